Background: an optimization exercise with open tools, aiming at small area, a short achievable clock period and few clock cycles per item. Do not read the settings as production practice.
Only simulation tests tie the RTL to the original design; equivalence was not proved.
Runs are listed by start time; runs that overlapped did not see each other's results, and the first one shown may already differ from the original design.
The series may have gaps, and a smaller design here may also do less where the tests do not look.

## flow/constraint.sdc

```tcl
create_clock -name core_clock -period 12.5 [get_ports {clk}]
set_input_delay 2.5000 -clock core_clock [delete_from_list [all_inputs] [get_ports {clk}]]
set_output_delay 2.5000 -clock core_clock [all_outputs]
set_load 0.01 [all_outputs]
```

## flow/config.mk

```make
export PLATFORM = sky130hd
export DESIGN_NAME = quantsilicon_top
export DESIGN_NICKNAME = quantsilicon_top
export VERILOG_FILES = /design/flow/design.v
export SDC_FILE = /design/flow/constraint.sdc
export NUM_CORES = 4
export LEC_CHECK = 0
export CAP_MARGIN = 20
export CORE_MARGIN = 2
export CORE_UTILIZATION = 40
export SLEW_MARGIN = 20
```

## flow/run.sh

```bash
#!/bin/bash
# synth_recipe.tcl (not shown) runs the flow's synth.tcl, then flattens the netlist and writes it again
# the make line also repeats each setting of config.mk as NAME=value (left out here)
make -C /OpenROAD-flow-scripts/flow DESIGN_CONFIG=/design/flow/config.mk WORK_HOME=/design/flow/orfs CLKGATE_MAP_FILE= SYNTH_SCRIPT=/design/flow/synth_recipe.tcl finish
```

## flow/design.v

```verilog
package fxp_pkg;
  localparam int FXP_FRAC = 16;
  localparam int ALPHA_SHIFT = 5;   
  localparam logic signed [31:0] W1 = 32'sd49152;    
  localparam logic signed [31:0] W2 = 32'sd16384;    
  localparam logic signed [31:0] LIMIT = 32'sd131072;  
  function automatic logic signed [31:0] fxp_abs(
      input logic signed [31:0] x
  );
    fxp_abs = (x < 0) ? -x : x;
  endfunction
  function automatic logic signed [31:0] fxp_mul_q16(
      input logic signed [31:0] a,
      input logic signed [31:0] b
  );
    logic signed [63:0] product;
    begin
      product = $signed(a) * $signed(b);
      fxp_mul_q16 = product >>> FXP_FRAC;
    end
  endfunction
endpackage
import fxp_pkg::*;
module feature_engine (
    input  logic                clk,
    input  logic                rst_n,
    input  logic                in_valid,
    output logic                in_ready,
    input  logic signed [31:0]  price_in,     
    output logic                out_valid,
    input  logic                out_ready,
    output logic signed [31:0]  ret_out,      
    output logic signed [31:0]  ema_out       
);
    logic signed [31:0] prev_price;
    logic signed [31:0] ema;
    logic signed [31:0] ret_reg;
    logic signed [31:0] ema_reg;
    logic signed [31:0] ret_next;
    logic signed [31:0] ema_delta;
    logic signed [31:0] ema_next;
    logic accept_input;
    logic consume_output;
    assign consume_output = out_valid && out_ready;
    assign accept_input = in_valid && in_ready;
    assign in_ready = ~out_valid || consume_output;
    assign ret_next = price_in - prev_price;
    assign ema_delta = ret_next - ema;
    assign ema_next = ema + (ema_delta >>> ALPHA_SHIFT);
    assign ret_out = ret_reg;
    assign ema_out = ema_reg;
    always_ff @(posedge clk or negedge rst_n) begin
        if (!rst_n) begin
            prev_price  <= 32'sd0;
            ema         <= 32'sd0;
            ret_reg     <= 32'sd0;
            ema_reg     <= 32'sd0;
            out_valid   <= 1'b0;
        end else begin
            if (consume_output && !accept_input) begin
                out_valid <= 1'b0;
            end else if (accept_input) begin
                out_valid <= 1'b1;
            end
            if (accept_input) begin
                prev_price <= price_in;
                ema <= ema_next;
                ret_reg <= ret_next;
                ema_reg <= ema_next;
            end
        end
    end
endmodule
import fxp_pkg::*;
module signal_engine (
    input  logic                clk,
    input  logic                rst_n,
    input  logic                in_valid,
    output logic                in_ready,
    input  logic signed [31:0]  ret_in,       
    input  logic signed [31:0]  ema_in,       
    output logic                out_valid,
    input  logic                out_ready,
    output logic signed [31:0]  signal_out    
);
    logic signed [31:0] signal_reg;
    logic signed [31:0] signal_next;
    logic signed [31:0] term1;
    logic signed [31:0] term2;
    logic accept_input;
    logic consume_output;
    assign consume_output = out_valid && out_ready;
    assign accept_input = in_valid && in_ready;
    assign in_ready = ~out_valid || consume_output;
    assign term1 = fxp_pkg::fxp_mul_q16(ret_in, W1);
    assign term2 = fxp_pkg::fxp_mul_q16(ema_in, W2);
    assign signal_next = term1 + term2;
    assign signal_out = signal_reg;
    always_ff @(posedge clk or negedge rst_n) begin
        if (!rst_n) begin
            signal_reg  <= 32'sd0;
            out_valid   <= 1'b0;
        end else begin
            if (consume_output && !accept_input) begin
                out_valid <= 1'b0;
            end else if (accept_input) begin
                out_valid <= 1'b1;
            end
            if (accept_input) begin
                signal_reg <= signal_next;
            end
        end
    end
endmodule
import fxp_pkg::*;
module risk_engine (
    input  logic                clk,
    input  logic                rst_n,
    input  logic                in_valid,
    output logic                in_ready,
    input  logic signed [31:0]  position_in,  
    input  logic signed [31:0]  beta_in,      
    output logic                out_valid,
    input  logic                out_ready,
    output logic                allow_trade,
    output logic                kill_switch
);
    logic allow_trade_reg;
    logic kill_switch_reg;
    logic signed [31:0] abs_pos;
    logic signed [31:0] expo;
    logic allow_trade_next;
    logic kill_switch_next;
    logic accept_input;
    logic consume_output;
    assign consume_output = out_valid && out_ready;
    assign accept_input = in_valid && in_ready;
    assign in_ready = ~out_valid || consume_output;
    assign abs_pos = fxp_pkg::fxp_abs(position_in);
    assign expo = fxp_pkg::fxp_mul_q16(abs_pos, beta_in);
    assign kill_switch_next = (expo > LIMIT) ? 1'b1 : 1'b0;
    assign allow_trade_next = (expo > LIMIT) ? 1'b0 : 1'b1;
    assign allow_trade = allow_trade_reg;
    assign kill_switch = kill_switch_reg;
    always_ff @(posedge clk or negedge rst_n) begin
        if (!rst_n) begin
            allow_trade_reg <= 1'b0;
            kill_switch_reg <= 1'b0;
            out_valid       <= 1'b0;
        end else begin
            if (consume_output && !accept_input) begin
                out_valid <= 1'b0;
            end else if (accept_input) begin
                out_valid <= 1'b1;
            end
            if (accept_input) begin
                allow_trade_reg <= allow_trade_next;
                kill_switch_reg <= kill_switch_next;
            end
        end
    end
endmodule
import fxp_pkg::*;
module quantsilicon_top (
    input  logic                clk,
    input  logic                rst_n,
    input  logic                in_valid,
    output logic                in_ready,
    input  logic signed [31:0]  price,        
    input  logic signed [31:0]  position,     
    input  logic signed [31:0]  beta,         
    output logic                out_valid,
    input  logic                out_ready,
    output logic signed [31:0]  signal_out,   
    output logic                allow_trade,
    output logic                kill_switch
);
    logic                feat_in_valid;
    logic                feat_in_ready;
    logic signed [31:0]  feat_price_in;
    logic                feat_out_valid;
    logic                feat_out_ready;
    logic signed [31:0]  feat_ret_out;
    logic signed [31:0]  feat_ema_out;
    logic                sig_in_valid;
    logic                sig_in_ready;
    logic signed [31:0]  sig_ret_in;
    logic signed [31:0]  sig_ema_in;
    logic                sig_out_valid;
    logic                sig_out_ready;
    logic signed [31:0]  sig_signal_out;
    logic                risk_in_valid;
    logic                risk_in_ready;
    logic signed [31:0]  risk_position_in;
    logic signed [31:0]  risk_beta_in;
    logic                risk_out_valid;
    logic                risk_out_ready;
    logic                risk_allow_trade;
    logic                risk_kill_switch;
    logic                signal_buf_valid;
    logic signed [31:0]  signal_buf_data;
    logic                risk_buf_valid;
    logic                risk_buf_allow;
    logic                risk_buf_kill;
    assign in_ready = feat_in_ready && risk_in_ready;
    assign feat_in_valid = in_valid && risk_in_ready;   
    assign feat_price_in = price;
    assign risk_in_valid = in_valid && feat_in_ready;   
    assign risk_position_in = position;
    assign risk_beta_in = beta;
    assign sig_in_valid = feat_out_valid;
    assign sig_ret_in = feat_ret_out;
    assign sig_ema_in = feat_ema_out;
    assign feat_out_ready = sig_in_ready;
wire pop = out_valid && out_ready;
assign sig_out_ready  = !signal_buf_valid || pop;
assign risk_out_ready = !risk_buf_valid   || pop;
always_ff @(posedge clk or negedge rst_n) begin
  if (!rst_n) begin
    signal_buf_valid <= 1'b0;
    signal_buf_data  <= '0;
  end else begin
    if (sig_out_valid && sig_out_ready) begin
      signal_buf_valid <= 1'b1;
      signal_buf_data  <= sig_signal_out;
    end else if (pop) begin
      signal_buf_valid <= 1'b0;
    end
  end
end
always_ff @(posedge clk or negedge rst_n) begin
  if (!rst_n) begin
    risk_buf_valid <= 1'b0;
    risk_buf_allow <= 1'b0;
    risk_buf_kill  <= 1'b0;
  end else begin
    if (risk_out_valid && risk_out_ready) begin
      risk_buf_valid <= 1'b1;
      risk_buf_allow <= risk_allow_trade;
      risk_buf_kill  <= risk_kill_switch;
    end else if (pop) begin
      risk_buf_valid <= 1'b0;
    end
  end
end
assign out_valid    = signal_buf_valid && risk_buf_valid;
assign signal_out   = signal_buf_data;
assign allow_trade  = risk_buf_allow;
assign kill_switch  = risk_buf_kill;
    feature_engine u_feature_engine (
        .clk        (clk),
        .rst_n      (rst_n),
        .in_valid   (feat_in_valid),
        .in_ready   (feat_in_ready),
        .price_in   (feat_price_in),
        .out_valid  (feat_out_valid),
        .out_ready  (feat_out_ready),
        .ret_out    (feat_ret_out),
        .ema_out    (feat_ema_out)
    );
    signal_engine u_signal_engine (
        .clk        (clk),
        .rst_n      (rst_n),
        .in_valid   (sig_in_valid),
        .in_ready   (sig_in_ready),
        .ret_in     (sig_ret_in),
        .ema_in     (sig_ema_in),
        .out_valid  (sig_out_valid),
        .out_ready  (sig_out_ready),
        .signal_out (sig_signal_out)
    );
    risk_engine u_risk_engine (
        .clk         (clk),
        .rst_n       (rst_n),
        .in_valid    (risk_in_valid),
        .in_ready    (risk_in_ready),
        .position_in (risk_position_in),
        .beta_in     (risk_beta_in),
        .out_valid   (risk_out_valid),
        .out_ready   (risk_out_ready),
        .allow_trade (risk_allow_trade),
        .kill_switch (risk_kill_switch)
    );
endmodule
```

==> qor.yml, run 1 <==
outcome: "complete, no violations"
synth_edf_count: 0
dieArea_um2: 110700
slowest_stage: "or4_1"
critPathLaunchType: "input port"
antenna_found_initial: 1
nets: 6198
gp_congestion: 0.9046
seqCellArea_um2: 4229
drtIter0Drc: 1520
crit_required_ps: 12820
clock-skew-final_ps: 9.216
max-cap-violations: 0
rsz0062_at_grt: "false"
synthToLayoutAreaGrowth_pct: 11.31
path_class: "in -> reg"
clkTransAtPathRegs_ps: 70
syn_avg_cell_area_um2: 9.094
cts_root_buf: "clkbuf_16"
rows: 120
gr-usage-all-layers_pct: 20.74
vias_per_cell: 5.003
cts_buffers: 17
port_buffers: 135
slew_headroom_pct: 28.96
dp_slack_ps: -302.1
num_io_pins: 136
cts_hold_buf: 0
setup_violations: 0
dieWidth_um: 332.7
worstPathMaxFanout: 9
netlist_area_um2: 43220
ys_ff_latch: 169
clk_path_buf_depth: 2
synthCells: 4752
layout_common_cells: "inv_1, fa_1, and2_1, nand2_1, ha_1"
period_needed_ps: 12050
dieHeight_um: 332.7
yosysWarningCount: 4
synth_cell_types: 76
firstDrtPassIters: 7
r2r_slack_ps: 4690
multi_input_comb_area_um2: 35070
nFillCells: 10420
mostFrequentLayoutCell: "inv_1"
routed_wirelength_um: 108900
async_flop_share_pct: 100.0
grt_first_pass_wirelength_um: 185100
ys_seq_area_share_pct: 9.786
synth-main-ff-cell: "dfrtp_1"
clock.fmax_ghz: 0.08298
drv_slew: 0
grt_overflow: 0
cp-end-kind: "register"
clkLatencyLatePin_ps: 450
dp_hpwl_um: 95320
postLayoutSetupSlackWorst_ps: 449.5
start_util_pct: 40.37
ant_nets: 0
hold_viol: 0
min_path_type: "reg -> reg"
cp_common_cell: "fa_1"
vias: 31650
cts_sinks: 169
htree_levels: 4
grt_pass1_vias: 34580
post-route-period-util_pct: 96.40
drc: 0
arrival_ps: 12370
grt_max_degree: 97
cpPeakStageDelay_ps: 610
wl_per_cell_um: 17.21
core_um2: 107100
cts_tree: "yes"
worst_pin_slew_ps: 1062
drive_above_1_share_pct: 7.659
[per-layer routing]
metal	wire, um	vias to the layer above	share of wire (%)	track usage (%)
li1	-	14930	-	-
met1	51670	16080	47	29.24
met2	51610	566	47	34.83
met3	4477	74	4.1	2.402
met4	1133	0	1.0	3.395
met5	0	-	0	0
[cells by family (layout without fill, tap and decap cells)]
kind of cell | after synthesis | count (layout) | share of synthesized area, %
other | 0 | 1 | 0
DFF | 169 | 169 | 9.786
and+or+nand+nor | 1418 | 1418 | 16.86
adders and majority gates | 1189 | 1189 | 49.05
AOI/OAI and AO/OA | 578 | 578 | 8.532
buffers and inverters | 1120 | 1290 | 9.734
xor gates and xnor gates | 219 | 219 | 4.505
muxes | 59 | 59 | 1.534
[synthesized netlist by cell type (all sizes together), types with 14 or more instances]
cell type	count	area [um2]
a211oi	15	112.6
a21o	78	585.6
a21oi	142	710.7
a31oi	22	137.6
and2	570	3566
and3	23	143.9
clkbuf	197	739.5
dfrtp	169	4229
fa	842	16860
ha	347	4342
inv	913	3427
mux2	58	653.1
nand2	529	1988
nand2b	30	187.7
nand3	25	125.1
nand4	18	112.6
nor2	113	424.2
nor2b	16	100.1
nor3	18	90.09
o211ai	15	112.6
o21a	30	225.2
o21ai	160	800.8
o21bai	18	135.1
o31ai	22	165.2
or2	18	112.6
or3	14	87.58
or4	15	116.4
xnor2	154	1356
xor2	64	568.1
[path summary, 6_finish.rpt]
check | cells past startpoint | start | to
setup / recovery | 35 | position[8] | u_risk_engine.kill_switch_reg$_DFFE_PN0P_
hold / removal | 2 | u_signal_engine.signal_reg[22]$_DFFE_PN0P_ | u_signal_engine.signal_reg[22]$_DFFE_PN0P_
setup reg to reg | 32 | u_feature_engine.prev_price[8]$_DFFE_PN0P_ | u_feature_engine.ema_reg[31]$_DFFE_PN0P_
hold reg to reg | 2 | u_signal_engine.signal_reg[22]$_DFFE_PN0P_ | u_signal_engine.signal_reg[22]$_DFFE_PN0P_
max in group asynchronous | 2 | rst_n | u_feature_engine.ret_reg[20]$_DFFE_PN0P_
min in group asynchronous | 1 | rst_n | u_feature_engine.prev_price[29]$_DFFE_PN0P_
[worst max-delay path: cells and delay by family]
| family | cells | cell delay [ps] |
|---|---|---|
| buffers and inverters | 12 | 1610 |
| adders and majority gates | 9 | 4410 |
| AOI/OAI and AO/OA | 6 | 1310 |
| and+or+nand+nor | 7 | 2300 |
| xor gates and xnor gates | 1 | 200 |
[area by class of cell]
| type | count | share of cell area (%) |
|---|---|---|
| diodes | 1 | 0.005202 |
| flip-flops and latches | 169 | 8.791 |
| clock buffers | 22 | 1.007 |
| repair buffers | 345 | 6.297 |
| clock inverters | 10 | 0.2263 |
| multi-input cells | 3463 | 72.90 |
| well taps | 1403 | 3.649 |
| inverters | 913 | 7.124 |
[metrics by stage]
stage	cells	hold slack, ps	cell area, um2	util [%]	TNS (ps)
after global placement	6291	465.2	47400	44.28	-440.0
after floorplan	4752	439.3	43220	-	0
after CTS	6323	486.7	48000	44.84	0
after global routing	6326	508.7	48110	44.94	0
after detailed placement	6291	469.3	47400	44.28	-597.8
final	6326	477.3	48110	44.94	0
[what timing repair did]
action / CTS / global route
resized for setup: 0 / 21
endpoints found under the setup margin: 0 / 2
buffers inserted: 0 / 1
Testbench counts, summed over its fixed seeds: cycles 36,016, items 24,000.
Power of run 1 is not shown: default switching activity piles up to over one toggle a cycle in this logic, so the estimate is an artifact.
--- run 2: outline of the changes from run 1 ---
flow/design.v: 284 -> 2830 lines; modules unchanged: 0
  feature_engine: edited, 50 -> 13 lines
  signal_engine: edited, 40 -> 14 lines
  risk_mul_tree: new, 2683 lines, shown in part
  quantsilicon_top: edited, 121 -> 115 lines
  removed: risk_engine
  code outside the modules changed too, not shown
==> module feature_engine as of run 2 <==
module feature_engine (
    input  logic signed [31:0] ret,
    input  logic signed [31:0] ema,
    output logic signed [31:0] ema_next,
    output logic signed [31:0] t
);
    logic signed [31:0] d;
    logic        [33:0] ret3;
    assign d        = ret - ema;
    assign ema_next = ema + (d >>> fxp_pkg::ALPHA_SHIFT);
    assign ret3     = {{2{ret[31]}}, ret} + {ret[31], ret, 1'b0};
    assign t        = ret3[33:2];
endmodule
==> module signal_engine as of run 2 <==
module signal_engine (
    input  logic signed [31:0] t,
    input  logic signed [31:0] ema,
    input  logic        [31:0] px,
    input  logic        [31:0] py,
    input  logic               pc,
    output logic signed [31:0] signal_out,
    output logic               kill
);
    logic signed [31:0] expo;
    assign signal_out = t + (ema >>> 2);
    assign expo       = px + py + {31'd0, pc};
    assign kill       = expo > fxp_pkg::LIMIT;
endmodule
==> module risk_mul_tree as of run 2, first 98 of 2683 lines <==
module risk_mul_tree (
    input  logic [31:0] a,
    input  logic [31:0] b,
    input  logic        flip,
    output logic [47:0] x,
    output logic [47:0] y
);
    logic [15:0] one, two, neg;
    logic pp0_0;
    logic pp0_1;
    logic pp0_2;
    logic pp0_3;
    logic pp0_4;
    logic pp0_5;
    logic pp0_6;
    logic pp0_7;
    logic pp0_8;
    logic pp0_9;
    logic pp0_10;
    logic pp0_11;
    logic pp0_12;
    logic pp0_13;
    logic pp0_14;
    logic pp0_15;
    logic pp0_16;
    logic pp0_17;
    logic pp0_18;
    logic pp0_19;
    logic pp0_20;
    logic pp0_21;
    logic pp0_22;
    logic pp0_23;
    logic pp0_24;
    logic pp0_25;
    logic pp0_26;
    logic pp0_27;
    logic pp0_28;
    logic pp0_29;
    logic pp0_30;
    logic pp0_31;
    logic pp0_32;
    logic pp1_0;
    logic pp1_1;
    logic pp1_2;
    logic pp1_3;
    logic pp1_4;
    logic pp1_5;
    logic pp1_6;
    logic pp1_7;
    logic pp1_8;
    logic pp1_9;
    logic pp1_10;
    logic pp1_11;
    logic pp1_12;
    logic pp1_13;
    logic pp1_14;
    logic pp1_15;
    logic pp1_16;
    logic pp1_17;
    logic pp1_18;
    logic pp1_19;
    logic pp1_20;
    logic pp1_21;
    logic pp1_22;
    logic pp1_23;
    logic pp1_24;
    logic pp1_25;
    logic pp1_26;
    logic pp1_27;
    logic pp1_28;
    logic pp1_29;
    logic pp1_30;
    logic pp1_31;
    logic pp1_32;
    logic pp2_0;
    logic pp2_1;
    logic pp2_2;
    logic pp2_3;
    logic pp2_4;
    logic pp2_5;
    logic pp2_6;
    logic pp2_7;
    logic pp2_8;
    logic pp2_9;
    logic pp2_10;
    logic pp2_11;
    logic pp2_12;
    logic pp2_13;
    logic pp2_14;
    logic pp2_15;
    logic pp2_16;
    logic pp2_17;
    logic pp2_18;
    logic pp2_19;
    logic pp2_20;
    logic pp2_21;
    logic pp2_22;
    logic pp2_23;
==> module quantsilicon_top as of run 2 <==
module quantsilicon_top (
    input  logic                clk,
    input  logic                rst_n,
    input  logic                in_valid,
    output logic                in_ready,
    input  logic signed [31:0]  price,        
    input  logic signed [31:0]  position,     
    input  logic signed [31:0]  beta,         
    output logic                out_valid,
    input  logic                out_ready,
    output logic signed [31:0]  signal_out,   
    output logic                allow_trade,
    output logic                kill_switch
);
    logic v0, v1;           
    logic mv, sv;           
    logic adv;
    assign adv       = ~sv;
    assign in_ready  = adv;
    assign out_valid = mv;
    logic signed [31:0] prev, ema;
    logic signed [31:0] ret_r;
    logic        [31:0] pos_r, beta_r;
    always_ff @(posedge clk or negedge rst_n) begin
        if (!rst_n) begin
            prev <= 32'sd0;
            v0   <= 1'b0;
        end else if (adv) begin
            v0 <= in_valid;
            if (in_valid) prev <= price;
        end
    end
    always_ff @(posedge clk) begin
        if (adv) begin
            ret_r  <= price - prev;
            pos_r  <= position;
            beta_r <= beta;
        end
    end
    logic signed [31:0] ema_next, t_next, t_r;
    logic        [47:0] mx, my;
    logic        [16:0] lo;
    logic        [31:0] px_r, py_r;
    logic               pc_r;
    logic               flip;
    feature_engine u_feature (
        .ret      (ret_r),
        .ema      (ema),
        .ema_next (ema_next),
        .t        (t_next)
    );
    assign flip = pos_r[31] & (|pos_r[30:0]);
    risk_mul_tree u_mul (
        .a    (pos_r),
        .b    (beta_r),
        .flip (flip),
        .x    (mx),
        .y    (my)
    );
    assign lo = {1'b0, mx[15:0]} + {1'b0, my[15:0]};
    always_ff @(posedge clk or negedge rst_n) begin
        if (!rst_n) begin
            ema <= 32'sd0;
            v1  <= 1'b0;
        end else if (adv) begin
            v1 <= v0;
            if (v0) ema <= ema_next;
        end
    end
    always_ff @(posedge clk) begin
        if (adv) begin
            t_r  <= t_next;
            px_r <= mx[47:16];
            py_r <= my[47:16];
            pc_r <= lo[16];
        end
    end
    logic signed [31:0] sig_in, sig_h, sig_s;
    logic               kill_in, kill_h, kill_s;
    logic               pop, inc;
    signal_engine u_signal (
        .t          (t_r),
        .ema        (ema),
        .px         (px_r),
        .py         (py_r),
        .pc         (pc_r),
        .signal_out (sig_in),
        .kill       (kill_in)
    );
    assign pop = mv & out_ready;
    assign inc = v1 & adv;
    always_ff @(posedge clk or negedge rst_n) begin
        if (!rst_n) begin
            mv <= 1'b0;
            sv <= 1'b0;
        end else begin
            if (~mv | pop) mv <= sv | inc;
            if (sv) sv <= ~pop;
            else    sv <= inc & mv & ~pop;
        end
    end
    always_ff @(posedge clk) begin
        if (adv) begin
            sig_s  <= sig_in;
            kill_s <= kill_in;
        end
        if (~mv | out_ready) begin
            sig_h  <= sv ? sig_s  : sig_in;
            kill_h <= sv ? kill_s : kill_in;
        end
    end
    assign signal_out  = sig_h;
    assign kill_switch = kill_h;
    assign allow_trade = ~kill_h;
endmodule
==> qor.yml, run 2 <==
path_buf_inv: 5
clk_path_buf_depth: 3
mostFrequentLayoutCell: "a21oi_1"
crit_chain: "nor4_1, nand4_1, o21ai_4, buf_12, buf_4, xor2_1, fa_1, fa_1, inv_1, fa_1, inv_1, fa_1, inv_1, ha_1, nor2b_1, o21ai_0, nand2b_1, a221o_1, a2111oi_0, nor3_1"
post_cts_buffers: 0
yosysWarningCount: 1
layout_common_cells: "a21oi_1, nand2_1, inv_1, xor2_1, fa_1"
clock.fmax_ghz: 0.1254
final_util_pct: 43.44
drtIter0Drc: 4622
critPathLaunchType: "register"
synthToLayoutAreaGrowth_pct: 7.839
cts_sinks: 327
drc: 0
syn_avg_cell_area_um2: 8.655
dieArea_um2: 119800
ys_seq_area_share_pct: 19.54
min_path_type: "reg -> reg"
grt_max_degree: 142
clkTransAtPathRegs_ps: 60
cts_root_buf: "clkbuf_16"
cpPeakStageDelay_ps: 920
gp_congestion: 0.9458
cts_buffers: 43
cp_common_cell: "fa_1"
vias_per_cell: 6.056
dieHeight_um: 346.1
synth_edf_count: 226
cp_top_family: "adder cells"
drv_slew: 0
grt_pass1_vias: 38870
rows: 125
synth_top_area_cell: "fa_1"
cts_tree: "yes"
yosysTopAreaCellShare_pct: 15.65
async_flop_share_pct: 20.80
dieWidth_um: 346.1
clock-skew-final_ps: 19.99
htree_levels: 2
firstDrtPassIters: 7
nets: 5869
antenna_found_initial: 6
worst_pin_slew_ps: 1233
worstPathMaxFanout: 141
dp_hpwl_um: 111100
yosysMostFrequentCell: "a21oi_1"
ys_ff_latch: 327
hold_viol: 0
rsz0062_at_grt: "false"
hold-worst-slack_ps: 459.4
synth-main-ff-cell: "edfxtp_1"
cts_hold_buf: 0
grt_first_pass_wirelength_um: 238000
post-route-period-util_pct: 63.77
crit_required_ps: 12840
ant_nets: 0
routed_wirelength_um: 155600
cp-end-kind: "register"
core_um2: 116200
port_buffers: 135
slowest_stage: "buf_4"
gr-usage-all-layers_pct: 25.36
setup_violations: 0
synth.area.top_cells: "fa_1, edfxtp_1, xor2_1, a21oi_1, ha_1"
synth_cell_types: 81
ctsResizeCount: 0
path_class: "reg -> reg"
netlist_area_um2: 46810
synthCells: 5409
wl_per_cell_um: 23.15
num_io_pins: 136
vias: 40710
start_util_pct: 40.29
grt_overflow: 0
arrival_ps: 8320
max-cap-violations: 0
slew_headroom_pct: 17.78
clkLatencyLatePin_ps: 620
synthTopCellsByCount: "a21oi_1, clkbuf_1, nand2_1, inv_1, xor2_1"
period_needed_ps: 7972
setup_tns_ps: 0
outcome: "complete, no violations"
drive_above_1_share_pct: 9.257
## run 2: cell count changes after synthesis, sizes merged, moves of 169 or more
cell,before,now
a21oi,142,616
clkbuf,197,435
and2,570,28
o21ai,160,364
xor2,64,367
mux2,58,227
a221oi,5,330
inv,913,386
fa,842,366
edfxtp,0,226
## run 2: stage by stage
step                setup WS [ps]  instance area (um2)  cells
global placement             4706                49020   6640
global route                 4148                50480   6723
detailed placement           4660                49020   6640
floorplan                    5701                46810   5409
CTS                          4606                50470   6720
finish                       4528                50480   6723
## run 2: final timing paths
| kind | from | endpoint | slack, ps | cells past startpoint |
|---|---|---|---|---|
| worst max-delay path | pos_r[5]$_DFFE_PN_ | pc_r$_DFFE_PN_ | 4530 | 20 |
| worst min-delay path | sig_s[26]$_DFF_P_ | sig_s[26]$_DFF_P_ | 460 | 2 |
| worst max register to register | pos_r[5]$_DFFE_PN_ | pc_r$_DFFE_PN_ | 4530 | 20 |
| worst min register to register | sig_s[26]$_DFF_P_ | sig_s[26]$_DFF_P_ | 460 | 2 |
| max in group asynchronous | rst_n | sv$_DFF_PN0_ | 9720 | 2 |
| min in group asynchronous | rst_n | prev[1]$_DFFE_PN0P_ | 1840 | 1 |
## run 2: area by class of cell
type                       count  area, um2
antenna                        3      7.507
clock buffer                  56       1176
clock inverter                24      275.3
fill                       11330      65720
inverter                     388       1464
multi-input combinational   4140      34190
sequential                   327       9150
tap                         1524       1907
timing repair buffer         261       2320
## run 2: cell families after synthesis
logic type,share of synthesized area [%]
muxes,5.589
AOI/OAI and AO/OA,23.45
and+or+nand+nor,8.414
adders and majority gates,23.06
buffers and inverters,7.569
DFF,19.54
xor gates and xnor gates,12.38
## run 2: metal layers
layer	global-route usage, %	wire length (um)
met5	0	13
met4	10.61	7213
met3	5.635	14810
met2	39.69	68640
met1	33.74	64950
## run 2: worst reg2reg max path, stage by stage, from the launching register on
cell	delay (ps)
edfxtp_1	680
nor4_1	700
nand4_1	280
o21ai_4	250
buf_12	730
buf_4	1020
xor2_1	230
fa_1	550
fa_1	550
inv_1	60
fa_1	490
inv_1	60
fa_1	500
inv_1	40
ha_1	290
nor2b_1	130
o21ai_0	150
nand2b_1	80
a221o_1	330
a2111oi_0	450
nor3_1	130
Testbench counts for the RTL of run 2, summed over its fixed seeds: cycles 24,024, items 24,000.
Power of run 2 is left out for the same reason.
## Run 3: large edit since run 2, in outline
flow/design.v: 2830 -> 2425 lines; modules unchanged: 2
  risk_mul_tree: edited, 2683 -> 2232 lines, shown in part
  booth_enc: new, 17 lines
  booth_sel: new, 3 lines
  booth_sel_n: new, 3 lines
  full_add: new, 4 lines
  half_add: new, 4 lines
  quantsilicon_top: edited, 115 -> 130 lines
==> module risk_mul_tree as of run 3, first 98 of 2232 lines <==
module risk_mul_tree (
    input  logic [31:0] a,
    input  logic [15:0] one,
    input  logic [15:0] two,
    input  logic [15:0] neg,
    output logic [47:0] x,
    output logic [47:0] y
);
    logic pp0_0;
    logic pp0_1;
    logic pp0_2;
    logic pp0_3;
    logic pp0_4;
    logic pp0_5;
    logic pp0_6;
    logic pp0_7;
    logic pp0_8;
    logic pp0_9;
    logic pp0_10;
    logic pp0_11;
    logic pp0_12;
    logic pp0_13;
    logic pp0_14;
    logic pp0_15;
    logic pp0_16;
    logic pp0_17;
    logic pp0_18;
    logic pp0_19;
    logic pp0_20;
    logic pp0_21;
    logic pp0_22;
    logic pp0_23;
    logic pp0_24;
    logic pp0_25;
    logic pp0_26;
    logic pp0_27;
    logic pp0_28;
    logic pp0_29;
    logic pp0_30;
    logic pp0_31;
    logic pp0_32;
    logic pp1_0;
    logic pp1_1;
    logic pp1_2;
    logic pp1_3;
    logic pp1_4;
    logic pp1_5;
    logic pp1_6;
    logic pp1_7;
    logic pp1_8;
    logic pp1_9;
    logic pp1_10;
    logic pp1_11;
    logic pp1_12;
    logic pp1_13;
    logic pp1_14;
    logic pp1_15;
    logic pp1_16;
    logic pp1_17;
    logic pp1_18;
    logic pp1_19;
    logic pp1_20;
    logic pp1_21;
    logic pp1_22;
    logic pp1_23;
    logic pp1_24;
    logic pp1_25;
    logic pp1_26;
    logic pp1_27;
    logic pp1_28;
    logic pp1_29;
    logic pp1_30;
    logic pp1_31;
    logic pp1_32;
    logic pp2_0;
    logic pp2_1;
    logic pp2_2;
    logic pp2_3;
    logic pp2_4;
    logic pp2_5;
    logic pp2_6;
    logic pp2_7;
    logic pp2_8;
    logic pp2_9;
    logic pp2_10;
    logic pp2_11;
    logic pp2_12;
    logic pp2_13;
    logic pp2_14;
    logic pp2_15;
    logic pp2_16;
    logic pp2_17;
    logic pp2_18;
    logic pp2_19;
    logic pp2_20;
    logic pp2_21;
    logic pp2_22;
    logic pp2_23;
==> module booth_enc as of run 3 <==
module booth_enc (
    input  logic [31:0] b,
    input  logic        flip,
    output logic [15:0] one,
    output logic [15:0] two,
    output logic [15:0] neg
);
    logic [32:0] bx;
    assign bx = {b, 1'b0};
    always_comb begin
        for (int k = 0; k < 16; k++) begin
            one[k] = bx[2*k+1] ^ bx[2*k];
            two[k] = (bx[2*k+2] & ~bx[2*k+1] & ~bx[2*k]) | (~bx[2*k+2] & bx[2*k+1] & bx[2*k]);
            neg[k] = bx[2*k+2] ^ flip;
        end
    end
endmodule
==> module booth_sel as of run 3 <==
module booth_sel (input logic one, two, neg, a0, a1, output logic p);
    assign p = ((one & a0) | (two & a1)) ^ neg;
endmodule
==> module booth_sel_n as of run 3 <==
module booth_sel_n (input logic one, two, neg, a0, a1, output logic p);
    assign p = ~(((one & a0) | (two & a1)) ^ neg);
endmodule
==> module full_add as of run 3 <==
module full_add (input logic a, b, c, output logic s, co);
    assign s  = a ^ b ^ c;
    assign co = (a & b) | (a & c) | (b & c);
endmodule
==> module half_add as of run 3 <==
module half_add (input logic a, b, output logic s, co);
    assign s  = a ^ b;
    assign co = a & b;
endmodule
==> module quantsilicon_top, changes in run 3 <==
@@ -14,13 +14,24 @@
 );
     logic v0, v1;           
     logic mv, sv;           
+    logic rdy;              
     logic adv;
     assign adv       = ~sv;
-    assign in_ready  = adv;
+    assign in_ready  = rdy;
     assign out_valid = mv;
     logic signed [31:0] prev, ema;
     logic signed [31:0] ret_r;
-    logic        [31:0] pos_r, beta_r;
+    logic        [31:0] pos_r;
+    logic        [15:0] one_d, two_d, neg_d, one_r, two_r, neg_r;
+    logic               flip;
+    assign flip = position[31] & (|position[30:0]);
+    booth_enc u_enc (
+        .b    (beta),
+        .flip (flip),
+        .one  (one_d),
+        .two  (two_d),
+        .neg  (neg_d)
+    );
     always_ff @(posedge clk or negedge rst_n) begin
         if (!rst_n) begin
             prev <= 32'sd0;
@@ -34,7 +45,9 @@
         if (adv) begin
             ret_r  <= price - prev;
             pos_r  <= position;
-            beta_r <= beta;
+            one_r  <= one_d;
+            two_r  <= two_d;
+            neg_r  <= neg_d;
         end
     end
     logic signed [31:0] ema_next, t_next, t_r;
@@ -42,18 +55,17 @@
     logic        [16:0] lo;
     logic        [31:0] px_r, py_r;
     logic               pc_r;
-    logic               flip;
     feature_engine u_feature (
         .ret      (ret_r),
         .ema      (ema),
         .ema_next (ema_next),
         .t        (t_next)
     );
-    assign flip = pos_r[31] & (|pos_r[30:0]);
     risk_mul_tree u_mul (
         .a    (pos_r),
-        .b    (beta_r),
-        .flip (flip),
+        .one  (one_r),
+        .two  (two_r),
+        .neg  (neg_r),
         .x    (mx),
         .y    (my)
     );
@@ -89,14 +101,17 @@
     );
     assign pop = mv & out_ready;
     assign inc = v1 & adv;
+    logic sv_next;
+    assign sv_next = sv ? ~pop : (inc & mv & ~pop);
     always_ff @(posedge clk or negedge rst_n) begin
         if (!rst_n) begin
-            mv <= 1'b0;
-            sv <= 1'b0;
+            mv  <= 1'b0;
+            sv  <= 1'b0;
+            rdy <= 1'b1;
         end else begin
             if (~mv | pop) mv <= sv | inc;
-            if (sv) sv <= ~pop;
-            else    sv <= inc & mv & ~pop;
+            sv  <= sv_next;
+            rdy <= ~sv_next;
         end
     end
     always_ff @(posedge clk) begin
--- a/flow/config.mk
+++ b/flow/config.mk
@@ -9,3 +9,5 @@
 export CORE_MARGIN = 2
 export CORE_UTILIZATION = 40
 export SLEW_MARGIN = 20
+export SYNTH_HIERARCHICAL = 1
+export SYNTH_MINIMUM_KEEP_SIZE = 0
==> qor.yml, run 3 <==
cts_root_buf: "clkbuf_16"
start_util_pct: 40.32
rows: 116
syn_avg_cell_area_um2: 11.65
nFillCells: 9319
core_um2: 100000
port_buffers: 135
setup_violations: 0
cts_hold_buf: 0
outcome: "complete, no violations"
grt_pass1_vias: 30000
cts_sinks: 344
synth.area.top_cells: "fa_1, edfxtp_1, a22oi_2, xnor2_1, ha_1"
cts_buffers: 43
ys_ff_latch: 344
htree_levels: 2
yosysMostFrequentCell: "xnor2_1"
clk_path_buf_depth: 3
ctsResizeCount: 0
clock.fmax_ghz: 0.1966
drv_slew: 0
path_buf_inv: 1
nets: 4347
synthToLayoutAreaGrowth_pct: 10.40
path_class: "reg -> reg"
grt_max_degree: 131
holdCritStartpoint: "sig_s[13]$_DFF_P_"
r2r_slack_ps: 7410
worstPathMaxFanout: 6
wl_met2_um: 53770
dieWidth_um: 321.5
netlist_area_um2: 40320
grt_first_pass_wirelength_um: 173500
slowest_stage: "dfrtp_1"
ant_nets: 0
hold_viol: 0
vias: 28460
cp_top_family: "compound AO/OA/AOI/OAI gates"
worst_pin_slew_ps: 1096
firstDrtPassIters: 5
yosysWarningCount: 8
layout_common_cells: "xnor2_1, a22oi_2, fa_1, ha_1, edfxtp_1"
fin_area_um2: 44520
min_path_type: "reg -> reg"
met3_wirelength_um: 7261
highest_layer: "met4"
post-route-period-util_pct: 40.69
gr-usage-all-layers_pct: 21.65
clkLatencyLatePin_ps: 630
routed_wirelength_um: 111500
critPathLaunchType: "register"
post_cts_buffers: 0
slew_headroom_pct: 26.93
gp_congestion: 0.8455
r2r_cells: 22
synth_cell_types: 96
drc: 0
dpl_cell_area_um2: 43110
synth_edf_count: 242
cp-end-kind: "register"
synthCells: 3460
cp_num_cells: 22
clock-skew-final_ps: 25.99
crit_required_ps: 13000
cts_tree: "yes"
wl_met1_um: 47520
clkTransAtPathRegs_ps: 60
max-cap-violations: 0
rsz0062_at_grt: "false"
synth-main-ff-cell: "edfxtp_1"
dp_slack_ps: 7020
dieHeight_um: 321.5
mostFrequentLayoutCell: "xnor2_1"
arrival_ps: 5590
wl_per_cell_um: 22.57
r2r-start: "ema[4]$_DFFE_PN0P_"
synthTopCellsByCount: "xnor2_1, a22oi_2, fa_1, ha_1, edfxtp_1"
cpPeakStageDelay_ps: 410
num_io_pins: 136
reg2reg_to: "ema[30]$_DFFE_PN0P_"
vias_per_cell: 5.759
yosysTopAreaCellShare_pct: 19.41
hold_path_end: "sig_s[13]$_DFF_P_"
dieArea_um2: 103400
holdPathStages: 1
drive_above_1_share_pct: 20.04
ys_seq_area_share_pct: 23.95
cp_common_cell: "o21ai_1"
crit_chain: "inv_1, ha_1, a21oi_1, o21ai_1, a21oi_1, o21ai_1, nor2_1, nor2b_1, o21ai_1, nand2b_1, xor2_1, ha_1, a2111oi_0, o21ai_1, o21a_1, o2111ai_1, a21oi_1, a31oi_1, o21bai_1, a311oi_1, xnor2_1, mux2_2"
async_flop_share_pct: 20.06
drtIter0Drc: 2028
period_needed_ps: 5087
synth_top_area_cell: "fa_1"
dp_hpwl_um: 76350
setup_tns_ps: 0
grt_overflow: 0
postLayoutSetupSlackWorst_ps: 7413
antenna_found_initial: 1
## run 3: changes by cell type after synthesis, sizes merged, moves of 215 or more
| cell | delta |
|---|---|
| a21oi | -451 |
| a221oi | -321 |
| a22oi | +426 |
| clkbuf | -412 |
| inv | -251 |
| nand2 | -269 |
| o21ai | -215 |
| xnor2 | +253 |
| xor2 | -276 |
## run 3: worst max path at each step
stage	start	endpoint	slack, ps
final	ema[4]$_DFFE_PN0P_	ema[30]$_DFFE_PN0P_	7410
after global routing	ret_r[2]$_DFFE_PN_	ema[30]$_DFFE_PN0P_	6880
after CTS	ema[4]$_DFFE_PN0P_	ema[30]$_DFFE_PN0P_	7440
after detailed placement	price[0]	ret_r[30]$_DFFE_PN_	7020
after global placement	price[0]	ret_r[30]$_DFFE_PN_	7040
after floorplan	sv$_DFF_PN0_	neg_r[0]$_DFFE_PN_	7040
## run 3: metal layers
layer	up-vias	track usage, %
met4	0	6.428
met1	14280	27.59
met2	982	37.52
met3	198	3.653
li1	12990	-
met5	-	0
## run 3: cell families (layout without fill, tap and decap cells)
family | after synthesis | after routing | share of synthesized area, %
adders and majority gates | 638 | 638 | 27.08
buffers and inverters | 267 | 433 | 3.519
muxes | 73 | 73 | 2.020
xor gates and xnor gates | 636 | 636 | 13.81
AOI/OAI and AO/OA | 1043 | 1043 | 23.76
DFF | 344 | 344 | 23.95
and+or+nand+nor | 458 | 458 | 5.858
other | 1 | 18 | 0.009300
## run 3: worst reg2reg max path, stage by stage, from the launching register on
cell,delay [ps]
dfrtp_1,410
inv_1,70
ha_1,320
a21oi_1,190
o21ai_1,90
a21oi_1,320
o21ai_1,160
nor2_1,220
nor2b_1,100
o21ai_1,130
nand2b_1,100
xor2_1,150
ha_1,360
a2111oi_0,390
o21ai_1,110
o21a_1,150
o2111ai_1,330
a21oi_1,220
a31oi_1,250
o21bai_1,150
a311oi_1,380
xnor2_1,100
mux2_2,260
## run 3: layout make-up
type,instances,area [um2],share of cell area (%)
tap,1298,1624,3.648
inverter,135,514.2,1.155
clock inverter,27,269.0,0.6043
timing repair buffer,220,1987,4.463
sequential,344,9657,21.69
clock buffer,51,1137,2.555
multi-input combinational,2865,29330,65.88
antenna,1,2.502,0.005621
## run 3: stage by stage
stage / hold WS, ps / std cells / utilization (%)
after detailed placement: 455.2 / 4862 / 43.11
final: 467.1 / 4941 / 44.52
after global routing: 480.5 / 4940 / 44.51
after floorplan: 446.0 / 3476 / -
after CTS: 472.0 / 4940 / 44.51
after global placement: 454.0 / 4862 / 43.11
## run 3: per-module statistics from Yosys (local to each module, per instance)
| module | copies in the design | cell area (um2) |
|---|---|---|
| signal_engine | 1 | 3442 |
| full_add | 385 | 20.02 |
| risk_mul_tree | 1 | 754.5 |
| feature_engine | 1 | 4288 |
| booth_sel | 456 | 21.27 |
| booth_sel_n | 8 | 21.27 |
| half_add | 46 | 12.51 |
| booth_enc | 1 | 595.6 |
| quantsilicon_top | 1 | 13090 |
Testbench counts for the RTL of run 3, summed over its fixed seeds: cycles 24,024, items 24,000.
Power of run 3 is left out for the same reason.
==> inputs of run 4 (changes only) <==
==> flow/flow/run.sh (new file) <==
#!/bin/bash
# Layout flow: the standard synthesis, then every cell set to its smallest
# drive strength, then the standard ORFS layout with timing repair aiming
# SETUP_SLACK_MARGIN ns below the clock period (cells on critical paths get
# upsized again). Each tool's output goes to a log file of its own here.
set -euo pipefail
MARGIN=${MARGIN:-8}
bash standard.sh synth > synth.log 2>&1
R=$PWD/orfs/results/$FLOW_PLATFORM/quantsilicon_top/base
DS_IN=$R/1_synth.odb DS_OUT=$R/1_synth.odb \
  openroad -no_init -exit flow/downsize.tcl > downsize.log 2>&1
bash standard.sh SETUP_SLACK_MARGIN=$MARGIN finish > layout.log 2>&1
==> flow/flow/downsize.tcl (new file) <==
# Set every cell of the synthesized netlist to the smallest drive strength of
# its type (same function and pins); the timing repair that follows upsizes
# the cells on critical paths again.
set db [ord::get_db]

read_db $::env(DS_IN)
set block [ord::get_db_block]

set n 0
foreach inst [$block getInsts] {
  set m [$inst getMaster]
  set name [$m getName]
  if {![regexp {^(sky130_fd_sc_hd__[a-z0-9]+)_([0-9]+)$} $name -> base drv]} { continue }
  if {[string match "*lpflow*" $name] || [string match "*probe*" $name]} { continue }
  set best $m
  set best_area [expr {[$m getWidth] * [$m getHeight]}]
  foreach d {0 1 2} {
    set cand ${base}_$d
    if {$cand eq $name} { continue }
    set cm [$db findMaster $cand]
    if {$cm eq "NULL"} { continue }
    set a [expr {[$cm getWidth] * [$cm getHeight]}]
    if {$a < $best_area} { set best $cm; set best_area $a }
  }
  if {$best ne $m} { $inst swapMaster $best; incr n }
}
puts "downsize: swapped $n instances"
write_db $::env(DS_OUT)
==> flow/standard.sh (new file) <==
#!/bin/bash
# synth_recipe.tcl (not shown) runs the flow's synth.tcl, then flattens the netlist and writes it again
# the make line also repeats each setting of config.mk as NAME=value (left out here)
make -C /OpenROAD-flow-scripts/flow DESIGN_CONFIG=/design/flow/config.mk WORK_HOME=/design/flow/orfs CLKGATE_MAP_FILE= SYNTH_SCRIPT=/design/flow/synth_recipe.tcl "${@:-finish}"
--- a/flow/config.mk
+++ b/flow/config.mk
@@ -9,5 +9,3 @@
 export CORE_MARGIN = 2
 export CORE_UTILIZATION = 40
 export SLEW_MARGIN = 20
-export SYNTH_HIERARCHICAL = 1
-export SYNTH_MINIMUM_KEEP_SIZE = 0
removed: flow/run.sh
==> qor.yml, run 4 <==
outcome: "complete, no violations"
drive_above_1_share_pct: 12.80
cts_sinks: 344
yosysWarningCount: 2
synthToLayoutAreaGrowth_pct: 17.50
grt_first_pass_wirelength_um: 168000
wl_per_cell_um: 20.86
start_util_pct: 40.24
clock.fmax_ghz: 0.2110
cpPeakStageDelay_ps: 430
post-route-period-util_pct: 37.92
vias: 29310
min_path_type: "reg -> reg"
netlist_area_um2: 38070
dp_hpwl_um: 71830
setup_tns_ps: 0
hold_viol: 0
worst_pin_slew_ps: 1028
cp-end-kind: "register"
mostFrequentLayoutCell: "a22oi_1"
slowest_stage: "clkdlybuf4s50_1"
cts_root_buf: "clkbuf_16"
rsz0062_at_grt: "true"
arrival_ps: 5110
routed_wirelength_um: 109300
num_io_pins: 136
multi_input_comb_area_um2: 26980
syn_avg_cell_area_um2: 9.970
synth_top_area_cell: "fa_1"
path_class: "in -> reg"
cp_common_cell: "a211o_1"
synth-main-ff-cell: "edfxtp_1"
rows: 113
synth_cell_types: 78
layout_common_cells: "a22oi_1, inv_1, xor2_1, fa_1, xnor2_1"
dieWidth_um: 312.5
worstPathMaxFanout: 5
grt_overflow: 0
ys_seq_area_share_pct: 25.35
clkLatencyLatePin_ps: 620
port_buffers: 135
ant_nets: 0
place_inst: 5029
r2r_slack_ps: 7880
crit_required_ps: 12870
grt_max_degree: 146
clock-skew-final_ps: 22.59
core_um2: 94590
seqCellArea_um2: 9662
cts_tree: "yes"
synth_edf_count: 242
yosysTopAreaCellShare_pct: 19.65
gr-usage-all-layers_pct: 21.82
drc: 0
synthTopCellsByCount: "a22oi_1, inv_1, fa_1, xor2_1, xnor2_1"
nets: 4662
firstDrtPassIters: 6
synthCells: 3818
final_cells: 5242
htree_levels: 2
gp_congestion: 0.8634
crit_chain: "clkdlybuf4s50_1, ha_1, a21o_1, a32o_2, a31o_4, a211o_1, a211o_1, o311a_1, xor2_1"
clk_path_buf_depth: 3
critPathLaunchType: "input port"
drtIter0Drc: 2322
nFillCells: 8719
vias_per_cell: 5.591
synth.area.top_cells: "fa_1, edfxtp_1, a22oi_1, xor2_1, ha_1"
setup_violations: 0
dieArea_um2: 97650
antenna_found_initial: 4
max-cap-violations: 0
drv_slew: 0
yosysMostFrequentCell: "a22oi_1"
grt_pass1_vias: 29840
slew_headroom_pct: 30.56
dieHeight_um: 312.5
async_flop_share_pct: 20.06
ys_ff_latch: 344
period_needed_ps: 4740
cts_buffers: 42
final_util_pct: 47.29
clkTransAtPathRegs_ps: 60
-- run 4: final cells by class --
type | count | area share (%)
Timing Repair Buffer | 349 | 8.040
Antenna cell | 1 | 0.005595
Tap cell | 1265 | 3.539
Clock inverter | 27 | 0.5875
Clock buffer | 50 | 2.532
Multi-Input combinational cell | 2809 | 60.32
Sequential cell | 344 | 21.60
Inverter | 397 | 3.377
-- run 4: repair_timing --
item	in CTS	in global routing
hold buffers	0	0
gates cloned	0	9
resized for setup	131	226
endpoints found under the setup margin	79	50
buffers inserted	65	61
pin swaps	48	137
-- run 4: layer usage --
metal / wire (um) / part of all wire [%] / up-vias / global-route usage (%)
met4: 4996 / 4.6 / 0 / 8.927
met5: 0 / 0 / - / 0
met1: 45180 / 41 / 14180 / 28.07
met3: 9389 / 8.6 / 344 / 4.930
li1: - / - / 13500 / -
met2: 49790 / 46 / 1288 / 35.51
-- run 4: path summary, 6_finish.rpt --
check,startpoint,end,depth (start not counted)
setup / recovery,price[13],ret_r[30]$_DFFE_PN_,9
max in group asynchronous,rst_n,sv$_DFF_PN0_,2
min in group asynchronous,rst_n,prev[4]$_DFFE_PN0P_,1
setup reg to reg,ret_r[4]$_DFFE_PN_,ema[30]$_DFFE_PN0P_,23
hold / removal,sig_s[3]$_DFF_P_,sig_s[3]$_DFF_P_,2
hold reg to reg,sig_s[3]$_DFF_P_,sig_s[3]$_DFF_P_,2
-- run 4: logic make-up after synthesis --
family / count (synthesis) / share of synthesized area, %
AND/OR/NAND/NOR: 490 / 6.211
multiplexers: 20 / 0.5649
AO/OA/AOI/OAI: 1025 / 18.53
buffers and inverters: 665 / 6.552
adder cells (fa/ha/maj): 619 / 27.70
flip-flops: 344 / 25.35
XOR/XNOR: 655 / 15.10
-- run 4: worst max-delay path, delay by kind of cell --
kind            cells  cell delay, ps
compound gates      6            1660
buf+inv             1             430
fa+ha+maj           1             370
xor+xnor            1             150
-- run 4: through the flow --
stage	setup WS [ps]	cell area (um2)	hold WS [ps]
global route	7699	44730	491.2
detailed placement	6460	40750	445.8
global placement	6462	40750	444.2
floorplan	7378	38200	422.5
finish	7760	44730	456.4
CTS	7704	43220	460.4
Power of run 4 is left out for the same reason.
==> inputs of run 5 (changes only) <==
--- a/flow/design.v
+++ b/flow/design.v
@@ -9,12 +9,49 @@
     output logic signed [31:0] ema_next,
     output logic signed [31:0] t
 );
-    logic signed [31:0] d;
-    logic        [33:0] ret3;
-    assign d        = ret - ema;
-    assign ema_next = ema + (d >>> fxp_pkg::ALPHA_SHIFT);
-    assign ret3     = {{2{ret[31]}}, ret} + {ret[31], ret, 1'b0};
-    assign t        = ret3[33:2];
+    logic [37:0] a, b, c, s, k;
+    logic [32:0] lo, d;
+    logic [4:0]  h0;
+    logic        wp, wn;
+    logic [33:0] ret3;
+    assign a = {ema[31], ema, 5'b0};           
+    assign b = ~{{6{ema[31]}}, ema};           
+    assign c = {{6{ret[31]}}, ret};            
+    for (genvar i = 0; i < 5; i++) begin : g_ha
+        half_add u_ha (.a(b[i]), .b(c[i]), .s(s[i]), .co(k[i]));
+    end
+    for (genvar i = 5; i < 38; i++) begin : g_fa
+        full_add u_fa (.a(a[i]), .b(b[i]), .c(c[i]), .s(s[i]), .co(k[i]));
+    end
+    assign lo = {1'b0, s[31:0]} + {1'b0, k[30:0], 1'b1};
+    assign h0 = s[36:32] + k[35:31];
+    assign d  = {ret[31], ret} - {ema[31], ema};
+    assign wp = ~d[32] &  d[31];
+    assign wn =  d[32] & ~d[31];
+    ema_hi_sel u_hi (
+        .h0  (h0),
+        .cin (lo[32]),
+        .wp  (wp),
+        .wn  (wn),
+        .hi  (ema_next[31:27])
+    );
+    assign ema_next[26:0] = lo[31:5];
+    assign ret3 = {{2{ret[31]}}, ret} + {ret[31], ret, 1'b0};
+    assign t    = ret3[33:2];
+endmodule
+module ema_hi_sel (
+    input  logic [4:0] h0,
+    input  logic       cin,
+    input  logic       wp,
+    input  logic       wn,
+    output logic [4:0] hi
+);
+    logic [4:0] hm1, hp1, hp2;
+    assign hm1 = h0 - 5'd1;
+    assign hp1 = h0 + 5'd1;
+    assign hp2 = h0 + 5'd2;
+    assign hi = cin ? (wp ? h0  : (wn ? hp2 : hp1))
+                    : (wp ? hm1 : (wn ? hp1 : h0));
 endmodule
 module signal_engine (
     input  logic signed [31:0] t,
--- a/flow/config.mk
+++ b/flow/config.mk
@@ -9,3 +9,5 @@
 export CORE_MARGIN = 2
 export CORE_UTILIZATION = 40
 export SLEW_MARGIN = 20
+export SYNTH_HIERARCHICAL = 1
+export SYNTH_MINIMUM_KEEP_SIZE = 0
==> qor.yml, run 5 <==
drc: 0
cts_root_buf: "clkbuf_16"
wl_per_cell_um: 22.61
cts_buffers: 41
clk_path_buf_depth: 3
drv_slew: 0
slowest_stage: "clkdlybuf4s50_1"
nets: 4416
core_um2: 94730
firstDrtPassIters: 6
arrival_ps: 4780
num_io_pins: 136
rsz0062_at_grt: "false"
antenna_found_initial: 2
synthCells: 3481
cp_common_cell: "o31ai_1"
grt_max_degree: 70
rows: 113
nFillCells: 8835
gr-usage-all-layers_pct: 22.62
slew_headroom_pct: 25.93
final_cells: 4929
yosysWarningCount: 8
min_path_type: "reg -> reg"
hold-worst-slack_ps: 470.5
path_class: "in -> reg"
mostFrequentLayoutCell: "xnor2_1"
seqCellArea_um2: 9666
critPathLaunch: "price[12]"
multi_input_comb_area_um2: 28040
cp_top_family: "simple AND/OR/NAND/NOR gates"
cts_sinks: 344
clkLatencyLatePin_ps: 600
r2r-start: "pos_r[13]$_DFFE_PN_"
syn_avg_cell_area_um2: 10.95
drive_above_1_share_pct: 10.81
cp-end-kind: "register"
dieHeight_um: 312.7
ant_nets: 0
drtIter0Drc: 2566
routed_wirelength_um: 111400
port_buffers: 135
clock.fmax_ghz: 0.2248
start_util_pct: 40.24
fin_area_um2: 43820
post-route-period-util_pct: 35.58
cts_tree: "yes"
htree_levels: 2
crit_required_ps: 12840
dieWidth_um: 312.7
synthToLayoutAreaGrowth_pct: 14.96
holdCritStartpoint: "sig_s[21]$_DFF_P_"
dpl_cell_area_um2: 41280
worstPathMaxFanout: 6
clkTransAtPathRegs_ps: 60
critPathLaunchType: "input port"
path_buf_inv: 1
clock-skew-final_ps: 15.82
layout_common_cells: "xnor2_1, a22oi_1, fa_1, edfxtp_1, ha_1"
grt_first_pass_wirelength_um: 173800
netlist_area_um2: 38120
period_needed_ps: 4448
setup_violations: 0
dp_hpwl_um: 77340
grt_overflow: 0
vias: 29000
max-cap-violations: 0
cpPeakStageDelay_ps: 490
setup_tns_ps: 0
worst_pin_slew_ps: 1111
hold_viol: 0
crit_chain: "clkdlybuf4s50_1, ha_4, nand4_1, or4_4, a211oi_4, o31ai_1, o31ai_1, xor2_1"
diodes: 0
dieArea_um2: 97770
place_inst: 4804
grt_pass1_vias: 29710
vias_per_cell: 5.884
outcome: "complete, no violations"
gp_congestion: 0.9084
## run 5: what timing repair did
action,4_1_cts,5_1_grt
setup endpoints to repair,46,34
gates resized for setup,53,131
hold buffers,0,0
gates cloned,0,2
setup buffers,26,23
pin swaps,8,22
## run 5: final timing paths
check | to | slack, ps | cells past startpoint
worst max-delay path | ret_r[30]$_DFFE_PN_ | 8050 | 8
worst min-delay path | sig_s[21]$_DFF_P_ | 470 | 1
worst max register to register | pc_r$_DFFE_PN_ | 8070 | 12
worst min register to register | sig_s[21]$_DFF_P_ | 470 | 1
max in group asynchronous | rdy$_DFF_PN1_ | 9980 | 2
min in group asynchronous | ema[1]$_DFFE_PN0P_ | 1850 | 1
## run 5: per-layer routing
metal  routed length, um  vias to the layer above  GRT usage, %
met3                7738                      208         3.718
met2               53790                     1121         37.84
li1                    -                    13030             -
met5                   0                        -             0
met1               46940                    14640         30.16
met4                2986                        0         6.742
## run 5: worst register-to-register path: cells and delay by family (launching register included)
family	cells	cell delay, ps
XOR/XNOR	1	110
buffers and inverters	1	190
AND/OR/NAND/NOR	2	540
flip-flops	1	420
adder cells (fa/ha/maj)	5	2380
AO/OA/AOI/OAI	3	530
## run 5: cell type report
| class | count | share of cell area, % |
|---|---|---|
| clock buffer | 52 | 2.533 |
| clock inverter | 21 | 0.3626 |
| inverter | 134 | 1.156 |
| multi-input combinational | 2850 | 64.00 |
| sequential | 344 | 22.06 |
| tap | 1265 | 3.612 |
| timing repair buffer | 263 | 6.279 |
## run 5: stage by stage
step           utilization [%]  worst slack (ps)
2_1_floorplan                -              7630
3_3_place_gp             43.58              7099
3_5_place_dp             43.58              7078
4_1_cts                  45.44              7998
5_1_grt                  46.26              8000
6_report                 46.26              8052
Testbench counts for the RTL of run 5, summed over its fixed seeds: cycles 24,024, items 24,000.
Power of run 5 is left out for the same reason.
==> inputs of run 6 (changes only) <==
==> flow/flow/run.sh (replaced) <==
#!/bin/bash
# Layout flow: the standard synthesis, then every cell set to its smallest
# drive strength, then the standard ORFS layout with timing repair aiming
# SETUP_SLACK_MARGIN ns below the clock period (cells on critical paths get
# upsized again) and buf_2 port buffers. Each tool's output goes to a log file
# of its own here.
set -euo pipefail
MARGIN=${MARGIN:-8}
bash standard.sh synth > synth.log 2>&1
R=$PWD/orfs/results/$FLOW_PLATFORM/quantsilicon_top/base
DS_IN=$R/1_synth.odb DS_OUT=$R/1_synth.odb \
  openroad -no_init -exit flow/downsize.tcl > downsize.log 2>&1
bash standard.sh SETUP_SLACK_MARGIN=$MARGIN \
  "BUFFER_PORTS_ARGS=-buffer_cell sky130_fd_sc_hd__buf_2" finish > layout.log 2>&1
--- a/flow/config.mk
+++ b/flow/config.mk
@@ -7,7 +7,10 @@
 export LEC_CHECK = 0
 export CAP_MARGIN = 20
 export CORE_MARGIN = 2
-export CORE_UTILIZATION = 40
+export CORE_UTILIZATION = 55
+export CTS_BUF_LIST = sky130_fd_sc_hd__clkbuf_8
+export CTS_CLUSTER_DIAMETER = 80
+export CTS_CLUSTER_SIZE = 20
 export SLEW_MARGIN = 20
 export SYNTH_HIERARCHICAL = 1
 export SYNTH_MINIMUM_KEEP_SIZE = 0
==> qor.yml, run 6 <==
min_path_type: "reg -> reg"
dieArea_um2: 71420
clkLatencyLatePin_ps: 730
core_um2: 68590
vias: 30220
port_buffers: 135
drc: 0
antenna_found_initial: 2
holdPathStages: 1
worstPathMaxFanout: 17
cp-end-kind: "register"
setup_tns_ps: 0
cts_buffers: 28
worst_pin_slew_ps: 1156
routed_wirelength_um: 121000
path_class: "reg -> reg"
final_util_pct: 61.84
hold-worst-slack_ps: 483.0
slew_headroom_pct: 22.96
syn_avg_cell_area_um2: 10.95
drtIter0Drc: 3092
clock.fmax_ghz: 0.2177
cts_root_buf: "clkbuf_8"
vias_per_cell: 6.579
cts_tree: "yes"
mostFrequentLayoutCell: "xnor2_1"
start_util_pct: 55.57
drive_above_1_share_pct: 14.29
hold_viol: 0
crit_chain: "buf_12, a22oi_2, xnor2_2, fa_2, fa_1, fa_1, fa_2, ha_4, and3_4, nand3_1, a21oi_1, or4b_4"
period_needed_ps: 4595
rsz0062_at_grt: "true"
num_io_pins: 136
gr-usage-all-layers_pct: 32.84
clk_path_buf_depth: 3
clock-skew-final_ps: 23.06
clkTransAtPathRegs_ps: 120
r2r_cells: 12
synthToLayoutAreaGrowth_pct: 11.28
grt_first_pass_wirelength_um: 180500
setup_violations: 0
wl_per_cell_um: 26.34
gp_congestion: 0.9616
max-cap-violations: 0
layout_common_cells: "xnor2_1, a22oi_1, fa_1, ha_1, edfxtp_1"
multi_input_comb_area_um2: 27860
cpPeakStageDelay_ps: 590
cts_sinks: 344
postLayoutSetupSlackWorst_ps: 7905
yosysWarningCount: 8
arrival_ps: 5040
dieHeight_um: 267.3
grt_overflow: 0
firstDrtPassIters: 7
critPathLaunchType: "register"
nets: 4423
seqCellArea_um2: 9663
synthCells: 3481
drv_slew: 0
cts_hold_buf: 0
post-route-period-util_pct: 36.76
grt_max_degree: 82
htree_levels: 1
slowest_stage: "fa_1"
crit_required_ps: 12950
dp_slack_ps: 7402
rows: 96
outcome: "complete, no violations"
nFillCells: 5514
ant_nets: 0
dp_hpwl_um: 80590
grt_pass1_vias: 31620
dieWidth_um: 267.3
netlist_area_um2: 38120
-- run 6: path summary, 6_finish.rpt --
kind                                       end  slack (ps)          startpoint
setup / recovery                pc_r$_DFFE_PN_        7910  one_r[0]$_DFFE_PN_
hold / removal               sig_s[21]$_DFF_P_         480   sig_s[21]$_DFF_P_
setup reg to reg                pc_r$_DFFE_PN_        7910  one_r[0]$_DFFE_PN_
hold reg to reg              sig_s[21]$_DFF_P_         480   sig_s[21]$_DFF_P_
max in group asynchronous         sv$_DFF_PN0_        9770               rst_n
min in group asynchronous  prev[0]$_DFFE_PN0P_        1720               rst_n
-- run 6: metrics by stage --
stage | instances | area [um2]
after global routing | 4593 | 42410
final | 4594 | 42420
after global placement | 4467 | 40170
after floorplan | 3497 | 38400
after CTS | 4539 | 41230
after detailed placement | 4469 | 40200
-- run 6: area by class of cell --
cell class / count / share of cell area (%)
Multi-Input combinational cell: 2850 / 65.68
Inverter: 134 / 1.195
Clock inverter: 20 / 0.5192
Clock buffer: 30 / 0.9735
Antenna cell: 2 / 0.01180
Timing Repair Buffer: 283 / 6.097
Tap cell: 931 / 2.746
Sequential cell: 344 / 22.78
-- run 6: critical path: cells and delay by family (launching register included) --
family	cells	cell delay, ps
adder cells (fa/ha/maj)	5	2350
buffers and inverters	1	190
XOR/XNOR	1	160
AND/OR/NAND/NOR	3	850
AO/OA/AOI/OAI	2	310
flip-flops	1	450
-- run 6: metal layers --
metal / share of wire [%] / up-vias / global-route usage, %
li1: - / 13020 / -
met1: 38 / 15060 / 40.20
met2: 48 / 1712 / 57.01
met3: 8.2 / 426 / 5.480
met4: 5.3 / 2 / 14.52
met5: 0.011 / - / 0
-- run 6: what timing repair did --
action | 4_1_cts | 5_1_grt
setup endpoints to repair | 42 | 19
setup buffers | 19 | 40
pin swaps | 3 | 46
cloned | 1 | 13
gates resized for setup | 48 | 118
Power of run 6 is left out for the same reason.
==> inputs of run 7 (changes only) <==
--- a/flow/design.v
+++ b/flow/design.v
@@ -54,18 +54,14 @@
                     : (wp ? hm1 : (wn ? hp1 : h0));
 endmodule
 module signal_engine (
-    input  logic signed [31:0] t,
-    input  logic signed [31:0] ema,
-    input  logic        [31:0] px,
-    input  logic        [31:0] py,
-    input  logic               pc,
-    output logic signed [31:0] signal_out,
-    output logic               kill
+    input  logic [31:0] px,
+    input  logic [31:0] py,
+    input  logic        pc,
+    output logic        kill
 );
     logic signed [31:0] expo;
-    assign signal_out = t + (ema >>> 2);
-    assign expo       = px + py + {31'd0, pc};
-    assign kill       = expo > fxp_pkg::LIMIT;
+    assign expo = px + py + {31'd0, pc};
+    assign kill = expo > fxp_pkg::LIMIT;
 endmodule
 module risk_mul_tree (
     input  logic [31:0] a,
@@ -2345,25 +2341,17 @@
     output logic                kill_switch
 );
     logic v0, v1;           
+    logic rv0, rv1;         
     logic mv, sv;           
     logic rdy;              
-    logic adv;
+    logic adv, acc, pop;
     assign adv       = ~sv;
+    assign acc       = in_valid & adv;
+    assign pop       = mv & out_ready;
     assign in_ready  = rdy;
     assign out_valid = mv;
     logic signed [31:0] prev, ema;
     logic signed [31:0] ret_r;
-    logic        [31:0] pos_r;
-    logic        [15:0] one_d, two_d, neg_d, one_r, two_r, neg_r;
-    logic               flip;
-    assign flip = position[31] & (|position[30:0]);
-    booth_enc u_enc (
-        .b    (beta),
-        .flip (flip),
-        .one  (one_d),
-        .two  (two_d),
-        .neg  (neg_d)
-    );
     always_ff @(posedge clk or negedge rst_n) begin
         if (!rst_n) begin
             prev <= 32'sd0;
@@ -2374,34 +2362,15 @@
         end
     end
     always_ff @(posedge clk) begin
-        if (adv) begin
-            ret_r  <= price - prev;
-            pos_r  <= position;
-            one_r  <= one_d;
-            two_r  <= two_d;
-            neg_r  <= neg_d;
-        end
+        if (adv) ret_r <= price - prev;
     end
     logic signed [31:0] ema_next, t_next, t_r;
-    logic        [47:0] mx, my;
-    logic        [16:0] lo;
-    logic        [31:0] px_r, py_r;
-    logic               pc_r;
     feature_engine u_feature (
         .ret      (ret_r),
         .ema      (ema),
         .ema_next (ema_next),
         .t        (t_next)
     );
-    risk_mul_tree u_mul (
-        .a    (pos_r),
-        .one  (one_r),
-        .two  (two_r),
-        .neg  (neg_r),
-        .x    (mx),
-        .y    (my)
-    );
-    assign lo = {1'b0, mx[15:0]} + {1'b0, my[15:0]};
     always_ff @(posedge clk or negedge rst_n) begin
         if (!rst_n) begin
             ema <= 32'sd0;
@@ -2412,28 +2381,12 @@
         end
     end
     always_ff @(posedge clk) begin
-        if (adv) begin
-            t_r  <= t_next;
-            px_r <= mx[47:16];
-            py_r <= my[47:16];
-            pc_r <= lo[16];
-        end
+        if (adv) t_r <= t_next;
     end
     logic signed [31:0] sig_in, sig_h, sig_s;
-    logic               kill_in, kill_h, kill_s;
-    logic               pop, inc;
-    signal_engine u_signal (
-        .t          (t_r),
-        .ema        (ema),
-        .px         (px_r),
-        .py         (py_r),
-        .pc         (pc_r),
-        .signal_out (sig_in),
-        .kill       (kill_in)
-    );
-    assign pop = mv & out_ready;
-    assign inc = v1 & adv;
-    logic sv_next;
+    logic               inc, sv_next;
+    assign sig_in  = t_r + (ema >>> 2);        
+    assign inc     = v1 & adv;
     assign sv_next = sv ? ~pop : (inc & mv & ~pop);
     always_ff @(posedge clk or negedge rst_n) begin
         if (!rst_n) begin
@@ -2447,16 +2400,79 @@
         end
     end
     always_ff @(posedge clk) begin
-        if (adv) begin
-            sig_s  <= sig_in;
-            kill_s <= kill_in;
+        if (adv) sig_s <= sig_in;
+        if (~mv | out_ready) sig_h <= sv ? sig_s : sig_in;
+    end
+    assign signal_out = sig_h;
+    logic        [31:0] pos_r;
+    logic        [15:0] one_d, two_d, neg_d, one_r, two_r, neg_r;
+    logic               flip;
+    assign flip = position[31] & (|position[30:0]);
+    booth_enc u_enc (
+        .b    (beta),
+        .flip (flip),
+        .one  (one_d),
+        .two  (two_d),
+        .neg  (neg_d)
+    );
+    always_ff @(posedge clk) begin
+        pos_r <= position;
+        one_r <= one_d;
+        two_r <= two_d;
+        neg_r <= neg_d;
+    end
+    logic        [47:0] mx, my;
+    logic        [16:0] lo;
+    logic        [31:0] px_r, py_r;
+    logic               pc_r;
+    risk_mul_tree u_mul (
+        .a    (pos_r),
+        .one  (one_r),
+        .two  (two_r),
+        .neg  (neg_r),
+        .x    (mx),
+        .y    (my)
+    );
+    assign lo = {1'b0, mx[15:0]} + {1'b0, my[15:0]};
+    always_ff @(posedge clk) begin
+        px_r <= mx[47:16];
+        py_r <= my[47:16];
+        pc_r <= lo[16];
+    end
+    logic kill_in;
+    signal_engine u_risk_cmp (
+        .px   (px_r),
+        .py   (py_r),
+        .pc   (pc_r),
+        .kill (kill_in)
+    );
+    always_ff @(posedge clk or negedge rst_n) begin
+        if (!rst_n) begin
+            rv0 <= 1'b0;
+            rv1 <= 1'b0;
+        end else begin
+            rv0 <= acc;
+            rv1 <= rv0;
         end
-        if (~mv | out_ready) begin
-            sig_h  <= sv ? sig_s  : sig_in;
-            kill_h <= sv ? kill_s : kill_in;
+    end
+    logic [3:0] kf;
+    logic [2:0] kn;         
+    logic       wr;
+    assign wr = rv1;
+    always_ff @(posedge clk or negedge rst_n) begin
+        if (!rst_n) kn <= 3'd0;
+        else        kn <= kn + {2'b0, wr} - {2'b0, pop};
+    end
+    always_ff @(posedge clk) begin
+        for (int i = 0; i < 4; i++) begin
+            if (pop) begin
+                if (wr && kn == 3'(i + 1)) kf[i] <= kill_in;
+                else if (i < 3)            kf[i] <= kf[i + 1];
+            end else if (wr && kn == 3'(i)) begin
+                kf[i] <= kill_in;
+            end
         end
     end
-    assign signal_out  = sig_h;
-    assign kill_switch = kill_h;
-    assign allow_trade = ~kill_h;
+    assign kill_switch = kf[0];
+    assign allow_trade = ~kf[0];
 endmodule
--- a/flow/config.mk
+++ b/flow/config.mk
@@ -8,9 +8,6 @@
 export CAP_MARGIN = 20
 export CORE_MARGIN = 2
 export CORE_UTILIZATION = 55
-export CTS_BUF_LIST = sky130_fd_sc_hd__clkbuf_8
-export CTS_CLUSTER_DIAMETER = 80
-export CTS_CLUSTER_SIZE = 20
 export SLEW_MARGIN = 20
 export SYNTH_HIERARCHICAL = 1
 export SYNTH_MINIMUM_KEEP_SIZE = 0
==> qor.yml, run 7 <==
use_met3_pct: 6.512
critPathLaunchType: "register"
met1_usage_pct: 37.65
dp_hpwl_um: 74040
clkTransAtPathRegs_ps: 60
r2r_slack_ps: 8060
place_inst: 4450
critPathLaunch: "one_r[6]$_DFF_P_"
synthToLayoutAreaGrowth_pct: 10.13
antenna_found_initial: 4
period_needed_ps: 4441
holdCritStartpoint: "rv0$_DFF_PN0_"
grt_max_degree: 69
nets: 4435
vias_per_cell: 6.478
layout_common_cells: "xnor2_1, a22oi_1, fa_1, ha_1, a21oi_1"
setup_violations: 0
hold_viol: 0
drc: 0
firstDrtPassIters: 6
use_met2_pct: 55.42
ant_nets: 0
routed_wirelength_um: 111300
grt_first_pass_wirelength_um: 173100
path_buf_inv: 1
cts_sinks: 351
cts_root_buf: "clkbuf_16"
cp-end-kind: "register"
syn_avg_cell_area_um2: 10.41
path_class: "reg -> reg"
slowest_stage: "fa_1"
drv_slew: 0
final_cells: 4549
slew_headroom_pct: 16.80
port_buffers: 135
cp_common_cell: "fa_1"
worstPathMaxFanout: 33
max-cap-violations: 0
wl_per_cell_um: 24.47
synthCells: 3536
outcome: "complete, no violations"
grt_pass1_vias: 31360
netlist_area_um2: 36820
clkLatencyLatePin_ps: 580
worst_pin_slew_ps: 1246
core_um2: 65980
dieHeight_um: 262.8
rows: 94
num_io_pins: 136
drive_above_1_share_pct: 11.43
cts_buffers: 41
setup_tns_ps: 0
cpPeakStageDelay_ps: 610
cp_top_family: "adder cells"
gp_congestion: 0.9558
dieWidth_um: 262.8
crit_required_ps: 12960
r2r-start: "one_r[6]$_DFF_P_"
cts_tree: "yes"
gr-max-usage-layer: "met2"
yosysWarningCount: 8
post-route-period-util_pct: 35.53
clk_path_buf_depth: 3
hold-worst-slack_ps: 352.5
arrival_ps: 4900
clock-skew-final_ps: 15.90
grt_overflow: 0
rsz0062_at_grt: "true"
min_path_type: "reg -> reg"
start_util_pct: 55.81
clock.fmax_ghz: 0.2252
crit_chain: "buf_4, a22oi_1, xnor2_1, fa_1, fa_1, fa_1, fa_1, fa_1, fa_1"
mostFrequentLayoutCell: "xnor2_1"
final_util_pct: 61.46
drtIter0Drc: 2897
nFillCells: 5414
vias: 29470
cts_hold_buf: 0
dieArea_um2: 69040
gr-usage-all-layers_pct: 31.78
htree_levels: 2
-- run 7: metal layers --
| metal | up-vias | wire (um) |
|---|---|---|
| li1 | 12940 | - |
| met1 | 14580 | 42000 |
| met2 | 1516 | 54350 |
| met3 | 433 | 9336 |
| met4 | 4 | 5584 |
| met5 | - | 25 |
-- run 7: per-stage QoR --
step	worst slack [ps]	area [um2]
global route	7947	40550
floorplan	7827	36970
CTS	7979	40220
finish	8059	40550
detailed placement	7030	38640
global placement	7073	38640
-- run 7: repair_timing --
item	CTS	global route
gates resized for setup	27	48
buffers inserted	7	14
pin swaps	7	16
endpoints found under the setup margin	38	34
-- run 7: layout make-up --
cell class,instances,area [um2],share of cell area (%)
inverters,132,508.0,1.253
multi-input cells,2897,27600,68.06
well taps,864,1081,2.666
repair buffers,227,1505,3.712
clock buffers,57,1189,2.931
flip-flops and latches,351,8443,20.82
diodes,3,7.507,0.01851
clock inverters,18,220.2,0.5430
-- run 7: path summary, 6_finish.rpt --
| path | end | cells after the start |
|---|---|---|
| worst max-delay path | px_r[14]$_DFF_P_ | 9 |
| worst min-delay path | rv1$_DFF_PN0_ | 0 |
| worst max register to register | px_r[14]$_DFF_P_ | 9 |
| worst min register to register | rv1$_DFF_PN0_ | 0 |
| max in group asynchronous | sv$_DFF_PN0_ | 2 |
| min in group asynchronous | prev[0]$_DFFE_PN0P_ | 1 |
Testbench counts for the RTL of run 7, summed over its fixed seeds: cycles 24,024, items 24,000.
Power of run 7 is left out for the same reason.
==> inputs of run 8 (changes only) <==
--- a/flow/config.mk
+++ b/flow/config.mk
@@ -8,6 +8,8 @@
 export CAP_MARGIN = 20
 export CORE_MARGIN = 2
 export CORE_UTILIZATION = 55
+export CTS_CLUSTER_DIAMETER = 100
+export CTS_CLUSTER_SIZE = 30
 export SLEW_MARGIN = 20
 export SYNTH_HIERARCHICAL = 1
 export SYNTH_MINIMUM_KEEP_SIZE = 0
==> qor.yml, run 8 <==
outcome: "complete, no violations"
path_class: "in -> reg"
met3_wirelength_um: 9238
post-route-period-util_pct: 35.39
wl_met2_um: 54430
final_cells: 4509
grt_overflow: 0
clkTransAtPathRegs_ps: 120
setup_tns_ps: 0
max-cap-violations: 0
dieHeight_um: 262.8
seqCellArea_um2: 8443
slew_headroom_pct: 14.73
slowest_stage: "o31ai_2"
netlist_area_um2: 36820
drc: 0
arrival_ps: 4770
nFillCells: 5480
num_io_pins: 136
critPathLaunchType: "input port"
drv_slew: 0
worst_pin_slew_ps: 1277
routed_wirelength_um: 110500
gp_congestion: 0.9558
port_buffers: 135
wl_per_cell_um: 24.50
cts_buffers: 20
gr-usage-all-layers_pct: 31.44
drive_above_1_share_pct: 10.68
grt_first_pass_wirelength_um: 171800
period_needed_ps: 4423
ant_nets: 0
setup_violations: 0
multi_input_comb_area_um2: 27590
cts_hold_buf: 0
cts_sinks: 351
nets: 4414
yosysWarningCount: 8
crit_chain: "buf_2, ha_1, nor2b_1, o21ai_1, a21oi_1, o21a_1, o31ai_2, a21oi_1, a31oi_1, o21ai_1, xnor2_1"
rows: 94
clock-skew-final_ps: 44.90
rsz0062_at_grt: "true"
mostFrequentLayoutCell: "xnor2_1"
cpPeakStageDelay_ps: 350
crit_required_ps: 12840
cts_root_buf: "clkbuf_16"
core_um2: 65980
wl_met1_um: 41800
start_util_pct: 55.81
grt_max_degree: 69
layout_common_cells: "xnor2_1, a22oi_1, fa_1, ha_1, a21oi_1"
cp-end-kind: "register"
grt_pass1_vias: 31030
highest_layer: "met5"
min_path_type: "reg -> reg"
clkLatencyLatePin_ps: 600
place_inst: 4450
htree_levels: 1
dieArea_um2: 69040
hold_viol: 0
synthCells: 3536
vias_per_cell: 6.475
drtIter0Drc: 2869
cts_tree: "yes"
firstDrtPassIters: 6
dp_hpwl_um: 74040
clk_path_buf_depth: 3
clock.fmax_ghz: 0.2261
vias: 29200
synthToLayoutAreaGrowth_pct: 8.366
syn_avg_cell_area_um2: 10.41
dieWidth_um: 262.8
antenna_found_initial: 3
worstPathMaxFanout: 4
-- run 8: layout make-up --
type                    count  share of cell area [%]
repair buffers            227                   3.898
diodes                      2                 0.01254
well taps                 864                   2.709
multi-input cells        2897                   69.15
clock inverters            12                  0.4296
flip-flops and latches    351                   21.16
inverters                 132                   1.273
clock buffers              24                   1.370
-- run 8: path summary, 6_finish.rpt --
kind	endpoint	slack (ps)	startpoint	cells past startpoint
max	ret_r[31]$_DFFE_PN_	8080	price[1]	11
min	rv1$_DFF_PN0_	360	rv0$_DFF_PN0_	0
max reg2reg	px_r[14]$_DFF_P_	8090	pos_r[17]$_DFF_P_	9
max in group asynchronous	ema[7]$_DFFE_PN0P_	9620	rst_n	2
min in group asynchronous	prev[0]$_DFFE_PN0P_	1900	rst_n	1
min reg2reg	rv1$_DFF_PN0_	360	rv0$_DFF_PN0_	0
-- run 8: timing repair --
item	4_1_cts	5_1_grt
gates resized for setup	27	57
hold endpoints to repair	0	0
buffers inserted	3	18
pin swaps	3	12
endpoints found under the setup margin	38	30
-- run 8: routing by layer --
layer	global-route usage, %	vias up
met4	14.12	4
met1	37.42	14460
met2	55.22	1494
met5	0	-
met3	5.941	358
li1	-	12880
-- run 8: worst max-delay path: cells and delay by family --
family	cells	cell delay, ps
AOI/OAI and AO/OA	7	1610
buffers and inverters	1	110
xor gates and xnor gates	1	130
adders and majority gates	1	270
and+or+nand+nor	1	130
-- run 8: per-stage QoR --
step | hold slack, ps | setup WS [ps] | utilization (%) | area (um2)
2_1_floorplan | 331.2 | 7827 | - | 36970
3_3_place_gp | 335.6 | 7073 | 58.57 | 38640
3_5_place_dp | 336.2 | 7030 | 58.57 | 38640
4_1_cts | 364.0 | 8006 | 59.86 | 39500
5_1_grt | 378.6 | 7973 | 60.47 | 39900
6_report | 363.4 | 8077 | 60.48 | 39900
Power of run 8 is left out for the same reason.
==> inputs of run 9 (changes only) <==
--- a/flow/design.v
+++ b/flow/design.v
@@ -6,14 +6,12 @@
 module feature_engine (
     input  logic signed [31:0] ret,
     input  logic signed [31:0] ema,
-    output logic signed [31:0] ema_next,
-    output logic signed [31:0] t
+    output logic signed [31:0] ema_next
 );
     logic [37:0] a, b, c, s, k;
     logic [32:0] lo, d;
     logic [4:0]  h0;
     logic        wp, wn;
-    logic [33:0] ret3;
     assign a = {ema[31], ema, 5'b0};           
     assign b = ~{{6{ema[31]}}, ema};           
     assign c = {{6{ret[31]}}, ret};            
@@ -36,8 +34,24 @@
         .hi  (ema_next[31:27])
     );
     assign ema_next[26:0] = lo[31:5];
-    assign ret3 = {{2{ret[31]}}, ret} + {ret[31], ret, 1'b0};
-    assign t    = ret3[33:2];
+endmodule
+module signal_sum (
+    input  logic signed [31:0] ret,
+    input  logic signed [31:0] ema,
+    output logic signed [31:0] signal_out
+);
+    logic [33:0] a, b, c, s, k, sum;
+    assign a = {{2{ret[31]}}, ret};
+    assign b = {ret[31], ret, 1'b0};
+    assign c = {{2{ema[31]}}, ema[31:2], 2'b00};
+    assign s[0] = a[0];
+    assign k[0] = 1'b0;
+    half_add u_ha1 (.a(a[1]), .b(b[1]), .s(s[1]), .co(k[1]));
+    for (genvar i = 2; i < 34; i++) begin : g_fa
+        full_add u_fa (.a(a[i]), .b(b[i]), .c(c[i]), .s(s[i]), .co(k[i]));
+    end
+    assign sum        = s + {k[32:0], 1'b0};
+    assign signal_out = sum[33:2];
 endmodule
 module ema_hi_sel (
     input  logic [4:0] h0,
@@ -2364,12 +2378,11 @@
     always_ff @(posedge clk) begin
         if (adv) ret_r <= price - prev;
     end
-    logic signed [31:0] ema_next, t_next, t_r;
+    logic signed [31:0] ema_next, ret2_r;
     feature_engine u_feature (
         .ret      (ret_r),
         .ema      (ema),
-        .ema_next (ema_next),
-        .t        (t_next)
+        .ema_next (ema_next)
     );
     always_ff @(posedge clk or negedge rst_n) begin
         if (!rst_n) begin
@@ -2381,11 +2394,15 @@
         end
     end
     always_ff @(posedge clk) begin
-        if (adv) t_r <= t_next;
+        if (adv) ret2_r <= ret_r;
     end
     logic signed [31:0] sig_in, sig_h, sig_s;
     logic               inc, sv_next;
-    assign sig_in  = t_r + (ema >>> 2);        
+    signal_sum u_sum (
+        .ret        (ret2_r),
+        .ema        (ema),
+        .signal_out (sig_in)
+    );
     assign inc     = v1 & adv;
     assign sv_next = sv ? ~pop : (inc & mv & ~pop);
     always_ff @(posedge clk or negedge rst_n) begin
--- a/flow/config.mk
+++ b/flow/config.mk
@@ -8,8 +8,8 @@
 export CAP_MARGIN = 20
 export CORE_MARGIN = 2
 export CORE_UTILIZATION = 55
-export CTS_CLUSTER_DIAMETER = 100
-export CTS_CLUSTER_SIZE = 30
+export CTS_CLUSTER_DIAMETER = 60
+export CTS_CLUSTER_SIZE = 25
 export SLEW_MARGIN = 20
 export SYNTH_HIERARCHICAL = 1
 export SYNTH_MINIMUM_KEEP_SIZE = 0
==> qor.yml, run 9 <==
final_util_pct: 61.05
grt_pass1_vias: 30950
firstDrtPassIters: 8
num_io_pins: 136
max-cap-violations: 0
wl_per_cell_um: 25.33
cts_root_buf: "clkbuf_16"
netlist_area_um2: 36550
core_um2: 65750
drtIter0Drc: 2909
yosysWarningCount: 8
rsz0062_at_grt: "true"
synthToLayoutAreaGrowth_pct: 9.826
gr-max-usage-layer: "met2"
dieHeight_um: 261.8
worst_pin_slew_ps: 1036
clkLatencyLatePin_ps: 600
synthCells: 3430
rows: 94
grt_first_pass_wirelength_um: 171800
use_met3_pct: 8.391
drv_slew: 0
clock.fmax_ghz: 0.2190
hold-worst-slack_ps: 361.5
port_buffers: 135
hold_viol: 0
routed_wirelength_um: 111800
mostFrequentLayoutCell: "xnor2_1"
post-route-period-util_pct: 36.53
holdCritStartpoint: "rv0$_DFF_PN0_"
clkTransAtPathRegs_ps: 70
setup_violations: 0
cts_tree: "yes"
period_needed_ps: 4566
nets: 4306
arrival_ps: 4900
cts_buffers: 37
vias: 28970
outcome: "complete, no violations"
gp_congestion: 0.9123
fin_area_um2: 40140
clock-skew-final_ps: 28.51
grt_overflow: 0
gr-usage-all-layers_pct: 32.48
dieWidth_um: 261.8
met1_usage_pct: 38.17
layout_common_cells: "xnor2_1, a22oi_1, fa_1, ha_1, a21oi_1"
cp-end-kind: "register"
syn_avg_cell_area_um2: 10.65
htree_levels: 2
start_util_pct: 55.59
slew_headroom_pct: 30.91
path_class: "in -> reg"
ant_nets: 0
critPathLaunchType: "input port"
clk_path_buf_depth: 3
dieArea_um2: 68530
dp_hpwl_um: 74880
cts_sinks: 351
critPathLaunch: "price[0]"
worstPathMaxFanout: 3
drive_above_1_share_pct: 12.26
grt_max_degree: 66
r2r-start: "neg_r[4]$_DFF_P_"
antenna_found_initial: 1
min_path_type: "reg -> reg"
setup_tns_ps: 0
vias_per_cell: 6.564
crit_required_ps: 12830
cts_hold_buf: 0
dpl_cell_area_um2: 38300
use_met2_pct: 55.18
drc: 0
nFillCells: 5453
==> run 9: worst paths after layout <==
| kind | end | slack, ps | cells past startpoint |
|---|---|---|---|
| worst max-delay path | ret_r[28]$_DFFE_PN_ | 7930 | 14 |
| worst min-delay path | rv1$_DFF_PN0_ | 360 | 0 |
| worst max register to register | px_r[22]$_DFF_P_ | 8050 | 8 |
| worst min register to register | rv1$_DFF_PN0_ | 360 | 0 |
| max in group asynchronous | ema[5]$_DFFE_PN0P_ | 9600 | 2 |
| min in group asynchronous | prev[2]$_DFFE_PN0P_ | 1790 | 1 |
==> run 9: timing repair <==
action | CTS | global route
hold endpoints to repair | 0 | 0
cloned | 0 | 0
pin swaps | 7 | 13
endpoints found under the setup margin | 47 | 29
setup buffers | 5 | 10
resized for setup | 32 | 53
==> run 9: final cells by class <==
| cell class | instances | area (um2) | share of cell area (%) |
|---|---|---|---|
| Multi-Input combinational cell | 2782 | 27270 | 67.94 |
| Clock buffer | 40 | 989.7 | 2.466 |
| Clock inverter | 28 | 374.1 | 0.9321 |
| Sequential cell | 351 | 8467 | 21.09 |
| Timing Repair Buffer | 215 | 1445 | 3.601 |
| Antenna cell | 1 | 2.502 | 0.006235 |
| Inverter | 132 | 508.0 | 1.266 |
| Tap cell | 864 | 1081 | 2.693 |
==> run 9: stage by stage <==
stage | worst slack, ps | std cells
CTS | 7961 | 4402
global placement | 7107 | 4329
global route | 7882 | 4412
finish | 7934 | 4413
detailed placement | 7045 | 4329
floorplan | 7737 | 3446
==> run 9: worst max-delay path, stage by stage <==
cell and delay (ps):
buf_8 110, clkinv_8 40, ha_4 120, fa_2 200, nand2b_4 140, a21oi_4 70
o311ai_4 320, a31oi_4 150, a31oi_4 260, a21oi_4 90, buf_12 150, a221o_1 370
a221oi_2 270, xnor2_1 100
==> run 9: routing by layer <==
metal	up-vias	part of all wire (%)
li1	12510	-
met1	14310	37
met2	1656	48
met3	489	9.7
met4	2	5.3
met5	-	0.033
Testbench counts for the RTL of run 9, summed over its fixed seeds: cycles 24,024, items 24,000.
Power of run 9 is left out for the same reason.
==> inputs of run 10 (changes only) <==
--- a/flow/config.mk
+++ b/flow/config.mk
@@ -7,7 +7,7 @@
 export LEC_CHECK = 0
 export CAP_MARGIN = 20
 export CORE_MARGIN = 2
-export CORE_UTILIZATION = 55
+export CORE_UTILIZATION = 70
 export CTS_CLUSTER_DIAMETER = 60
 export CTS_CLUSTER_SIZE = 25
 export SLEW_MARGIN = 20
==> qor.yml, run 10 <==
syn_avg_cell_area_um2: 10.65
post-route-period-util_pct: 36.06
cp-end-kind: "register"
hold_viol: 0
vias: 29850
dp_hpwl_um: 71360
dieWidth_um: 232.5
vias_per_cell: 7.086
setup_tns_ps: 0
firstDrtPassIters: 10
ant_nets: 0
core_um2: 51510
cts_sinks: 351
grt_pass1_vias: 31440
clock.fmax_ghz: 0.2218
setup_violations: 0
cts_buffers: 31
grt_max_degree: 66
drc: 0
rsz0062_at_grt: "true"
arrival_ps: 4880
crit_required_ps: 12870
nets: 4295
drtIter0Drc: 3688
final_util_pct: 76.89
path_class: "in -> reg"
slowest_stage: "ha_1"
cts_root_buf: "clkbuf_16"
grt_first_pass_wirelength_um: 166800
dieHeight_um: 232.5
cts_hold_buf: 0
max-cap-violations: 0
antenna_found_initial: 0
clock-skew-final_ps: 25.02
min_path_type: "reg -> reg"
grt_overflow: 0
drive_above_1_share_pct: 11.41
outcome: "complete, no violations"
cpPeakStageDelay_ps: 350
wl_per_cell_um: 25.24
crit_chain: "buf_2, ha_1, a21oi_1, a21boi_1, a31oi_4, a31oi_2, a21oi_2, buf_6, a221o_1, a221oi_2, xnor2_1"
gp_congestion: 0.9897
synthCells: 3430
yosysWarningCount: 8
diodes: 0
mostFrequentLayoutCell: "xnor2_1"
slew_headroom_pct: 26.33
drv_slew: 0
worstPathMaxFanout: 4
layout_common_cells: "xnor2_1, a22oi_1, fa_1, ha_1"
port_buffers: 135
gr-usage-all-layers_pct: 39.36
period_needed_ps: 4508
start_util_pct: 70.95
worst_pin_slew_ps: 1104
clkTransAtPathRegs_ps: 70
routed_wirelength_um: 106400
htree_levels: 1
clk_path_buf_depth: 3
rows: 83
critPathLaunchType: "input port"
clkLatencyLatePin_ps: 630
cts_tree: "yes"
num_io_pins: 136
dieArea_um2: 54050
synthToLayoutAreaGrowth_pct: 8.378
netlist_area_um2: 36550
run 10: cell types whose count changed in the layout (fill, tap and decap cells not counted), moves of 3 or more:
| cell | delta |
|---|---|
| dfxtp_1 | +7 |
| clkbuf_1 | +3 |
| clkinv_2 | -3 |
| dfxtp_2 | -3 |
| dfxtp_4 | -4 |
| buf_8 | -3 |
| a2111oi_2 | -3 |
| clkbuf_16 | -6 |
| clkinv_8 | -4 |
run 10: worst paths after layout:
check,start,to,slack [ps],cells after the start
max,price[9],ret_r[28]$_DFFE_PN_,7990,11
min,rv0$_DFF_PN0_,rv1$_DFF_PN0_,350,0
max reg2reg,pos_r[16]$_DFF_P_,px_r[14]$_DFF_P_,8040,8
min reg2reg,rv0$_DFF_PN0_,rv1$_DFF_PN0_,350,0
max in group asynchronous,rst_n,prev[4]$_DFFE_PN0P_,9680,2
min in group asynchronous,rst_n,ema[22]$_DFFE_PN0P_,1780,1
run 10: per-layer routing:
metal	vias up	routed length (um)	track usage, %
met5	-	0	0
met4	0	7272	19.75
met1	14470	36570	46.43
met3	689	12320	10.53
met2	2199	50190	66.41
li1	12490	-	-
run 10: layout make-up:
class / instances / area, um2
clock buffer: 37 / 850.8
clock inverter: 21 / 336.6
fill: 3418 / 11900
inverter: 132 / 503.0
multi-input combinational: 2782 / 27250
sequential: 351 / 8447
tap: 680 / 850.8
timing repair buffer: 210 / 1371
run 10: repair_timing:
| item | 4_1_cts | 5_1_grt |
|---|---|---|
| gates resized for setup | 18 | 47 |
| pin swaps | 4 | 10 |
| buffers inserted | 4 | 5 |
| setup endpoints to repair | 45 | 42 |
| endpoints found under the hold margin | 0 | 0 |
run 10: worst max-delay path: cells and delay by family:
family | cells | cell delay (ps)
xor gates and xnor gates | 1 | 90
buffers and inverters | 2 | 270
AOI/OAI and AO/OA | 7 | 1670
adders and majority gates | 1 | 350
run 10: metrics by stage:
| step | instance area, um2 | hold WS (ps) | std cells | worst slack, ps |
|---|---|---|---|---|
| 5_1_grt | 39610 | 364.6 | 4213 | 7912 |
| 2_1_floorplan | 36690 | 331.2 | 3446 | 7737 |
| 3_5_place_dp | 38070 | 341.0 | 4146 | 7129 |
| 6_report | 39610 | 351.4 | 4213 | 7992 |
| 3_3_place_gp | 38050 | 333.6 | 4145 | 7173 |
| 4_1_cts | 39340 | 360.5 | 4208 | 7989 |
Power of run 10 is left out for the same reason.
==> inputs of run 11 (changes only) <==
--- a/flow/design.v
+++ b/flow/design.v
@@ -9,7 +9,7 @@
     output logic signed [31:0] ema_next
 );
     logic [37:0] a, b, c, s, k;
-    logic [32:0] lo, d;
+    logic [32:0] lo;
     logic [4:0]  h0;
     logic        wp, wn;
     assign a = {ema[31], ema, 5'b0};           
@@ -21,11 +21,14 @@
     for (genvar i = 5; i < 38; i++) begin : g_fa
         full_add u_fa (.a(a[i]), .b(b[i]), .c(c[i]), .s(s[i]), .co(k[i]));
     end
-    assign lo = {1'b0, s[31:0]} + {1'b0, k[30:0], 1'b1};
+    fast_add #(.W(32), .L(5)) u_lo (.a(s[31:0]), .b({k[30:0], 1'b0}), .cin(1'b1),
+                         .s(lo[31:0]), .co(lo[32]));
     assign h0 = s[36:32] + k[35:31];
-    assign d  = {ret[31], ret} - {ema[31], ema};
-    assign wp = ~d[32] &  d[31];
-    assign wn =  d[32] & ~d[31];
+    logic c31, d31;
+    fast_carry #(.W(31), .L(5)) u_c31 (.a(ret[30:0]), .b(~ema[30:0]), .cin(1'b1), .co(c31));
+    assign d31 = ret[31] ^ ~ema[31] ^ c31;
+    assign wp  = ~ret[31] &  ema[31] &  d31;
+    assign wn  =  ret[31] & ~ema[31] & ~d31;
     ema_hi_sel u_hi (
         .h0  (h0),
         .cin (lo[32]),
@@ -50,7 +53,7 @@
     for (genvar i = 2; i < 34; i++) begin : g_fa
         full_add u_fa (.a(a[i]), .b(b[i]), .c(c[i]), .s(s[i]), .co(k[i]));
     end
-    assign sum        = s + {k[32:0], 1'b0};
+    fast_add #(.W(34), .L(6)) u_add (.a(s), .b({k[32:0], 1'b0}), .cin(1'b0), .s(sum), .co());
     assign signal_out = sum[33:2];
 endmodule
 module ema_hi_sel (
@@ -74,9 +77,100 @@
     output logic        kill
 );
     logic signed [31:0] expo;
-    assign expo = px + py + {31'd0, pc};
+    fast_add #(.W(32), .L(5)) u_add (.a(px), .b(py), .cin(pc), .s(expo), .co());
     assign kill = expo > fxp_pkg::LIMIT;
 endmodule
+module fast_add #(
+    parameter int W = 32,
+    parameter int L = 5             
+) (
+    input  logic [W-1:0] a,
+    input  logic [W-1:0] b,
+    input  logic         cin,
+    output logic [W-1:0] s,
+    output logic         co
+);
+    logic [W-1:0] g [0:L];
+    logic [W-1:0] p [0:L];
+    logic [W-1:0] g0, p0;
+    for (genvar i = 0; i < W; i++) begin : g_pg
+        half_add u_pg (.a(a[i]), .b(b[i]), .s(p0[i]), .co(g0[i]));
+    end
+    pg_gray u_cin (.gh(g0[0]), .ph(p0[0]), .gl(cin), .g(g[0][0]));
+    assign p[0][0] = p0[0];
+    assign g[0][W-1:1] = g0[W-1:1];
+    assign p[0][W-1:1] = p0[W-1:1];
+    for (genvar l = 0; l < L; l++) begin : g_lvl
+        for (genvar i = 0; i < W; i++) begin : g_bit
+            if (((i >> l) & 1) == 1) begin : g_op
+                localparam int J = ((i >> l) << l) - 1;
+                localparam int START = (i >> (l + 1)) << (l + 1);
+                if (START == 0) begin : g_gray
+                    pg_gray u_c (.gh(g[l][i]), .ph(p[l][i]), .gl(g[l][J]), .g(g[l+1][i]));
+                    assign p[l+1][i] = p[l][i];
+                end else begin : g_black
+                    pg_black u_c (.gh(g[l][i]), .ph(p[l][i]), .gl(g[l][J]), .pl(p[l][J]),
+                                  .g(g[l+1][i]), .p(p[l+1][i]));
+                end
+            end else begin : g_pass
+                assign g[l+1][i] = g[l][i];
+                assign p[l+1][i] = p[l][i];
+            end
+        end
+    end
+    assign s  = p0 ^ {g[L][W-2:0], cin};
+    assign co = g[L][W-1];
+endmodule
+module pg_gray (input logic gh, ph, gl, output logic g);
+    assign g = gh | (ph & gl);
+endmodule
+module pg_black (input logic gh, ph, gl, pl, output logic g, p);
+    assign g = gh | (ph & gl);
+    assign p = ph & pl;
+endmodule
+module fast_carry #(
+    parameter int W = 16,
+    parameter int L = 4             
+) (
+    input  logic [W-1:0] a,
+    input  logic [W-1:0] b,
+    input  logic         cin,
+    output logic         co
+);
+    logic [W-1:0] g [0:L];
+    logic [W-1:0] p [0:L];
+    logic [W-1:0] g0, p0;
+    for (genvar i = 0; i < W; i++) begin : g_pg
+        half_add u_pg (.a(a[i]), .b(b[i]), .s(p0[i]), .co(g0[i]));
+    end
+    pg_gray u_cin (.gh(g0[0]), .ph(p0[0]), .gl(cin), .g(g[0][0]));
+    assign p[0][0] = p0[0];
+    assign g[0][W-1:1] = g0[W-1:1];
+    assign p[0][W-1:1] = p0[W-1:1];
+    for (genvar l = 0; l < L; l++) begin : g_lvl
+        localparam int N  = (W + (1 << l) - 1) >> l;        
+        for (genvar n = 0; n < (N + 1) / 2; n++) begin : g_node
+            if (2 * n + 1 < N) begin : g_op
+                if (n == 0) begin : g_gray
+                    pg_gray u_c (.gh(g[l][2*n+1]), .ph(p[l][2*n+1]), .gl(g[l][2*n]),
+                                 .g(g[l+1][n]));
+                    assign p[l+1][n] = 1'b0;
+                end else begin : g_black
+                    pg_black u_c (.gh(g[l][2*n+1]), .ph(p[l][2*n+1]), .gl(g[l][2*n]),
+                                  .pl(p[l][2*n]), .g(g[l+1][n]), .p(p[l+1][n]));
+                end
+            end else begin : g_pass
+                assign g[l+1][n] = g[l][2*n];
+                assign p[l+1][n] = p[l][2*n];
+            end
+        end
+        for (genvar n = (N + 1) / 2; n < W; n++) begin : g_zero
+            assign g[l+1][n] = 1'b0;
+            assign p[l+1][n] = 1'b0;
+        end
+    end
+    assign co = g[L][0];
+endmodule
 module risk_mul_tree (
     input  logic [31:0] a,
     input  logic [15:0] one,
@@ -2375,8 +2469,10 @@
             if (in_valid) prev <= price;
         end
     end
+    logic signed [31:0] ret_d;
+    fast_add #(.W(32), .L(5)) u_ret (.a(price), .b(~prev), .cin(1'b1), .s(ret_d), .co());
     always_ff @(posedge clk) begin
-        if (adv) ret_r <= price - prev;
+        if (adv) ret_r <= ret_d;
     end
     logic signed [31:0] ema_next, ret2_r;
     feature_engine u_feature (
@@ -2450,7 +2546,8 @@
         .x    (mx),
         .y    (my)
     );
-    assign lo = {1'b0, mx[15:0]} + {1'b0, my[15:0]};
+    fast_carry #(.W(16), .L(4)) u_lo (.a(mx[15:0]), .b(my[15:0]), .cin(1'b0), .co(lo[16]));
+    assign lo[15:0] = '0;
     always_ff @(posedge clk) begin
         px_r <= mx[47:16];
         py_r <= my[47:16];
--- a/flow/config.mk
+++ b/flow/config.mk
@@ -7,7 +7,7 @@
 export LEC_CHECK = 0
 export CAP_MARGIN = 20
 export CORE_MARGIN = 2
-export CORE_UTILIZATION = 70
+export CORE_UTILIZATION = 55
 export CTS_CLUSTER_DIAMETER = 60
 export CTS_CLUSTER_SIZE = 25
 export SLEW_MARGIN = 20
==> qor.yml, run 11 <==
slew_headroom_pct: 29.88
syn_avg_cell_area_um2: 11.31
cts_hold_buf: 0
wl_per_cell_um: 23.91
critPathLaunch: "neg_r[3]$_DFF_P_"
cp-end-kind: "register"
r2r_cells: 8
cp_num_cells: 8
cts_tree: "yes"
r2r_slack_ps: 8090
cpPeakStageDelay_ps: 630
cp_common_cell: "fa_1"
grt_pass1_vias: 28550
cp_top_family: "adder cells"
cts_sinks: 351
nets: 4136
core_um2: 65510
wl_met1_um: 40400
critPathLaunchType: "register"
synthCells: 3200
clk_path_buf_depth: 3
drc: 0
cp-endpoint: "px_r[14]$_DFF_P_"
yosysWarningCount: 28
gr-usage-all-layers_pct: 30.19
grt_overflow: 0
firstDrtPassIters: 6
grt_max_degree: 67
synthToLayoutAreaGrowth_pct: 9.190
met3_wirelength_um: 9075
dieWidth_um: 260.6
wl_met2_um: 47690
setup_tns_ps: 0
reg2reg_to: "px_r[14]$_DFF_P_"
clock-skew-final_ps: 28.60
antenna_found_initial: 0
htree_levels: 2
setup_violations: 0
cts_buffers: 35
drtIter0Drc: 2180
highest_layer: "met4"
dieHeight_um: 260.6
period_needed_ps: 4410
start_util_pct: 55.26
gp_congestion: 0.8694
rsz0062_at_grt: "false"
ant_nets: 0
slowest_stage: "fa_1"
clkTransAtPathRegs_ps: 80
drv_slew: 0
clkLatencyLatePin_ps: 580
r2r-start: "neg_r[3]$_DFF_P_"
crit_chain: "buf_4, xnor2_1, fa_1, fa_1, fa_1, fa_1, fa_1, fa_1"
min_path_type: "reg -> reg"
grt_first_pass_wirelength_um: 159100
max-cap-violations: 0
layout_common_cells: "xnor2_1, a22oi_1, fa_1, a21o_1, ha_1"
arrival_ps: 4870
worstPathMaxFanout: 34
vias_per_cell: 6.233
dp_hpwl_um: 67250
routed_wirelength_um: 101300
port_buffers: 135
post_cts_buffers: 0
num_io_pins: 136
diodes: 0
vias: 26390
outcome: "complete, no violations"
worst_pin_slew_ps: 1050
mostFrequentLayoutCell: "xnor2_1"
dieArea_um2: 67890
rows: 94
netlist_area_um2: 36200
path_class: "reg -> reg"
drive_above_1_share_pct: 10.09
clock.fmax_ghz: 0.2267
post-route-period-util_pct: 35.28
hold_viol: 0
path_buf_inv: 1
cts_root_buf: "clkbuf_16"
crit_required_ps: 12950
-- run 11: metrics by stage --
| step | cell area (um2) | hold WS [ps] | setup slack (ps) | std cells | utilization, % |
|---|---|---|---|---|---|
| CTS | 39440 | 362.9 | 7955 | 4234 | 60.20 |
| finish | 39530 | 364.0 | 8090 | 4234 | 60.34 |
| floorplan | 36300 | 331.2 | 8028 | 3220 | - |
| global placement | 38170 | 343.3 | 7749 | 4171 | 58.27 |
| global route | 39530 | 382.1 | 8001 | 4234 | 60.34 |
| detailed placement | 38180 | 338.8 | 7704 | 4171 | 58.27 |
-- run 11: worst min path at each step --
stage / to / slack (ps) / startpoint / cells past startpoint
6_report: rv1$_DFF_PN0_ / 360 / rv0$_DFF_PN0_ / 0
5_1_grt: rv1$_DFF_PN0_ / 380 / rv0$_DFF_PN0_ / 0
4_1_cts: rv1$_DFF_PN0_ / 360 / rv0$_DFF_PN0_ / 0
3_5_place_dp: rv1$_DFF_PN0_ / 340 / rv0$_DFF_PN0_ / 0
3_3_place_gp: rv1$_DFF_PN0_ / 340 / rv0$_DFF_PN0_ / 0
2_1_floorplan: rv1$_DFF_PN0_ / 330 / rv0$_DFF_PN0_ / 0
-- run 11: final cells by class --
class,instances,area (um2)
repair buffers,205,1275
flip-flops and latches,351,8438
clock inverters,20,295.3
multi-input cells,2662,27150
fillers,5380,25980
inverters,89,334.1
well taps,864,1081
clock buffers,43,958.4
-- run 11: per-layer routing --
metal / vias to the layer above / global-route usage (%)
li1: 11590 / -
met1: 13160 / 38.77
met2: 1337 / 49.68
met3: 303 / 6.294
met4: 0 / 12.63
met5: - / 0
-- run 11: timing repair --
item / 4_1_cts / 5_1_grt
setup endpoints to repair: 9 / 19
resized for setup: 5 / 28
endpoints found under the hold margin: 0 / 0
Testbench counts for the RTL of run 11, summed over its fixed seeds: cycles 24,024, items 24,000.
Power of run 11 is left out for the same reason.
==> inputs of run 12 (changes only) <==
--- a/flow/design.v
+++ b/flow/design.v
@@ -73,12 +73,25 @@
 module signal_engine (
     input  logic [31:0] px,
     input  logic [31:0] py,
-    input  logic        pc,
+    input  logic [31:0] pz,
+    input  logic        pca,
+    input  logic        pcb,
     output logic        kill
 );
-    logic signed [31:0] expo;
-    fast_add #(.W(32), .L(5)) u_add (.a(px), .b(py), .cin(pc), .s(expo), .co());
-    assign kill = expo > fxp_pkg::LIMIT;
+    localparam logic [31:0] K = 32'hFFFFFFFF - fxp_pkg::LIMIT;    
+    logic [31:0] s, k, k2, s3, k3;
+    logic        c31, t32, v31, cu;
+    for (genvar i = 0; i < 32; i++) begin : g_csa
+        full_add u_fa (.a(px[i]), .b(py[i]), .c(pz[i]), .s(s[i]), .co(k[i]));
+    end
+    assign k2 = {k[30:0], pca};
+    fast_carry #(.W(31), .L(5)) u_c31 (.a(s[30:0]), .b(k2[30:0]), .cin(pcb), .co(c31));
+    assign v31 = s[31] ^ k2[31] ^ c31;                        
+    assign t32 = (s[31] & k2[31]) | ((s[31] ^ k2[31]) & c31);   
+    assign s3 = s ^ k2 ^ K;
+    assign k3 = (s & k2) | (s & K) | (k2 & K);
+    fast_carry #(.W(32), .L(5)) u_cu (.a(s3), .b({k3[30:0], 1'b0}), .cin(pcb), .co(cu));
+    assign kill = ~v31 & ((k3[31] & cu) | ((k3[31] ^ cu) & ~t32));
 endmodule
 module fast_add #(
     parameter int W = 32,
@@ -177,7 +190,8 @@
     input  logic [15:0] two,
     input  logic [15:0] neg,
     output logic [47:0] x,
-    output logic [47:0] y
+    output logic [47:0] y,
+    output logic [47:0] z
 );
     logic pp0_0;
     logic pp0_1;
@@ -1413,98 +1427,6 @@
     logic c768;
     logic s769;
     logic c770;
-    logic s771;
-    logic c772;
-    logic s773;
-    logic c774;
-    logic s775;
-    logic c776;
-    logic s777;
-    logic c778;
-    logic s779;
-    logic c780;
-    logic s781;
-    logic c782;
-    logic s783;
-    logic c784;
-    logic s785;
-    logic c786;
-    logic s787;
-    logic c788;
-    logic s789;
-    logic c790;
-    logic s791;
-    logic c792;
-    logic s793;
-    logic c794;
-    logic s795;
-    logic c796;
-    logic s797;
-    logic c798;
-    logic s799;
-    logic c800;
-    logic s801;
-    logic c802;
-    logic s803;
-    logic c804;
-    logic s805;
-    logic c806;
-    logic s807;
-    logic c808;
-    logic s809;
-    logic c810;
-    logic s811;
-    logic c812;
-    logic s813;
-    logic c814;
-    logic s815;
-    logic c816;
-    logic s817;
-    logic c818;
-    logic s819;
-    logic c820;
-    logic s821;
-    logic c822;
-    logic s823;
-    logic c824;
-    logic s825;
-    logic c826;
-    logic s827;
-    logic c828;
-    logic s829;
-    logic c830;
-    logic s831;
-    logic c832;
-    logic s833;
-    logic c834;
-    logic s835;
-    logic c836;
-    logic s837;
-    logic c838;
-    logic s839;
-    logic c840;
-    logic s841;
-    logic c842;
-    logic s843;
-    logic c844;
-    logic s845;
-    logic c846;
-    logic s847;
-    logic c848;
-    logic s849;
-    logic c850;
-    logic s851;
-    logic c852;
-    logic s853;
-    logic c854;
-    logic s855;
-    logic c856;
-    logic s857;
-    logic c858;
-    logic s859;
-    logic c860;
-    logic s861;
-    logic c862;
     booth_sel u_pp0_0 (.one(one[0]), .two(two[0]), .neg(neg[0]), .a0(a[0]), .a1(1'b0), .p(pp0_0));
     booth_sel u_pp0_1 (.one(one[0]), .two(two[0]), .neg(neg[0]), .a0(a[1]), .a1(a[0]), .p(pp0_1));
     booth_sel u_pp0_2 (.one(one[0]), .two(two[0]), .neg(neg[0]), .a0(a[2]), .a1(a[1]), .p(pp0_2));
@@ -2354,54 +2276,9 @@
     full_add u_s765 (.a(s671), .b(s673), .c(c668), .s(s765), .co(c766));
     full_add u_s767 (.a(s675), .b(s677), .c(c672), .s(s767), .co(c768));
     full_add u_s769 (.a(s679), .b(s681), .c(c676), .s(s769), .co(c770));
-    half_add u_s771 (.a(pp0_2), .b(pp1_0), .s(s771), .co(c772));
-    half_add u_s773 (.a(pp0_3), .b(pp1_1), .s(s773), .co(c774));
-    full_add u_s775 (.a(pp2_0), .b(neg[2]), .c(s683), .s(s775), .co(c776));
-    full_add u_s777 (.a(pp2_1), .b(s685), .c(c684), .s(s777), .co(c778));
-    full_add u_s779 (.a(s519), .b(s687), .c(c686), .s(s779), .co(c780));
-    full_add u_s781 (.a(c520), .b(s689), .c(c688), .s(s781), .co(c782));
-    full_add u_s783 (.a(c522), .b(s691), .c(c690), .s(s783), .co(c784));
-    full_add u_s785 (.a(c526), .b(s693), .c(c692), .s(s785), .co(c786));
-    full_add u_s787 (.a(c530), .b(s695), .c(c694), .s(s787), .co(c788));
-    full_add u_s789 (.a(c534), .b(s697), .c(c696), .s(s789), .co(c790));
-    full_add u_s791 (.a(c538), .b(s699), .c(c698), .s(s791), .co(c792));
-    full_add u_s793 (.a(c542), .b(s701), .c(c700), .s(s793), .co(c794));
-    full_add u_s795 (.a(c546), .b(s703), .c(c702), .s(s795), .co(c796));
-    full_add u_s797 (.a(c550), .b(s705), .c(c704), .s(s797), .co(c798));
-    full_add u_s799 (.a(c554), .b(s707), .c(c706), .s(s799), .co(c800));
-    full_add u_s801 (.a(c558), .b(s709), .c(c708), .s(s801), .co(c802));
-    full_add u_s803 (.a(c562), .b(s711), .c(c710), .s(s803), .co(c804));
-    full_add u_s805 (.a(c566), .b(s713), .c(c712), .s(s805), .co(c806));
-    full_add u_s807 (.a(c570), .b(s715), .c(c714), .s(s807), .co(c808));
-    full_add u_s809 (.a(c574), .b(s717), .c(c716), .s(s809), .co(c810));
-    full_add u_s811 (.a(c578), .b(s719), .c(c718), .s(s811), .co(c812));
-    full_add u_s813 (.a(c582), .b(s721), .c(c720), .s(s813), .co(c814));
-    full_add u_s815 (.a(c586), .b(s723), .c(c722), .s(s815), .co(c816));
-    full_add u_s817 (.a(c590), .b(s725), .c(c724), .s(s817), .co(c818));
-    full_add u_s819 (.a(c594), .b(s727), .c(c726), .s(s819), .co(c820));
-    full_add u_s821 (.a(c598), .b(s729), .c(c728), .s(s821), .co(c822));
-    full_add u_s823 (.a(c602), .b(s731), .c(c730), .s(s823), .co(c824));
-    full_add u_s825 (.a(c606), .b(s733), .c(c732), .s(s825), .co(c826));
-    full_add u_s827 (.a(c610), .b(s735), .c(c734), .s(s827), .co(c828));
-    full_add u_s829 (.a(c614), .b(s737), .c(c736), .s(s829), .co(c830));
-    full_add u_s831 (.a(c618), .b(s739), .c(c738), .s(s831), .co(c832));
-    full_add u_s833 (.a(c622), .b(s741), .c(c740), .s(s833), .co(c834));
-    full_add u_s835 (.a(c626), .b(s743), .c(c742), .s(s835), .co(c836));
-    full_add u_s837 (.a(c630), .b(s745), .c(c744), .s(s837), .co(c838));
-    full_add u_s839 (.a(c634), .b(s747), .c(c746), .s(s839), .co(c840));
-    full_add u_s841 (.a(c638), .b(s749), .c(c748), .s(s841), .co(c842));
-    full_add u_s843 (.a(c642), .b(s751), .c(c750), .s(s843), .co(c844));
-    full_add u_s845 (.a(c646), .b(s753), .c(c752), .s(s845), .co(c846));
-    full_add u_s847 (.a(c650), .b(s755), .c(c754), .s(s847), .co(c848));
-    full_add u_s849 (.a(c654), .b(s757), .c(c756), .s(s849), .co(c850));
-    full_add u_s851 (.a(c658), .b(s759), .c(c758), .s(s851), .co(c852));
-    full_add u_s853 (.a(c662), .b(s761), .c(c760), .s(s853), .co(c854));
-    full_add u_s855 (.a(c666), .b(s763), .c(c762), .s(s855), .co(c856));
-    full_add u_s857 (.a(c670), .b(s765), .c(c764), .s(s857), .co(c858));
-    full_add u_s859 (.a(c674), .b(s767), .c(c766), .s(s859), .co(c860));
-    full_add u_s861 (.a(c678), .b(s769), .c(c768), .s(s861), .co(c862));
-    assign x = {s861, s859, s857, s855, s853, s851, s849, s847, s845, s843, s841, s839, s837, s835, s833, s831, s829, s827, s825, s823, s821, s819, s817, s815, s813, s811, s809, s807, s805, s803, s801, s799, s797, s795, s793, s791, s789, s787, s785, s783, s781, s779, s777, s775, s773, neg[1], pp0_1, pp0_0};
-    assign y = {c860, c858, c856, c854, c852, c850, c848, c846, c844, c842, c840, c838, c836, c834, c832, c830, c828, c826, c824, c822, c820, c818, c816, c814, c812, c810, c808, c806, c804, c802, c800, c798, c796, c794, c792, c790, c788, c786, c784, c782, c780, c778, c776, c774, c772, s771, 1'b0, neg[0]};
+    assign x = {c678, c674, c670, c666, c662, c658, c654, c650, c646, c642, c638, c634, c630, c626, c622, c618, c614, c610, c606, c602, c598, c594, c590, c586, c582, c578, c574, c570, c566, c562, c558, c554, c550, c546, c542, c538, c534, c530, c526, c522, c520, s519, pp2_1, pp2_0, pp0_3, pp0_2, pp0_1, pp0_0};
+    assign y = {s769, s767, s765, s763, s761, s759, s757, s755, s753, s751, s749, s747, s745, s743, s741, s739, s737, s735, s733, s731, s729, s727, s725, s723, s721, s719, s717, s715, s713, s711, s709, s707, s705, s703, s701, s699, s697, s695, s693, s691, s689, s687, s685, neg[2], pp1_1, pp1_0, 1'b0, neg[0]};
+    assign z = {c768, c766, c764, c762, c760, c758, c756, c754, c752, c750, c748, c746, c744, c742, c740, c738, c736, c734, c732, c730, c728, c726, c724, c722, c720, c718, c716, c714, c712, c710, c708, c706, c704, c702, c700, c698, c696, c694, c692, c690, c688, c686, c684, s683, 1'b0, neg[1], 1'b0, 1'b0};
 endmodule
 module booth_enc (
     input  logic [31:0] b,
@@ -2534,30 +2411,37 @@
         two_r <= two_d;
         neg_r <= neg_d;
     end
-    logic        [47:0] mx, my;
-    logic        [16:0] lo;
-    logic        [31:0] px_r, py_r;
-    logic               pc_r;
+    logic        [47:0] mx, my, mz;
+    logic        [15:0] ls, lk;
+    logic        [31:0] px_r, py_r, pz_r;
+    logic               pca_r, pcb_r, pcb;
     risk_mul_tree u_mul (
         .a    (pos_r),
         .one  (one_r),
         .two  (two_r),
         .neg  (neg_r),
         .x    (mx),
-        .y    (my)
+        .y    (my),
+        .z    (mz)
     );
-    fast_carry #(.W(16), .L(4)) u_lo (.a(mx[15:0]), .b(my[15:0]), .cin(1'b0), .co(lo[16]));
-    assign lo[15:0] = '0;
+    for (genvar i = 0; i < 16; i++) begin : g_lo
+        full_add u_fa (.a(mx[i]), .b(my[i]), .c(mz[i]), .s(ls[i]), .co(lk[i]));
+    end
+    fast_carry #(.W(16), .L(4)) u_lo (.a(ls), .b({lk[14:0], 1'b0}), .cin(1'b0), .co(pcb));
     always_ff @(posedge clk) begin
-        px_r <= mx[47:16];
-        py_r <= my[47:16];
-        pc_r <= lo[16];
+        px_r  <= mx[47:16];
+        py_r  <= my[47:16];
+        pz_r  <= mz[47:16];
+        pca_r <= lk[15];
+        pcb_r <= pcb;
     end
     logic kill_in;
     signal_engine u_risk_cmp (
         .px   (px_r),
         .py   (py_r),
-        .pc   (pc_r),
+        .pz   (pz_r),
+        .pca  (pca_r),
+        .pcb  (pcb_r),
         .kill (kill_in)
     );
     always_ff @(posedge clk or negedge rst_n) begin
--- a/flow/flow/run.sh
+++ b/flow/flow/run.sh
@@ -5,7 +5,7 @@
 # upsized again) and buf_2 port buffers. Each tool's output goes to a log file
 # of its own here.
 set -euo pipefail
-MARGIN=${MARGIN:-8}
+MARGIN=${MARGIN:-8.6}
 bash standard.sh synth > synth.log 2>&1
 R=$PWD/orfs/results/$FLOW_PLATFORM/quantsilicon_top/base
 DS_IN=$R/1_synth.odb DS_OUT=$R/1_synth.odb \
==> qor.yml, run 12 <==
syn_avg_cell_area_um2: 11.09
synthToLayoutAreaGrowth_pct: 13.69
cts_root_buf: "clkbuf_16"
mostFrequentLayoutCell: "xnor2_1"
num_io_pins: 136
setup_violations: 0
netlist_area_um2: 37990
drtIter0Drc: 2516
drive_above_1_share_pct: 13.02
gp_congestion: 0.8766
layout_common_cells: "xnor2_1, fa_1, a22oi_1, a21o_1, ha_1"
gr-usage-all-layers_pct: 29.40
max-cap-violations: 0
grt_pass1_vias: 29370
yosysWarningCount: 33
clock-skew-final_ps: 43.02
clk_path_buf_depth: 3
ant_nets: 0
nFillCells: 5444
slew_headroom_pct: 26.58
htree_levels: 2
dp_hpwl_um: 70760
wl_per_cell_um: 24.18
rows: 96
cts_sinks: 384
rsz0062_at_grt: "true"
grt_first_pass_wirelength_um: 162500
firstDrtPassIters: 7
holdPathStages: 0
vias: 27750
synthCells: 3426
start_util_pct: 55.49
dieHeight_um: 266.8
multi_input_comb_area_um2: 27930
dieArea_um2: 71200
worstPathMaxFanout: 6
clkTransAtPathRegs_ps: 90
setup_tns_ps: 0
grt_overflow: 0
r2r_cells: 12
vias_per_cell: 6.136
crit_required_ps: 13000
worst_pin_slew_ps: 1100
critPathLaunchType: "register"
grt_max_degree: 67
outcome: "complete, no violations"
clock.fmax_ghz: 0.2548
cts_tree: "yes"
clkLatencyLatePin_ps: 600
cp-end-kind: "register"
period_needed_ps: 3924
arrival_ps: 4420
post-route-period-util_pct: 31.40
path_class: "reg -> reg"
routed_wirelength_um: 109300
port_buffers: 135
diodes: 0
cts_hold_buf: 0
core_um2: 68470
antenna_found_initial: 1
drv_slew: 0
hold_viol: 0
nets: 4467
min_path_type: "reg -> reg"
cts_buffers: 41
drc: 0
seqCellArea_um2: 9210
dieWidth_um: 266.8
[run 12: through the flow]
stage	utilization (%)	instances	area, um2	setup WS [ps]	hold slack, ps
final	63.09	4522	43200	8576	358.0
after global routing	63.09	4522	43200	8464	362.2
after CTS	60.69	4444	41550	8392	360.0
after detailed placement	58.07	4359	39760	7795	342.5
after global placement	58.07	4359	39760	7842	342.3
after floorplan	-	3450	38130	8185	331.2
[run 12: cell type report]
type                    instances  area share, %
clock buffers                  44          2.450
clock inverters                31          1.005
inverters                     214          1.868
multi-input cells            2687          64.66
flip-flops and latches        384          21.32
well taps                     882          2.555
repair buffers                280          6.141
[run 12: critical path: stages, from the launching register on]
cell and delay, ps:
dfxtp_4 390, buf_12 140, a22oi_2 230, xnor2_2 170, fa_1 490, fa_1 500, fa_1 510, fa_1 420
ha_1 320, and2_1 180, and2_1 160, and2_1 150, a21o_1 160
[run 12: per-layer routing]
metal	track usage (%)	up-vias	wire (um)
li1	-	12220	-
met5	0	-	0
met3	5.397	367	9794
met1	36.45	13760	42350
met4	11.71	0	5451
met2	50.69	1404	51760
[run 12: timing repair]
action,CTS,global route
gates resized for setup,63,143
setup buffers,9,59
pin swaps,10,45
setup endpoints to repair,48,45
cloned,1,18
[run 12: worst paths after layout]
kind	start	to	slack, ps
worst min-delay path	rv0$_DFF_PN0_	rv1$_DFF_PN0_	360
min in group asynchronous	rst_n	prev[2]$_DFFE_PN0P_	1890
worst max-delay path	pos_r[9]$_DFF_P_	pcb_r$_DFF_P_	8580
worst min register to register	rv0$_DFF_PN0_	rv1$_DFF_PN0_	360
max in group asynchronous	rst_n	sv$_DFF_PN0_	9570
worst max register to register	pos_r[9]$_DFF_P_	pcb_r$_DFF_P_	8580
Testbench counts for the RTL of run 12, summed over its fixed seeds: cycles 24,024, items 24,000.
Power of run 12 is not shown: the default activity estimate is doubtful for this run.
==> inputs of run 13 (changes only) <==
--- a/flow/flow/run.sh
+++ b/flow/flow/run.sh
@@ -5,7 +5,7 @@
 # upsized again) and buf_2 port buffers. Each tool's output goes to a log file
 # of its own here.
 set -euo pipefail
-MARGIN=${MARGIN:-8.6}
+MARGIN=${MARGIN:-8.4}
 bash standard.sh synth > synth.log 2>&1
 R=$PWD/orfs/results/$FLOW_PLATFORM/quantsilicon_top/base
 DS_IN=$R/1_synth.odb DS_OUT=$R/1_synth.odb \
==> qor.yml, run 13 <==
crit_required_ps: 12990
clkTransAtPathRegs_ps: 70
reg2reg_to: "pcb_r$_DFF_P_"
arrival_ps: 4560
cts_hold_buf: 0
grt_max_degree: 67
max-cap-violations: 0
place_inst: 4361
path_class: "reg -> reg"
drtIter0Drc: 2037
hold_viol: 0
cts_tree: "yes"
dp_hpwl_um: 71290
mostFrequentLayoutCell: "xnor2_1"
critPathLaunch: "one_r[6]$_DFF_P_"
post-route-period-util_pct: 32.55
grt_overflow: 0
worstPathMaxFanout: 33
drv_slew: 0
layout_common_cells: "xnor2_1, a22oi_1, fa_1, a21o_1, ha_1"
port_buffers: 135
start_util_pct: 55.49
drive_above_1_share_pct: 9.498
vias_per_cell: 6.108
cp-end-kind: "register"
worst_pin_slew_ps: 1267
dp_slack_ps: 7779
r2r_slack_ps: 8430
cts_sinks: 384
dieWidth_um: 266.8
yosysWarningCount: 33
syn_avg_cell_area_um2: 11.09
cts_buffers: 39
gp_congestion: 0.8766
setup_violations: 0
ant_nets: 0
clk_path_buf_depth: 3
multi_input_comb_area_um2: 27690
critPathLaunchType: "register"
drc: 0
rsz0062_at_grt: "true"
netlist_area_um2: 37990
setup_tns_ps: 0
synthCells: 3426
synthToLayoutAreaGrowth_pct: 10.16
dieHeight_um: 266.8
clock-skew-final_ps: 27.96
seqCellArea_um2: 9129
cp-endpoint: "pcb_r$_DFF_P_"
postLayoutSetupSlackWorst_ps: 8431
r2r-start: "one_r[6]$_DFF_P_"
antenna_found_initial: 1
rows: 96
clock.fmax_ghz: 0.2458
vias: 27190
hold-worst-slack_ps: 359.3
slew_headroom_pct: 15.41
core_um2: 68470
period_needed_ps: 4069
nFillCells: 5702
nets: 4398
routed_wirelength_um: 105300
gr-usage-all-layers_pct: 29.67
r2r_cells: 12
final_cells: 4452
grt_first_pass_wirelength_um: 163400
wl_per_cell_um: 23.65
min_path_type: "reg -> reg"
htree_levels: 2
holdPathStages: 0
num_io_pins: 136
cts_root_buf: "clkbuf_16"
clkLatencyLatePin_ps: 600
dieArea_um2: 71200
holdCritStartpoint: "rv0$_DFF_PN0_"
firstDrtPassIters: 6
outcome: "complete, no violations"
grt_pass1_vias: 29140
-- run 13: worst min path at each step --
stage / to
2_1_floorplan: rv1$_DFF_PN0_
3_3_place_gp: rv1$_DFF_PN0_
3_5_place_dp: rv1$_DFF_PN0_
4_1_cts: rv1$_DFF_PN0_
5_1_grt: rv1$_DFF_PN0_
6_report: rv1$_DFF_PN0_
-- run 13: worst max-delay path, cell delays in order (launching register included) --
cell	delay [ps]
dfxtp_1	310
buf_4	440
a22oi_1	190
xnor2_1	160
ha_1	340
fa_1	610
fa_1	470
fa_1	470
ha_1	320
and2_1	170
and2_1	160
and2_1	150
a21o_1	170
-- run 13: metal layers --
metal,routed length (um),GRT usage (%)
met1,42280,37.21
met2,51210,50.72
met3,8219,5.895
met4,3597,10.95
met5,0,0
-- run 13: layout make-up --
type | instances | share of cell area [%]
Antenna cell | 1 | 0.005979
Sequential cell | 384 | 21.81
Clock buffer | 48 | 2.562
Multi-Input combinational cell | 2687 | 66.16
Timing Repair Buffer | 213 | 4.099
Clock inverter | 23 | 0.8072
Inverter | 214 | 1.919
Tap cell | 882 | 2.637
-- run 13: what timing repair did --
action                                  CTS  global route
pin swaps                                 1            10
buffers inserted                          5             4
gates resized for setup                  70            31
gates cloned                              2             7
endpoints found under the setup margin   28            39
-- run 13: per-stage QoR --
step	area, um2	utilization, %
2_1_floorplan	38130	-
3_3_place_gp	39760	58.08
3_5_place_dp	39760	58.08
4_1_cts	41550	60.69
5_1_grt	41850	61.13
6_report	41850	61.13
Power of run 13 is left out: the tool's default activity adds up to more than one toggle a clock period on the data nets, which glitch-free logic cannot reach.
==> inputs of run 14 (changes only) <==
--- a/flow/flow/run.sh
+++ b/flow/flow/run.sh
@@ -5,7 +5,7 @@
 # upsized again) and buf_2 port buffers. Each tool's output goes to a log file
 # of its own here.
 set -euo pipefail
-MARGIN=${MARGIN:-8.4}
+MARGIN=${MARGIN:-8.5}
 bash standard.sh synth > synth.log 2>&1
 R=$PWD/orfs/results/$FLOW_PLATFORM/quantsilicon_top/base
 DS_IN=$R/1_synth.odb DS_OUT=$R/1_synth.odb \
--- a/flow/config.mk
+++ b/flow/config.mk
@@ -7,7 +7,7 @@
 export LEC_CHECK = 0
 export CAP_MARGIN = 20
 export CORE_MARGIN = 2
-export CORE_UTILIZATION = 55
+export CORE_UTILIZATION = 70
 export CTS_CLUSTER_DIAMETER = 60
 export CTS_CLUSTER_SIZE = 25
 export SLEW_MARGIN = 20
==> qor.yml, run 14 <==
post-route-period-util_pct: 32.78
worst_pin_slew_ps: 1108
crit_required_ps: 13020
drc: 0
port_buffers: 135
rsz0062_at_grt: "true"
period_needed_ps: 4098
reg2reg_to: "pcb_r$_DFF_P_"
min_path_type: "reg -> reg"
num_io_pins: 136
critPathLaunchType: "register"
drv_slew: 0
arrival_ps: 4610
synthCells: 3426
dieWidth_um: 237.0
cts_tree: "yes"
max-cap-violations: 0
grt_pass1_vias: 29590
syn_avg_cell_area_um2: 11.09
nets: 4400
yosysWarningCount: 33
outcome: "complete, no violations"
vias_per_cell: 6.587
antenna_found_initial: 0
clkLatencyLatePin_ps: 610
gr-usage-all-layers_pct: 35.86
wl_per_cell_um: 23.78
start_util_pct: 70.74
drive_above_1_share_pct: 9.705
gp_congestion: 0.9130
clkTransAtPathRegs_ps: 90
netlist_area_um2: 37990
hold_path_end: "rv1$_DFF_PN0_"
htree_levels: 1
hold_viol: 0
grt_max_degree: 67
holdPathStages: 0
slowest_stage: "fa_2"
cts_root_buf: "clkbuf_16"
drtIter0Drc: 3231
clock-skew-final_ps: 36.23
grt_overflow: 0
mostFrequentLayoutCell: "xnor2_1"
vias: 28070
slew_headroom_pct: 26.06
cts_sinks: 384
cts_buffers: 31
cts_hold_buf: 0
r2r_slack_ps: 8400
dieHeight_um: 237.0
holdCritStartpoint: "rv0$_DFF_PN0_"
synthToLayoutAreaGrowth_pct: 9.082
cp_common_cell: "and2_1"
crit_chain: "buf_4, xnor2_1, ha_1, fa_2, fa_1, fa_1, ha_1, and2_1, and2_1, and2_1, a21o_1"
dieArea_um2: 56160
grt_first_pass_wirelength_um: 157900
rows: 85
path_buf_inv: 1
ant_nets: 0
r2r-start: "neg_r[6]$_DFF_P_"
routed_wirelength_um: 101300
path_class: "reg -> reg"
core_um2: 53710
setup_tns_ps: 0
worstPathMaxFanout: 34
firstDrtPassIters: 10
clock.fmax_ghz: 0.2440
r2r_cells: 11
setup_violations: 0
cp-end-kind: "register"
cp_top_family: "adder cells"
clk_path_buf_depth: 3
cpPeakStageDelay_ps: 610
layout_common_cells: "xnor2_1, a22oi_1, fa_1, a21o_1, ha_1"
diodes: 0
dp_hpwl_um: 68350
-- run 14: area by class of cell --
cell class | instances | area (um2)
well taps | 696 | 870.8
multi-input cells | 2687 | 27730
repair buffers | 223 | 1839
flip-flops and latches | 384 | 9126
clock inverters | 24 | 269.0
fillers | 3489 | 12260
clock buffers | 33 | 803.3
inverters | 214 | 803.3
-- run 14: worst max path at each step --
| stage | start | endpoint | slack (ps) | cells after the start |
|---|---|---|---|---|
| detailed placement | price[0] | ret_r[19]$_DFFE_PN_ | 7780 | 9 |
| global placement | price[0] | ret_r[17]$_DFFE_PN_ | 7820 | 9 |
| finish | neg_r[6]$_DFF_P_ | pcb_r$_DFF_P_ | 8400 | 11 |
| CTS | two_r[5]$_DFF_P_ | pcb_r$_DFF_P_ | 8410 | 12 |
| global route | pos_r[10]$_DFF_P_ | pcb_r$_DFF_P_ | 8370 | 12 |
| floorplan | pos_r[15]$_DFF_P_ | pcb_r$_DFF_P_ | 8180 | 12 |
-- run 14: layer usage --
layer  vias to the layer above  track usage, %  share of wire, %
met5                         -               0                 0
met4                         0           16.44               4.8
met3                       427           7.962               9.8
met2                      1704           60.83                48
met1                     13850           43.87                37
li1                      12090               -                 -
-- run 14: repair_timing --
action | in CTS | in global routing
pin swaps | 4 | 35
cloned | 4 | 6
setup endpoints to repair | 41 | 39
gates resized for setup | 70 | 49
setup buffers | 8 | 3
-- run 14: through the flow --
step / hold WS [ps] / setup slack (ps) / util (%) / area (um2) / std cells
floorplan: 331.2 / 8185 / - / 38130 / 3450
global placement: 342.6 / 7823 / 73.70 / 39580 / 4183
detailed placement: 339.6 / 7779 / 73.70 / 39580 / 4183
CTS: 360.2 / 8405 / 76.55 / 41110 / 4252
global route: 381.8 / 8366 / 77.17 / 41440 / 4261
finish: 356.2 / 8402 / 77.17 / 41440 / 4261
-- run 14: worst reg2reg max path: cells and delay by family, from the launching register on --
kind	cells	cell delay, ps
AO/OA/AOI/OAI	1	170
XOR/XNOR	1	200
adder cells (fa/ha/maj)	5	2240
buffers and inverters	1	570
flip-flops	1	320
AND/OR/NAND/NOR	3	490
Power of run 14 is left out for the same reason.
==> inputs of run 15 (changes only) <==
--- a/flow/flow/run.sh
+++ b/flow/flow/run.sh
@@ -5,7 +5,7 @@
 # upsized again) and buf_2 port buffers. Each tool's output goes to a log file
 # of its own here.
 set -euo pipefail
-MARGIN=${MARGIN:-8.5}
+MARGIN=${MARGIN:-8.6}
 bash standard.sh synth > synth.log 2>&1
 R=$PWD/orfs/results/$FLOW_PLATFORM/quantsilicon_top/base
 DS_IN=$R/1_synth.odb DS_OUT=$R/1_synth.odb \
--- a/flow/config.mk
+++ b/flow/config.mk
@@ -7,7 +7,7 @@
 export LEC_CHECK = 0
 export CAP_MARGIN = 20
 export CORE_MARGIN = 2
-export CORE_UTILIZATION = 70
+export CORE_UTILIZATION = 65
 export CTS_CLUSTER_DIAMETER = 60
 export CTS_CLUSTER_SIZE = 25
 export SLEW_MARGIN = 20
==> qor.yml, run 15 <==
routed_wirelength_um: 105100
antenna_found_initial: 2
dp_hpwl_um: 68750
grt_overflow: 0
syn_avg_cell_area_um2: 11.09
cpPeakStageDelay_ps: 590
outcome: "complete, no violations"
cp_common_cell: "fa_1"
hold_viol: 0
final_cells: 4368
clk_path_buf_depth: 3
holdPathStages: 0
gp_congestion: 0.9025
ant_nets: 0
wl_per_cell_um: 24.05
worst_pin_slew_ps: 1145
cp-end-kind: "register"
vias: 28140
holdCritStartpoint: "rv0$_DFF_PN0_"
clock.fmax_ghz: 0.2525
setup_violations: 0
mostFrequentLayoutCell: "xnor2_1"
worstPathMaxFanout: 16
drive_above_1_share_pct: 11.85
post-route-period-util_pct: 31.68
r2r_cells: 12
htree_levels: 2
firstDrtPassIters: 9
grt_pass1_vias: 29790
synthToLayoutAreaGrowth_pct: 11.35
cts_tree: "yes"
synthCells: 3426
layout_common_cells: "xnor2_1, a22oi_1, fa_1, a21o_1, ha_1"
max-cap-violations: 0
final_util_pct: 73.33
hold_path_end: "rv1$_DFF_PN0_"
cts_root_buf: "clkbuf_16"
cp_top_family: "adder cells"
yosysWarningCount: 33
drtIter0Drc: 2684
setup_tns_ps: 0
place_inst: 4245
path_buf_inv: 1
cts_sinks: 384
grt_first_pass_wirelength_um: 161200
arrival_ps: 4450
drc: 0
crit_required_ps: 12990
r2r_slack_ps: 8540
slew_headroom_pct: 23.57
clkTransAtPathRegs_ps: 80
netlist_area_um2: 37990
r2r-start: "pos_r[6]$_DFF_P_"
port_buffers: 135
reg2reg_to: "pcb_r$_DFF_P_"
period_needed_ps: 3960
gr-usage-all-layers_pct: 34.33
crit_chain: "buf_12, a22oi_2, xnor2_2, fa_1, fa_1, fa_1, fa_1, ha_1, and2_4, and2_1, and2_1, a21o_1"
drv_slew: 0
grt_max_degree: 67
nets: 4433
rows: 88
min_path_type: "reg -> reg"
core_um2: 57700
cp_num_cells: 12
dieWidth_um: 245.8
dieArea_um2: 60400
slowest_stage: "fa_1"
num_io_pins: 136
vias_per_cell: 6.441
start_util_pct: 65.85
clock-skew-final_ps: 21.12
dieHeight_um: 245.8
path_class: "reg -> reg"
cts_buffers: 36
rsz0062_at_grt: "true"
clkLatencyLatePin_ps: 590
critPathLaunchType: "register"
run 15: how the worst max path moves through the flow:
stage	from	endpoint	slack (ps)
2_1_floorplan	pos_r[15]$_DFF_P_	pcb_r$_DFF_P_	8180
3_3_place_gp	price[0]	ret_r[19]$_DFFE_PN_	7810
3_5_place_dp	price[0]	ret_r[21]$_DFFE_PN_	7760
4_1_cts	two_r[3]$_DFF_P_	pcb_r$_DFF_P_	8440
5_1_grt	two_r[1]$_DFF_P_	pcb_r$_DFF_P_	8470
6_report	pos_r[6]$_DFF_P_	pcb_r$_DFF_P_	8540
run 15: metal layers:
layer / part of all wire [%] / GRT usage (%) / wire length (um)
met1: 37 / 42.08 / 39310
met3: 10 / 8.196 / 10660
met4: 5.0 / 15.13 / 5234
met2: 47 / 57.75 / 49810
met5: 0.038 / 0 / 40
run 15: cell type report:
type	count	area (um2)
diodes	1	2.502
clock buffers	41	929.6
clock inverters	25	267.8
fillers	4018	15390
inverters	214	807.0
multi-input cells	2687	27880
flip-flops and latches	384	9185
well taps	765	957.2
repair buffers	251	2273
run 15: per-stage QoR:
stage | setup slack (ps) | cell area [um2] | hold slack, ps
after floorplan | 8185 | 38130 | 331.2
after global placement | 7814 | 39620 | 340.6
after detailed placement | 7757 | 39630 | 344.9
after CTS | 8438 | 41340 | 362.9
after global routing | 8468 | 42300 | 374.6
final | 8540 | 42310 | 360.5
run 15: repair_timing:
| item | in CTS | in global routing |
|---|---|---|
| resized for setup | 82 | 109 |
| gates cloned | 3 | 16 |
| pin swaps | 22 | 40 |
| hold buffers | 0 | 0 |
| buffers inserted | 12 | 25 |
| setup endpoints to repair | 47 | 40 |
Power of run 15 is left out for the same reason.

separate check: timing with driven ports:
No port has a modelled driver above. Below, the same layouts with a new extraction and two added sets of constraints.
Step 1 (the two cells are an assumption about what drives the block):
set clk [get_ports {clk}]
set_driving_cell -lib_cell sky130_fd_sc_hd__clkbuf_16 $clk
set_driving_cell -lib_cell sky130_fd_sc_hd__buf_2 [delete_from_list [all_inputs] $clk]
Step 2 times the ports against the registers' clock, not the clock port: input delays grow and output delays shrink by t, the midpoint of the rising clock arrivals with the driver on.
Three values: ideal, step 1, step 2; two values: the first two.
| run | t (ns) | slack for setup (ns) | worst setup path after step 2 | clock arrival spread, ns | slew at the worst register clock pin (ns) |
|---|---|---|---|---|---|
| run 1 | 0.490 | 0.449 / 0.475 / -0.015 | input to register | 0.010 / 0.009 | 0.07 / 0.07 |
| run 2 | 0.688 | 4.528 / 4.528 / 4.528 | register to register | 0.021 / 0.021 | 0.07 / 0.07 |
| run 3 | 0.686 | 7.413 / 7.413 / 7.062 | input to register | 0.026 / 0.026 | 0.06 / 0.06 |
| run 4 | 0.677 | 7.760 / 7.769 / 7.092 | input to register | 0.026 / 0.026 | 0.06 / 0.06 |
| run 5 | 0.661 | 8.052 / 8.071 / 7.433 | input to register | 0.021 / 0.020 | 0.07 / 0.07 |
| run 6 | 0.788 | 7.905 / 7.905 / 7.409 | input to register | 0.023 / 0.023 | 0.13 / 0.13 |
| run 7 | 0.641 | 8.059 / 8.059 / 7.491 | input to register | 0.018 / 0.017 | 0.07 / 0.07 |
| run 8 | 0.643 | 8.077 / 8.095 / 7.473 | input to register | 0.045 / 0.045 | 0.12 / 0.12 |
| run 9 | 0.647 | 7.934 / 7.961 / 7.314 | input to register | 0.032 / 0.032 | 0.08 / 0.08 |
| run 10 | 0.685 | 7.992 / 8.021 / 7.335 | input to register | 0.031 / 0.031 | 0.09 / 0.09 |
| run 11 | 0.633 | 8.090 / 8.090 / 7.678 | input to register | 0.031 / 0.031 | 0.09 / 0.09 |
| run 12 | 0.649 | 8.576 / 8.576 / 7.986 | input to register | 0.043 / 0.043 | 0.09 / 0.09 |
| run 13 | 0.649 | 8.431 / 8.431 / 7.829 | input to register | 0.032 / 0.032 | 0.08 / 0.08 |
| run 14 | 0.657 | 8.402 / 8.402 / 7.817 | input to register | 0.036 / 0.037 | 0.09 / 0.09 |
| run 15 | 0.644 | 8.540 / 8.540 / 7.951 | input to register | 0.026 / 0.026 | 0.08 / 0.08 |
With both steps, setup timing fails in run 1, where it was met with ideal ports. The setup slack of run 4, which loses most, moves by +0.009 ns with the drivers and by -0.668 ns with both steps.
